From an optimization exercise on the open Yosys and OpenROAD flow, aimed at small area; shortcuts taken in it are not production practice.
Where RTL was checked, it was by simulation tests only, not by an equivalence proof against the original.
Runs are listed by start time; runs that overlapped did not see each other's results, and the first one shown may already differ from the original design.
Not every run is shown, and edits may drop behaviour that the tests do not exercise.
Only the layout flow was run in runs 3 to 8; the RTL was not checked for function there.
The flow treats the clock pin as an ideal source, which a real chip does not have.
Power is estimated from default activity; no workload was simulated.

**design.v**
```verilog
module traffic_lights #(
  parameter CLK_FREQ          = 2,
  parameter TIME_RED_YELLOW   = 10,
  parameter BLINK_TIME_GREEN  = 15,
  parameter HALF_PERIOD_BLINK = 3  
) (
  input  logic        clk_i,
  input  logic        srst_i,
  input  logic [2:0]  cmd_type_i,
  input  logic        cmd_valid_i,
  input  logic [15:0] cmd_data_i,
  output logic        red_o,
  output logic        yellow_o,
  output logic        green_o
);
localparam CLK_FREQ_RED_YELLOW   = CLK_FREQ*TIME_RED_YELLOW;
localparam CLK_FREQ_BLINK_GREEN  = CLK_FREQ*BLINK_TIME_GREEN;
localparam PERIOD_BLINK          = 2*HALF_PERIOD_BLINK;
logic        turn_on;
logic        turn_off;
logic        notransition;
logic        set_yellow_time;
logic        set_red_time;
logic        set_green_time;
logic [15:0] time_red;
logic [15:0] time_yellow;
logic [15:0] time_green;
logic [15:0] clk_red;
logic [15:0] clk_yellow;
logic [15:0] clk_green;
logic [15:0] clk_red_yellow;
logic [15:0] clk_blink_green;
logic [9:0] cnt_blink_yellow;
logic [9:0] cnt_blink_green;
logic        timeout_yellow;
logic        timeout_green;
logic        timeout_red;
logic        green_time_valid;
logic        red_time_valid;
logic        yellow_time_valid;
logic        yellow_prev;
logic        green_prev;
enum logic [2:0] {
  IDLE_S,
  RED_S,
  RED_YELLOW_S,
  GREEN_S,
  BLINK_GREEN_S,
  YELLOW_S,
  NOTRANSITION_S
} state, next_state;
always_ff @( posedge clk_i )
  begin
    if( srst_i )
      state <= IDLE_S;
    else
      state <= next_state;
  end
always_comb
  begin
    next_state = state;
    case( state )
      IDLE_S:
        begin
          if( turn_on && cmd_valid_i )
            next_state = RED_S;
          if( notransition && cmd_valid_i )
            next_state = NOTRANSITION_S;
        end
      RED_S:
        begin
          if( timeout_red ) 
            next_state = RED_YELLOW_S;
          if( turn_off && cmd_valid_i )
            next_state = IDLE_S;
          if( notransition && cmd_valid_i )
            next_state = NOTRANSITION_S;
        end
      RED_YELLOW_S:
        begin
          if( clk_red_yellow == CLK_FREQ_RED_YELLOW - 16'd1 )
            next_state = GREEN_S;
          if( turn_off && cmd_valid_i )
            next_state = IDLE_S; 
          if( notransition && cmd_valid_i )
            next_state = NOTRANSITION_S;
        end
      GREEN_S:
        begin
          if( timeout_green ) 
            next_state = BLINK_GREEN_S;
          if( turn_off && cmd_valid_i )
            next_state = IDLE_S;
          if( notransition && cmd_valid_i )
            next_state = NOTRANSITION_S;
        end
      BLINK_GREEN_S:
        begin
          if( clk_blink_green == CLK_FREQ_BLINK_GREEN - 16'd1 )
            next_state = YELLOW_S;
          if( turn_off && cmd_valid_i )
            next_state = IDLE_S;
          if( notransition && cmd_valid_i )
            next_state = NOTRANSITION_S;
        end
      YELLOW_S:
        begin
          if( timeout_yellow ) 
            next_state = RED_S;
          if( turn_off && cmd_valid_i )
            next_state = IDLE_S;
          if( notransition && cmd_valid_i )
            next_state = NOTRANSITION_S;
        end
      NOTRANSITION_S:
        begin
          if( turn_off && cmd_valid_i )
            next_state = IDLE_S;
          if( turn_on && cmd_valid_i )
            next_state = RED_S;
        end
      default:
        next_state = IDLE_S;
    endcase
  end
always_comb
  begin
    red_o    = 1'b0;
    yellow_o = yellow_prev;
    green_o  = green_prev;
    case( state )
      IDLE_S:
        begin
          red_o    = 1'b0;
          yellow_o = 1'b0;
          green_o  = 1'b0;
        end
      RED_S:
        begin
          red_o    = 1'b1;
          yellow_o = 1'b0;
          green_o  = 1'b0;
        end
      RED_YELLOW_S:
        begin
          red_o    = 1'b1;
          yellow_o = 1'b1;
          green_o  = 1'b0;
        end
      GREEN_S:
        begin
          red_o    = 1'b0;
          yellow_o = 1'b0;
          green_o  = 1'b1;
        end
      BLINK_GREEN_S:
        begin
          red_o    = 1'b0;
          yellow_o = 1'b0;
          if( cnt_blink_green == PERIOD_BLINK*CLK_FREQ - 10'd1 || cnt_blink_green == 10'h3FF)
            green_o = !green_prev;
        end
      YELLOW_S:
        begin
          red_o    = 1'b0;
          yellow_o = 1'b1;
          green_o  = 1'b0;
        end
      NOTRANSITION_S:
        begin
          red_o    = 1'b0;
          green_o  = 1'b0;
          if( cnt_blink_yellow == PERIOD_BLINK*CLK_FREQ - 10'd1 || cnt_blink_yellow == 10'h3FF )
            yellow_o = !yellow_prev;
        end        
    endcase
  end
always_ff @( posedge clk_i )
  begin
    case( state )
      IDLE_S, NOTRANSITION_S:
        begin
        clk_red          <= 16'd0;
        clk_red_yellow   <= 16'd0; 
        clk_green        <= 16'd0;
        clk_blink_green  <= 16'd0;
        clk_yellow       <= 16'd0;   
        end 
      RED_S:
        begin
          if( clk_red == time_red*CLK_FREQ - 16'd2 )
            clk_red <= 16'd0;
          else if( !timeout_red )
            clk_red <= clk_red + 16'd1;          
        end
      RED_YELLOW_S:
        begin
          if( clk_red_yellow == CLK_FREQ_RED_YELLOW - 16'd1 )
            clk_red_yellow <= 16'd0;
          else
            clk_red_yellow <= clk_red_yellow + 16'd1;
        end
      GREEN_S:
        begin
        if( clk_green == CLK_FREQ*time_green  - 16'd2 )
          clk_green <= 16'd0;
        else if( !timeout_green )
          clk_green <= clk_green + 16'd1;
      end
      BLINK_GREEN_S:
        begin
          if( clk_blink_green == CLK_FREQ_BLINK_GREEN - 16'd1 )
            clk_blink_green <= 16'd0;
          else
            clk_blink_green <= clk_blink_green + 16'd1;
        end
      YELLOW_S:
        begin
          if( clk_yellow == time_yellow*CLK_FREQ - 16'd2 )
            clk_yellow <= 16'd0;
          else if( !timeout_yellow )
            clk_yellow <= clk_yellow + 16'd1;
        end
    endcase
  end
always_ff @( posedge clk_i )
  begin
    if( state == NOTRANSITION_S )
      begin
        if( cnt_blink_yellow == PERIOD_BLINK*CLK_FREQ - 10'd1 )
          cnt_blink_yellow <= 10'd0;
        else
          cnt_blink_yellow <= cnt_blink_yellow + 10'd1;
      end
    else
      cnt_blink_yellow <= 10'h3FF;
  end
always_ff @( posedge clk_i )
  begin
    if( state == RED_S )
      begin       
        if( clk_red == time_red*CLK_FREQ - 16'd2 )
          timeout_red <= 1'b1;
      end
    else
      timeout_red <= 1'b0;      
  end
always_ff @( posedge clk_i )
  begin
    if( state == GREEN_S )
      begin
        if( clk_green == CLK_FREQ*time_green  - 16'd2 )
          timeout_green <= 1'b1;
      end
    else
      timeout_green <= 1'b0;
  end
always_ff @( posedge clk_i )
  begin
    if( state == YELLOW_S )
      begin
        if( clk_yellow == time_yellow*CLK_FREQ - 16'd2 )
          timeout_yellow <= 1'b1;
      end
    else
      timeout_yellow <= 1'b0;
  end
always_ff @( posedge clk_i )
  begin
    if( state == BLINK_GREEN_S )
      begin
        if( cnt_blink_green == PERIOD_BLINK*CLK_FREQ - 10'd1 )
          cnt_blink_green <= 10'd0;
        else
          cnt_blink_green <= cnt_blink_green + 10'd1;
      end
    else
      cnt_blink_green  <= 10'h3FF;
  end
always_ff @( posedge clk_i )
  begin
    if( state == BLINK_GREEN_S )
      green_prev <= green_o;
    else
      green_prev <= 1'b0;
  end
always_ff @( posedge clk_i )
  begin
  if( state == NOTRANSITION_S )
    yellow_prev <= yellow_o;
  else
    yellow_prev <= 1'b0;
  end
assign green_time_valid  = ( cmd_valid_i ) && ( state == NOTRANSITION_S ) && ( set_green_time );
assign red_time_valid    = ( cmd_valid_i ) && ( state == NOTRANSITION_S ) && ( set_red_time );
assign yellow_time_valid = ( cmd_valid_i ) && ( state == NOTRANSITION_S ) && ( set_yellow_time );
always_ff @( posedge clk_i )
  begin
    if( green_time_valid )
      time_green  <= cmd_data_i;
  end
always_ff @( posedge clk_i )
  begin
    if( red_time_valid )
      time_red    <= cmd_data_i;
  end
always_ff @( posedge clk_i )
  begin
    if( yellow_time_valid )
      time_yellow <= cmd_data_i;
  end
assign turn_on         = ( cmd_type_i == 3'd0 );
assign turn_off        = ( cmd_type_i == 3'd1 );
assign notransition    = ( cmd_type_i == 3'd2 );
assign set_green_time  = ( cmd_type_i == 3'd3 );
assign set_red_time    = ( cmd_type_i == 3'd4 );
assign set_yellow_time = ( cmd_type_i == 3'd5 );
endmodule
```
**run.sh**
```bash
#!/bin/bash
# synth_recipe.tcl (not shown) runs the flow's synth.tcl, then flattens the netlist and writes it again
# the make line also repeats each setting of config.mk as NAME=value (left out here)
make -C /OpenROAD-flow-scripts/flow DESIGN_CONFIG=/design/flow/config.mk WORK_HOME=/design/flow/orfs CLKGATE_MAP_FILE= SYNTH_SCRIPT=/design/flow/synth_recipe.tcl finish
```
**config.mk**
```make
export PLATFORM = sky130hd
export DESIGN_NAME = traffic_lights
export DESIGN_NICKNAME = traffic_lights
export VERILOG_FILES = /design/flow/design.v
export SDC_FILE = /design/flow/constraint.sdc
export NUM_CORES = 4
export LEC_CHECK = 0
export CAP_MARGIN = 20
export CORE_MARGIN = 2
export CORE_UTILIZATION = 40
export SLEW_MARGIN = 20
```
**constraint.sdc**
```tcl
create_clock -name core_clock -period 5.0 [get_ports {clk_i}]
set_input_delay 1.0000 -clock core_clock [delete_from_list [all_inputs] [get_ports {clk_i}]]
set_output_delay 1.0000 -clock core_clock [all_outputs]
set_load 0.01 [all_outputs]
```
==> metrics.cfg, run 1 <==
[status]
outcome = no timing/DRC/antenna violations

[yosys]
synth-compound-area-share = 0.0797
synth_adder_area_share = 0.0170
synth_edf_count = 128
synth.top_cell.area_share = 0.443
synthTopCellsByCount = edfxtp_1, nor2_1, xnor2_1
syn_area_per_cell_um2 = 10.2
yosys.area_share.simple = 0.230
netlist_area_mm2 = 0.00867
ys_types = 67
synth_largest_area_cell = edfxtp_1
ys_ff_latch = 156
synth-xor-area-share = 0.140
async_flop_share = 0
synth.area.top_cells = edfxtp_1, xnor2_1, xor2_1, dfxtp_1, nor2_1
synth_cells = 850
synth_nets = 883
synth.most_common_cell = edfxtp_1
synth_top_family_by_area = simple AND/OR/NAND/NOR gates
yosys_warnings = 1
synth.mux.area_fraction = 0.00115
synth_ff_type = edfxtp_1
ys_seq_area_frac = 0.508

[clocking]
clock_sinks = 156
path_clk_slew_ns = 0.06
cts_tree = built
worstSkewPairLatency_ns = 0.42
clockRootBuffer = clkbuf_16
cts.repair.resized = 0
cts_inserted_buffers = 17
cts_max_level = 4
hold_buffers = 0
clockBufferDepth = 2
post-cts-setup-buffers = 0

[pwr]
power_density_mw_per_mm2 = 521
p_leak_uw = 0.00324
vdd_drop_max_v = 0.000270

[detailed_routing]
drtIter0Drc = 438
route.detailed.drc = 0
vias = 6101
drt-total-wl_mm = 17.5
wl_per_cell_um = 15.0
drtPass1Iterations = 5
vias_per_cell = 5.25
ant_nets = 0

[sta]
relSlewSlack = 0.384
rsz0062_at_grt = false
slew_violations = 0
fin_skew_ns = 0.0146
post-route-period-util = 0.823
fmax_mhz = 243
fin_crit_ns = 4.12
finalSetupTns_ns = 0
finalSetupViolCount = 0
tightest_slew_ns = 0.921
finalHoldViolCount = 0

[worst_setup_path]
slowest_delay_ns = 0.60
crit_type = flip-flop to output pin
end_kind = output pin
cp_cell_sequence = or4_1, nor4_1, a31oi_1, xnor2_1, o21ai_0, o21ai_0, clkdlybuf4s50_1
worstPathArrival_ns = 3.12
path_max_fanout = 5
startpoint_type = flip-flop
required_ns = 4.00
crit_slowest_cell = clkdlybuf4s50_1
crit_top_cell = o21ai_0

[placement]
io_buffer_count = 24
dp_hpwl_mm = 12.3
gp_congestion = 0.813

[hold_path]
hold_class = flip-flop to flip-flop

[die]
fp.dieW_um = 151
start_util = 0.410
die_area_mm2 = 0.0229
die_h_um = 151
core_area_mm2 = 0.0212
io_pins = 25
rows = 53

[grt]
grt_start_max_net_pins = 21
grt_util_all_layers = 0.161
grt_pass1_wl_mm = 28.8
antenna_found_initial = 0
grt_pass1_vias = 5727
grt-ovfl-total = 0

[cells_and_area]
area.growth.synth_to_final_pct = 13.8
multiInputGateArea_mm2 = 0.00408
ff_latch_area_mm2 = 0.00440
num_antenna_cells = 0
post-route-util = 0.466
fin_nets = 908
nFillCells = 1970
layout-drive-gt1-share = 0.0755

[flow_run]
maxCapViolations = 0

## critical path, delay by kind of cell (launching register included)
kind / cells / cell delay [ns]
and+or+nand+nor: 2 / 1.07
buffers and inverters: 1 / 0.60
AOI/OAI and AO/OA: 3 / 0.50
DFF: 1 / 0.33
xor gates and xnor gates: 1 / 0.19
## state kept, by name, summed over array words and instances (netlist names), 3 cells and up
name and cells:
time_green 16, time_red 16, clk_green 16, clk_red_yellow 16, cnt_blink_yellow 10, time_yellow 16
state 3, clk_red 16, clk_yellow 16, clk_blink_green 16, cnt_blink_green 10
## cells in the final DEF, fill, tap and decap left out, types with 9 or more instances in the layout
cell and count:
edfxtp_1 128, and3_1 23, nor3_1 18, clkbuf_16 17, nand4_1 19, or3_1 13
nand3_1 46, nor4_1 16, clkdlybuf4s50_1 24, xor2_1 66, or2_2 9, xnor2_1 70
nand2_1 55, inv_1 24, dfxtp_1 28, o21ai_0 25, nor2_2 10, buf_4 9
nor2_1 125, a21oi_1 16, ha_1 11
## power breakdown
part | internal [uW] | total (uW) | switching, uW | leakage (uW)
Sequential | 1880 | 2330 | 457 | 0.00153
Combinational | 652 | 1400 | 744 | 0.00141
Clock | 886 | 1410 | 528 | 0.000305
## worst paths after layout
check | end | cells after the start | slack [ns] | from
worst min register to register | timeout_red | 2 | 0.49 | timeout_red
worst max-delay path | yellow_o | 7 | 0.88 | cnt_blink_yellow[5]
worst min-delay path | timeout_red | 2 | 0.49 | timeout_red
worst max register to register | clk_red[5] | 9 | 1.15 | time_red[0]
## cells by family (layout without fill, tap and decap cells)
| logic type | count (synthesis) | after routing |
|---|---|---|
| muxes | 1 | 1 |
| DFF | 156 | 156 |
| AOI/OAI and AO/OA | 101 | 101 |
| xor gates and xnor gates | 137 | 137 |
| buffers and inverters | 51 | 89 |
| and+or+nand+nor | 392 | 392 |
| adders and majority gates | 12 | 12 |
## stage by stage
step / cells / instance area (um2) / hold WS (ns) / worst slack, ns / power, uW
after global routing: 1163 / 9870 / 0.530 / 0.531 / 5480
final: 1163 / 9870 / 0.495 / 0.885 / 5140
after detailed placement: 1131 / 9220 / 0.484 / 1.18 / 3760
after floorplan: 850 / 8670 / 0.456 / 0.616 / 3370
after CTS: 1163 / 9870 / 0.495 / 0.867 / 5200
after global placement: 1131 / 9220 / 0.487 / 1.35 / 3750
## layer usage
metal	vias to the layer above	global-route usage	wire length (um)
met1	2871	0.225	8650
met4	0	0.0491	205
met5	-	0	0
li1	3133	-	-
met3	10	0.0431	676
met2	87	0.245	7960
## layout make-up
cell class                 count  area share
timing repair buffer          33      0.0312
inverter                      24     0.00913
clock buffer                  17      0.0431
multi-input combinational    643       0.413
sequential                   156       0.446
clock inverter                15      0.0223
tap                          275      0.0349
==> run 2: changes to the inputs <==
==> design.v (replaced) <==
module traffic_lights (
  input  logic        clk_i,
  input  logic        srst_i,
  input  logic [2:0]  cmd_type_i,
  input  logic        cmd_valid_i,
  input  logic [15:0] cmd_data_i,
  output logic        red_o,
  output logic        yellow_o,
  output logic        green_o
);
localparam logic [2:0] S_OFF = 3'd0,
                       S_BLK = 3'd1,
                       S_R   = 3'd2,
                       S_RY  = 3'd3,
                       S_G   = 3'd4,
                       S_GB  = 3'd5,
                       S_Y   = 3'd6;
logic [2:0]  state, next_state;
logic [15:0] time_red, time_yellow, time_green;
logic [15:0] u;
logic        p;
logic        term;
logic cmd_on, cmd_off, cmd_blink;
assign cmd_on    = cmd_valid_i && ( cmd_type_i == 3'd0 );
assign cmd_off   = cmd_valid_i && ( cmd_type_i == 3'd1 );
assign cmd_blink = cmd_valid_i && ( cmd_type_i == 3'd2 );
assign term = ( &u ) && !p;
always_comb
  begin
    next_state = state;
    case( state )
      S_OFF:
        begin
          if( cmd_on )    next_state = S_R;
          if( cmd_blink ) next_state = S_BLK;
        end
      S_BLK:
        begin
          if( cmd_on )    next_state = S_R;
          if( cmd_off )   next_state = S_OFF;
        end
      default:
        begin
          if( term )
            case( state )
              S_R:     next_state = S_RY;
              S_RY:    next_state = S_G;
              S_G:     next_state = S_GB;
              S_GB:    next_state = S_Y;
              default: next_state = S_R;
            endcase
          if( cmd_off )   next_state = S_OFF;
          if( cmd_blink ) next_state = S_BLK;
        end
    endcase
  end
always_ff @( posedge clk_i )
  if( srst_i )
    state <= S_OFF;
  else
    state <= next_state;
logic        load;
logic [15:0] load_val;
assign load = term || ( next_state != state );
always_comb
  case( next_state )
    S_R:     load_val = ~time_red;
    S_RY:    load_val = ~16'd10;
    S_G:     load_val = ~time_green;
    S_GB:    load_val = ~16'd15;
    S_Y:     load_val = ~time_yellow;
    default: load_val = ~16'd12;
  endcase
always_ff @( posedge clk_i )
  if( load )
    begin
      u <= load_val;
      p <= 1'b1;
    end
  else
    begin
      p <= !p;
      if( p && ( u[15] || u[0] ) )
        u <= u + 16'd1;
    end
always_ff @( posedge clk_i )
  if( cmd_valid_i && state == S_BLK )
    case( cmd_type_i )
      3'd3: time_green  <= cmd_data_i;
      3'd4: time_red    <= cmd_data_i;
      3'd5: time_yellow <= cmd_data_i;
      default: ;
    endcase
logic [4:0] ph;
assign ph = { u[3:0], p };
assign red_o    = ( state == S_R ) || ( state == S_RY );
assign yellow_o = ( state == S_RY ) || ( state == S_Y ) ||
                  ( state == S_BLK && ph <= 5'd18 );
assign green_o  = ( state == S_G ) ||
                  ( state == S_GB && ( ph <= 5'd12 || ph >= 5'd25 ) );
endmodule
==> run 2 against run 1 <==
Against the previous run: fmax is 9.5% higher; critical path depth stayed put; sequential power is 67% lower; critical endpoint is now u[13].
==> metrics.cfg, run 2 <==
[worst_setup_path]
cp_num_buf_inv = 1
r2r_start = u[0]
end_kind = flip-flop
cp_cell_sequence = clkdlybuf4s50_1, nor3b_2, a2111oi_0, a31oi_1, nand3_2, xnor2_1, nand3_1
path_max_fanout = 16
r2r-end = u[6]
crit_type = primary input to flip-flop
crit_slowest_cell = nand3_1
startpoint_type = primary input
worstRegToRegCells = 7
slowest_delay_ns = 0.60
r2r_slack_ns = 1.73
worstPathArrival_ns = 3.62
worst-path-stages = 7
critPathLaunch = cmd_type_i[1]
required_ns = 4.86
crit_family = simple AND/OR/NAND/NOR gates

[pwr]
vdd_drop_max_v = 0.000187
p_leak_uw = 0.00130
total_power_uw = 1510
power_density_mw_per_mm2 = 399

[hold_path]
min_to = p
min-delay-start = p
min_path_cells = 1
hold_class = flip-flop to flip-flop

[sta]
slew_violations = 0
fin_skew_ns = 0.00686
post-route-period-util = 0.752
finalSetupViolCount = 0
setup_ws_ns = 1.24
rsz0062_at_grt = false
finalSetupTns_ns = 0
finalHoldViolCount = 0
tightest_slew_ns = 1.06
relSlewSlack = 0.295
fin_crit_ns = 3.76
fmax_mhz = 266

[clocking]
cts.repair.resized = 0
worstSkewPairLatency_ns = 0.33
clockBufferDepth = 2
cts_tree = built
post-cts-setup-buffers = 0
cts_max_level = 3
clock_sinks = 68
cts_inserted_buffers = 9
hold_buffers = 0
path_clk_slew_ns = 0.07
clockRootBuffer = clkbuf_8

[detailed_routing]
drtIter0Drc = 102
vias_per_cell = 5.30
ant_nets = 0
drt-total-wl_mm = 6.23
wl_per_cell_um = 16.1
vias = 2055
drtPass1Iterations = 4
route.detailed.drc = 0

[yosys]
synth.area.top_cells = edfxtp_1, mux2i_1, dfxtp_1, o22ai_1, a21oi_1
ys_seq_area_frac = 0.609
synthTopCellsByCount = edfxtp_1, nor2_1, a21oi_1, mux2i_1, nand2_1
synth_cells = 252
synth_ff_type = edfxtp_1
ys_types = 53
ys_ff_latch = 68
synth_edf_count = 64
synth_nets = 278
async_flop_share = 0
yosys_warnings = 1
syn_area_per_cell_um2 = 13.0
synth.top_cell.area_share = 0.585
netlist_area_mm2 = 0.00329
synth_largest_area_cell = edfxtp_1
synth.most_common_cell = edfxtp_1

[cells_and_area]
nFillCells = 761
layout-drive-gt1-share = 0.131
mostFrequentLayoutCells = edfxtp_1, clkdlybuf4s50_1, nor2_1
post-route-util = 0.467
layout.cells.non_filler = 388
fin_nets = 304
num_antenna_cells = 0
final_common_cell = edfxtp_1
area.growth.synth_to_final_pct = 14.9

[placement]
io_buffer_count = 24
dp_hpwl_mm = 4.36
dp.cells = 372
dp_worst_setup_slack_ns = 0.866
gp_congestion = 0.796

[flow_run]
maxCapViolations = 0

[die]
die_h_um = 94.7
core_area_mm2 = 0.00809
io_pins = 25
die_area_mm2 = 0.00896
start_util = 0.406
fp.dieW_um = 94.7
rows = 33

[status]
outcome = no timing/DRC/antenna violations

[grt]
grt-ovfl-total = 0
grt_util_all_layers = 0.152
grt_start_max_net_pins = 26
antenna_found_initial = 0
grt_pass1_vias = 1999
grt_pass1_wl_mm = 10.2

run 2: final cells by class:
| type | instances | area (um2) | share of cell area |
|---|---|---|---|
| clock buffer | 9 | 124 | 0.0328 |
| clock inverter | 7 | 42.5 | 0.0113 |
| inverter | 9 | 33.8 | 0.00895 |
| multi-input combinational | 162 | 1170 | 0.310 |
| sequential | 68 | 2000 | 0.530 |
| tap | 105 | 131 | 0.0348 |
| timing repair buffer | 28 | 270 | 0.0716 |
run 2: stage by stage:
| step | area [um2] | hold slack, ns |
|---|---|---|
| after floorplan | 3290 | 0.425 |
| after global placement | 3610 | 0.460 |
| after detailed placement | 3610 | 0.477 |
| after CTS | 3780 | 0.494 |
| after global routing | 3780 | 0.533 |
| final | 3780 | 0.494 |
run 2: cells by family (layout without fill, tap and decap cells):
kind of cell               count (synthesis)  count (layout)  synth area share
AOI/OAI and AO/OA                         58              58             0.127
and+or+nand+nor                           69              69             0.119
muxes                                     15              15            0.0472
buffers and inverters                     22              53            0.0396
DFF                                       68              68             0.609
xor gates and xnor gates                  16              16            0.0426
adders and majority gates                  4               4            0.0152
run 2: power breakdown:
part	switching (uW)	internal, uW	leakage [uW]
Clock	207	177	0.0000828
Combinational	205	142	0.000621
Sequential	72.2	704	0.000601
Total	484	1020	0.00130
run 2: worst max path at each step:
| stage | end | slack (ns) |
|---|---|---|
| finish | u[13] | 1.24 |
| global route | u[6] | 0.95 |
| CTS | u[13] | 1.23 |
| detailed placement | u[10] | 0.87 |
| global placement | u[9] | 0.96 |
| floorplan | time_yellow[0] | 1.69 |
run 2: per-layer routing:
layer,part of all wire,wire (um),vias to the layer above,global-route usage
met3,0.030,184,5,0.0311
met2,0.49,3070,31,0.243
li1,-,-,1021,-
met1,0.47,2920,998,0.205
met4,0.0096,60,0,0.0580
met5,0,0,-,0
==> run 3: changes to the inputs <==
--- a/design.v
+++ b/design.v
@@ -73,14 +73,9 @@
   endcase
+logic inc;
+assign inc = p && ( u[15] || u[0] );
 always_ff @( posedge clk_i )
-  if( load )
-    begin
-      u <= load_val;
-      p <= 1'b1;
-    end
-  else
-    begin
-      p <= !p;
-      if( p && ( u[15] || u[0] ) )
-        u <= u + 16'd1;
-    end
+  begin
+    p <= load || !p;
+    u <= load ? load_val : u + { 15'd0, inc };
+  end
 always_ff @( posedge clk_i )
==> flow/run.sh (new file) <==
#!/bin/bash
# Own layout flow: the standard synthesis, then an area-oriented re-mapping of
# its combinational logic (registers untouched), then the standard ORFS layout
# with small port buffers and a lighter clock tree.
set -euo pipefail
W=$(pwd)
F=$W/flow
PLAT=${FLOW_PLATFORM:-sky130hd}
R=$W/orfs/results/$PLAT/traffic_lights/base
LIB=$FLOW_HOME/platforms/$PLAT/lib/sky130_fd_sc_hd__tt_025C_1v80.lib

# 1. standard synthesis
bash standard.sh synth > $W/log_synth.txt 2>&1
cp $R/1_2_yosys.v $W/std_1_2_yosys.v

# 2. re-map combinational logic for area
python3 $F/genlib.py $W/comb_cells.v $LIB > $W/log_genlib.txt 2>&1
DU=$(make -s -f - <<MK
include $FLOW_HOME/platforms/$PLAT/config.mk
all:
	@echo \$(DONT_USE_CELLS)
MK
)
DUARGS=""
for c in $DU; do DUARGS="$DUARGS -dont_use $c"; done
yosys -p "read_verilog $W/comb_cells.v; read_liberty -lib -ignore_redef $LIB; read_verilog $W/std_1_2_yosys.v; hierarchy -top $FLOW_TOP; flatten; techmap; opt -purge; abc -liberty $LIB $DUARGS -script $F/remap.abc; opt_clean -purge; setundef -zero; hilomap -singleton -hicell sky130_fd_sc_hd__conb_1 HI -locell sky130_fd_sc_hd__conb_1 LO; hierarchy -top $FLOW_TOP; stat -liberty $LIB; write_verilog -noattr $W/remap.v" > $W/log_remap.txt 2>&1
cp $W/remap.v $R/1_2_yosys.v
touch $R/1_2_yosys.v

# 3. layout
bash standard.sh \
  "BUFFER_PORTS_ARGS=-buffer_cell sky130_fd_sc_hd__buf_1" \
  "CTS_ARGS=-sink_clustering_enable -repair_clock_nets -dont_use_dummy_load -buf_list sky130_fd_sc_hd__clkbuf_4 -root_buf sky130_fd_sc_hd__clkbuf_4" \
  finish > $W/log_layout.txt 2>&1
==> flow/genlib.py (new file) <==
import re,sys
t=open(sys.argv[2]).read()
cells=re.split(r'\n\s*cell\s*\(\s*"?',t)[1:]
out=[]
for c in cells:
    name=re.match(r'([\w]+)',c).group(1)
    if re.search(r'\b(ff|latch|statetable)\s*\(',c): continue
    ins=[];outs=[]
    for m in re.finditer(r'(?<![\w_])pin\s*\(\s*"?(\w+)"?\s*\)\s*\{',c):
        pn=m.group(1); body=c[m.end():]
        nxt=re.search(r'(?<![\w_])pin\s*\(',body)
        if nxt: body=body[:nxt.start()]
        d=re.search(r'direction\s*:\s*"?(\w+)',body)
        if not d: continue
        d=d.group(1)
        if d=='input': ins.append(pn)
        elif d=='output':
            f=re.search(r'\bfunction\s*:\s*"([^"]*)"',body)
            outs.append((pn,f.group(1) if f else None))
    if not outs or any(f is None for _,f in outs): continue
    ports=ins+[o for o,_ in outs]
    s=f"module {name}({', '.join(ports)});\n"
    for i in ins: s+=f"  input {i};\n"
    for o,f in outs:
        e=f.replace('!','~').replace('*','&').replace('+','|')
        e=re.sub(r'\)\s*\(',')&(',e)
        s+=f"  output {o};\n  assign {o} = {e};\n"
    s+="endmodule\n"
    out.append(s)
open(sys.argv[1],'w').write(''.join(out))
print(len(out))
==> flow/remap.abc (new file) <==
strash
&get -n
&st
&syn2
&dch -f
&nf -a -R 1000
&st
&syn2
&dch -f
&nf -a -R 1000
&put
==> standard.sh (new file) <==
#!/bin/bash
# synth_recipe.tcl (not shown) runs the flow's synth.tcl, then flattens the netlist and writes it again
# the make line also repeats each setting of config.mk as NAME=value (left out here)
make -C /OpenROAD-flow-scripts/flow DESIGN_CONFIG=/design/flow/config.mk WORK_HOME=/design/flow/orfs CLKGATE_MAP_FILE= SYNTH_SCRIPT=/design/flow/synth_recipe.tcl "${@:-finish}"
removed: run.sh
==> run 3 against run 2 <==
Against the previous run: still clean on timing, DRC and antenna; die area decreased by 12%; critical path depth is 2 higher; clock power decreased by 37%; largest cell class unchanged.
==> metrics.cfg, run 3 <==
[grt]
grt_start_max_net_pins = 21
grt_util_all_layers = 0.170
grt-ovfl-total = 0
antenna_found_initial = 0
grt_pass1_vias = 1971
grt_pass1_wl_mm = 9.69

[worst_setup_path]
required_ns = 5.27
slowest_delay_ns = 0.73
crit_type = flip-flop to flip-flop
path_max_fanout = 11
cp_cell_sequence = nand4_1, nor4_1, and4b_1, a21boi_0, o22a_1, nor4_2, a32oi_1, o21ai_0, a21oi_1
worstPathArrival_ns = 3.32
cp_num_buf_inv = 0
crit_family = simple AND/OR/NAND/NOR gates
crit_slowest_cell = nor4_2
end_kind = flip-flop
startpoint_type = flip-flop

[cells_and_area]
post-route-util = 0.468
fin_nets = 319
final_common_cell = edfxtp_1
mostFrequentLayoutCells = edfxtp_1, o21ai_0, nor2_1
area.growth.synth_to_final_pct = 12.0
num_antenna_cells = 0
layout-drive-gt1-share = 0.0576
layout.cells.non_filler = 391

[pwr]
switchingPower_uw = 283
vdd_drop_max_v = 0.000116
p_leak_uw = 0.00102
power_density_mw_per_mm2 = 333
combPwrFrac = 0.135
p_sw_frac = 0.263
p_seq_frac = 0.640
internal_power_uw = 790
clock_power_share = 0.225

[die]
start_util = 0.418
die_area_mm2 = 0.00787
die_h_um = 88.7
rows = 30
fp.dieW_um = 88.7
io_pins = 25
core_area_mm2 = 0.00687

[sta]
whs_ns = 0.444
post-route-period-util = 0.610
rsz0062_at_grt = false
setup_ws_ns = 1.95
relSlewSlack = 0.330
fmax_mhz = 328
finalSetupTns_ns = 0
fin_crit_ns = 3.05
fin_skew_ns = 0.0261
finalSetupViolCount = 0
finalHoldViolCount = 0
tightest_slew_ns = 1.00
slew_violations = 0

[clocking]
post-cts-setup-buffers = 0
path_clk_slew_ns = 0.08
clockRootBuffer = clkbuf_4
worstSkewPairLatency_ns = 0.40
cts_inserted_buffers = 9
cts_max_level = 3
cts_tree = built
clockBufferDepth = 2
clock_sinks = 68
cts.repair.resized = 0
hold_buffers = 0

[yosys]
yosys_warnings = 1
syn_area_per_cell_um2 = 11.1
netlist_area_mm2 = 0.00287
synth_cells = 259
synth_nets = 281

[status]
outcome = no timing/DRC/antenna violations

[detailed_routing]
wl_per_cell_um = 14.7
drt-total-wl_mm = 5.74
drtPass1Iterations = 4
drtIter0Drc = 173
ant_nets = 0
vias = 2073
route.detailed.drc = 0
vias_per_cell = 5.30

[placement]
gp_congestion = 0.884
dp_worst_setup_slack_ns = 1.67
dp_hpwl_mm = 3.98
io_buffer_count = 24
dp.cells = 382

[flow_run]
maxCapViolations = 0

[hold_path]
hold_class = flip-flop to flip-flop

==> run 3: final timing paths <==
path	start	endpoint	slack, ns	cells past startpoint
setup / recovery	u[5]	u[0]	1.95	9
hold / removal	p	p	0.44	1
setup reg to reg	u[5]	u[0]	1.95	9
hold reg to reg	p	p	0.44	1
==> run 3: layout make-up <==
cell class / count / area, um2
Clock buffer: 9 / 67.6
Fill cell: 671 / 3650
Inverter: 5 / 18.8
Multi-Input combinational cell: 186 / 1060
Sequential cell: 68 / 1840
Tap cell: 96 / 120
Timing Repair Buffer: 27 / 113
==> run 3: power by group through the flow <==
| stage | Combinational [uW] | Sequential, uW | Clock [uW] |
|---|---|---|---|
| 5_1_grt | 169 | 694 | 277 |
| 3_5_place_dp | 144 | 699 | 0 |
| 6_report | 145 | 686 | 241 |
| 3_3_place_gp | 142 | 698 | 0 |
| 2_1_floorplan | 108 | 689 | 0 |
| 4_1_cts | 146 | 686 | 254 |
==> run 3: layer usage <==
layer / track usage / routed length [um]
met3: 0.0289 / 178
met1: 0.219 / 2710
met2: 0.258 / 2700
met4: 0.121 / 147
met5: 0 / 0
==> run 3: through the flow <==
step                power [uW]  cell area [um2]
detailed placement         844             3150
finish                    1070             3220
global route              1140             3220
floorplan                  797             2870
global placement           841             3140
CTS                       1090             3220
==> run 4: changes to the inputs <==
==> design.v (replaced) <==
module traffic_lights (
  input  logic        clk_i,
  input  logic        srst_i,
  input  logic [2:0]  cmd_type_i,
  input  logic        cmd_valid_i,
  input  logic [15:0] cmd_data_i,
  output logic        red_o,
  output logic        yellow_o,
  output logic        green_o
);
localparam logic [2:0] S_OFF = 3'd0,
                       S_BLK = 3'd1,
                       S_R   = 3'd2,
                       S_RY  = 3'd3,
                       S_G   = 3'd4,
                       S_GB  = 3'd5,
                       S_Y   = 3'd6;
logic [2:0]  state, next_state;
logic [15:0] time_red, time_yellow, time_green;
logic [15:0] u;
logic        p;
logic        term;
logic is_off, is_blk, is_r, is_ry, is_g, is_gb, is_y;
assign is_off = ( state == S_OFF );
assign is_blk = ( state == S_BLK );
assign is_r   = ( state == S_R   );
assign is_ry  = ( state == S_RY  );
assign is_g   = ( state == S_G   );
assign is_gb  = ( state == S_GB  );
assign is_y   = ( state == S_Y   );
logic cmd_on, cmd_off, cmd_blink;
assign cmd_on    = cmd_valid_i && ( cmd_type_i == 3'd0 );
assign cmd_off   = cmd_valid_i && ( cmd_type_i == 3'd1 );
assign cmd_blink = cmd_valid_i && ( cmd_type_i == 3'd2 );
logic is_dur;
assign is_dur = is_r || is_g || is_y;
assign term = !p && ( is_dur ? ( &u ) :
                      is_ry  ? ( u[3] && u[0] ) :             
                      is_gb  ? ( u[3] && u[2] && u[1] ) :     
                               ( u[3] && u[1] && u[0] ) );    
logic go_on, go_blk;
assign go_on  = cmd_on && ( is_off || is_blk );
assign go_blk = cmd_blink && !is_blk;
always_comb
  begin
    next_state = state;
    if( term )
      case( state )
        S_R:     next_state = S_RY;
        S_RY:    next_state = S_G;
        S_G:     next_state = S_GB;
        S_GB:    next_state = S_Y;
        S_Y:     next_state = S_R;
        default: ;
      endcase
    if( go_on )                 next_state = S_R;
    if( go_blk )                next_state = S_BLK;
    if( cmd_off && !is_off )    next_state = S_OFF;
  end
always_ff @( posedge clk_i )
  if( srst_i )
    state <= S_OFF;
  else
    state <= next_state;
logic sel_r, sel_g, sel_y, load;
assign sel_r  = go_on || ( is_y && term && !cmd_blink );
assign sel_g  = is_ry && term && !cmd_blink;
assign sel_y  = is_gb && term && !cmd_blink;
assign load   = go_blk || go_on || term;
logic [15:0] nl;    
assign nl = ~( ( {16{sel_r}} & time_red   ) |
               ( {16{sel_g}} & time_green ) |
               ( {16{sel_y}} & time_yellow ) );
logic [16:0] c;     
logic [15:0] x;
assign c[0] = p && ( u[15] || u[0] || !is_dur );
always_comb
  for( int i = 0; i < 16; i++ )
    begin
      c[i+1] = c[i] && u[i];
      x[i]   = u[i] ^ c[i];
    end
always_ff @( posedge clk_i )
  begin
    p <= load || !p;
    u <= nl & ( {16{load}} | x );
  end
always_ff @( posedge clk_i )
  if( cmd_valid_i && is_blk )
    case( cmd_type_i )
      3'd3: time_green  <= cmd_data_i;
      3'd4: time_red    <= cmd_data_i;
      3'd5: time_yellow <= cmd_data_i;
      default: ;
    endcase
logic [3:0] m;
assign m = u[3:0];
assign red_o    = is_r || is_ry;
assign yellow_o = is_ry || is_y ||
                  ( is_blk && ( u[15] || m < 4'd5 || ( m == 4'd5 && !p ) ) );
assign green_o  = is_g ||
                  ( is_gb && ( u[15] || m < 4'd5 || ( m == 4'd5 && !p ) ||
                               m >= 4'd12 || ( m == 4'd11 && p ) ) );
endmodule
==> flow/run.sh (replaced) <==
#!/bin/bash
set -euo pipefail
W=$(pwd)
F=$W/flow
PLAT=${FLOW_PLATFORM:-sky130hd}
R=$W/orfs/results/$PLAT/traffic_lights/base

# 1. standard synthesis (reference for the registers)
bash standard.sh synth > $W/log_synth_std.txt 2>&1
cp $R/1_2_yosys.v $W/std_1_2_yosys.v

# 2. area-oriented synthesis with a few ABC scripts; keep the smallest
best=""; best_area=""
for s in $F/abc*.script; do
  n=$(basename $s .script)
  make -C $FLOW_HOME DESIGN_CONFIG=$W/config.mk WORK_HOME=$W/orfs_$n CLKGATE_MAP_FILE= \
    SYNTH_SCRIPT=$F/mysynth.tcl MY_ABC=$s synth > $W/log_synth_$n.txt 2>&1 || continue
  v=$W/orfs_$n/results/$PLAT/traffic_lights/base/1_2_yosys.v
  python3 $F/flopcheck.py $W/std_1_2_yosys.v $v >> $W/log_flopcheck.txt 2>&1 || continue
  a=$(grep 'Chip area' $W/orfs_$n/reports/$PLAT/traffic_lights/base/synth_stat.txt | awk '{print $NF}')
  echo "$n $a" >> $W/log_areas.txt
  if [[ -z "$best" ]] || python3 -c "import sys; sys.exit(0 if $a < $best_area else 1)"; then
    best=$v; best_area=$a
  fi
done
if [[ -n "$best" ]]; then
  cp $best $R/1_2_yosys.v
  touch $R/1_2_yosys.v
fi

# 3. layout
bash standard.sh \
  "BUFFER_PORTS_ARGS=-buffer_cell sky130_fd_sc_hd__buf_1" \
  "CTS_ARGS=${CTS_ARGS_OVERRIDE:--sink_clustering_enable -repair_clock_nets -dont_use_dummy_load -buf_list sky130_fd_sc_hd__clkbuf_4 -root_buf sky130_fd_sc_hd__clkbuf_4}" \
  finish > $W/log_layout.txt 2>&1
==> flow/abc1.script (new file) <==
strash
&get -n
&st
&syn2
&dch -f
&nf -a -R 1000
&st
&syn2
&dch -f
&nf -a -R 1000
&put
==> flow/abc2.script (new file) <==
strash
dc2
&get -n
&st
&dch -f
&nf -a -R 2000
&st
&syn3
&dch -f
&nf -a -R 2000
&st
&syn2
&dch -f
&nf -a -R 2000
&put
==> flow/abc3.script (new file) <==
strash
&get -n
&dch
&nf -a -R 1000
&put
==> flow/flopcheck.py (new file) <==
# flopcheck.py std.v my.v : same flip-flop instances (name and cell type)?
import re, sys
def flops(f):
    t = open(f).read()
    return sorted(re.findall(r'^\s*(sky130_fd_sc_hd__(?:e?df\w+|dl\w+|sdf\w+))\s+(\S+)\s*\(', t, re.M))
a, b = flops(sys.argv[1]), flops(sys.argv[2])
print(len(a), len(b))
sys.exit(0 if a == b and a else 1)
==> flow/mysynth.tcl (new file) <==
proc synth {args} { yosys synth -nofsm -noshare {*}$args }
set f [open $::env(SCRIPTS_DIR)/synth.tcl]
set t [read $f]
close $f
set n [regsub -all {log_cmd abc \{\*\}\$abc_args} $t {log_cmd abc {*}[lreplace $abc_args 1 1 $::env(MY_ABC)]} t]
if { $n != 1 } { error "abc call not found in synth.tcl" }
uplevel #0 $t
# left out here: clear keep_hierarchy, flatten, clean up, hide names made inside functions, write 1_2_yosys.v
removed: flow/remap.abc
==> run 4 against run 3 <==
Against the previous run: still clean; critical path depth increased by 11; clock skew increased by 0.0043 ns; design area decreased by 7.8%; combinational power increased by 42%; flip-flop and latch count unchanged; synthesized cell count decreased by 30%; worst setup slack got worse by 1.2 ns; core utilization decreased by 0.40 points.
==> metrics.cfg, run 4 <==
[sta]
finalHoldViolCount = 0
finalSetupTns_ns = 0
slew_violations = 0
finalSetupViolCount = 0
whs_ns = 0.443
fmax_mhz = 234
fin_crit_ns = 4.28
setup_ws_ns = 0.723
relSlewSlack = 0.441
fin_skew_ns = 0.0304
rsz0062_at_grt = false
post-route-period-util = 0.855
tightest_slew_ns = 0.837

[detailed_routing]
vias = 1656
vias_per_cell = 5.58
drtIter0Drc = 156
drtPass1Iterations = 5
route.detailed.drc = 0
ant_nets = 0
wl_per_cell_um = 16.5
drt-total-wl_mm = 4.91

[flow_run]
maxCapViolations = 0

[pwr]
vdd_drop_max_v = 0.000181
total_power_uw = 1160
power_density_mw_per_mm2 = 392
p_leak_uw = 0.000995

[clocking]
worstSkewPairLatency_ns = 0.41
path_clk_slew_ns = 0.10
clockBufferDepth = 2
clockRootBuffer = clkbuf_4
cts_inserted_buffers = 9
cts_tree = built
hold_buffers = 0
cts.repair.resized = 0
cts_max_level = 3
post-cts-setup-buffers = 0
clock_sinks = 68

[worst_setup_path]
required_ns = 5.31
r2r_slack_ns = 0.72
path_max_fanout = 9
cp_cell_sequence = nor2_1, or2_0, o31a_1, ha_1, ha_1, ha_1, ha_1, ha_1, ha_1, ha_1, ha_1, ha_1, ha_1, ha_1, ha_1, ha_1, ha_1, ha_1, xor2_1, o21a_1
crit_type = flip-flop to flip-flop
worstPathArrival_ns = 4.59
crit_slowest_cell = dfxtp_1
end_kind = flip-flop
slowest_delay_ns = 0.48
startpoint_type = flip-flop
crit_top_cell = ha_1

[die]
die_h_um = 85.7
io_pins = 25
fp.dieW_um = 85.7
rows = 29
start_util = 0.418
die_area_mm2 = 0.00734
core_area_mm2 = 0.00639

[cells_and_area]
fin_nets = 259
num_antenna_cells = 0
final_common_cell = edfxtp_1
layout-drive-gt1-share = 0.0682
area.growth.synth_to_final_pct = 11.1
stdcell_area_mm2 = 0.00297
mostFrequentLayoutCells = edfxtp_1, buf_1, dfxtp_1

[grt]
grt_start_max_net_pins = 19
grt_pass1_vias = 1657
grt-ovfl-total = 0
antenna_found_initial = 0
grt_pass1_wl_mm = 8.09
grt_util_all_layers = 0.148

[placement]
io_buffer_count = 24
gp_congestion = 0.794
placed_area_mm2 = 0.00290
dp_hpwl_mm = 3.25
dp_worst_setup_slack_ns = 0.768

[yosys]
synth_nets = 219
yosys_warnings = 1
syn_area_per_cell_um2 = 14.7
synth_cells = 182
netlist_area_mm2 = 0.00267

[status]
outcome = no timing/DRC/antenna violations

[hold_path]
hold_class = flip-flop to flip-flop

==> run 4: metal layers <==
metal	part of all wire	global-route usage	vias to the layer above	wire length (um)
li1	-	-	822	-
met1	0.48	0.195	781	2360
met2	0.45	0.220	44	2210
met3	0.052	0.0587	9	253
met4	0.018	0.0563	0	89
met5	0	0	-	0
==> run 4: cell type report <==
| cell class | instances | area (um2) |
|---|---|---|
| Sequential cell | 68 | 1840 |
| Timing Repair Buffer | 29 | 128 |
| Clock buffer | 9 | 67.6 |
| Fill cell | 615 | 3420 |
| Inverter | 3 | 11.3 |
| Multi-Input combinational cell | 111 | 821 |
| Tap cell | 77 | 96.3 |
==> run 4: critical path: cells and delay by family (launching register included) <==
| kind | cells | cell delay [ns] |
|---|---|---|
| and+or+nand+nor | 2 | 0.45 |
| DFF | 1 | 0.48 |
| AOI/OAI and AO/OA | 2 | 0.43 |
| xor gates and xnor gates | 1 | 0.14 |
| adders and majority gates | 15 | 2.71 |
==> run 4: worst paths after layout <==
path / to / cells past startpoint / startpoint
hold / removal: p / 1 / p
hold reg to reg: p / 1 / p
setup reg to reg: u[15] / 20 / state[2]
setup / recovery: u[15] / 20 / state[2]
==> run 4: report_power, final <==
part | total, uW | leakage [uW] | switching, uW | internal (uW)
clock network | 240 | 0.0000414 | 156 | 83.5
logic | 206 | 0.000357 | 99.3 | 107
registers | 716 | 0.000597 | 52.6 | 664
total | 1160 | 0.000995 | 308 | 854
==> run 4: stage by stage <==
| step | cells | utilization |
|---|---|---|
| after detailed placement | 288 | 0.454 |
| after CTS | 297 | 0.464 |
| after global placement | 288 | 0.454 |
| final | 297 | 0.464 |
| after global routing | 297 | 0.464 |
| after floorplan | 182 | - |
==> run 5: changes to the inputs <==
--- a/flow/run.sh
+++ b/flow/run.sh
@@ -33,3 +33,3 @@
   "BUFFER_PORTS_ARGS=-buffer_cell sky130_fd_sc_hd__buf_1" \
-  "CTS_ARGS=${CTS_ARGS_OVERRIDE:--sink_clustering_enable -repair_clock_nets -dont_use_dummy_load -buf_list sky130_fd_sc_hd__clkbuf_4 -root_buf sky130_fd_sc_hd__clkbuf_4}" \
+  "CTS_ARGS=-repair_clock_nets -dont_use_dummy_load -buf_list sky130_fd_sc_hd__clkbuf_8 -root_buf sky130_fd_sc_hd__clkbuf_8" \
   finish > $W/log_layout.txt 2>&1
--- a/config.mk
+++ b/config.mk
@@ -10,2 +10,3 @@
 export CORE_UTILIZATION = 40
+export GPL_TIMING_DRIVEN = 0
 export SLEW_MARGIN = 20
==> run 5 against run 4 <==
Against the previous run: core utilization up 0.94 points; worst setup slack lost 0.042 ns; combinational power shrank 2%; worst hold slack worse by 0.0023 ns; sequential power barely moved; largest cell class unchanged.
==> metrics.cfg, run 5 <==
[worst_setup_path]
worstPathArrival_ns = 4.54
r2r_start = state[1]
path_max_fanout = 9
r2r_slack_ns = 0.68
end_kind = flip-flop
crit_type = flip-flop to flip-flop
startpoint_type = flip-flop
worstRegToRegCells = 20
required_ns = 5.22
critPathLaunch = state[1]
r2r-end = u[15]

[detailed_routing]
drt-total-wl_mm = 4.95
drtIter0Drc = 141
route.detailed.drc = 0
drtPass1Iterations = 5
vias_per_cell = 5.64
wl_per_cell_um = 16.8
ant_nets = 0
vias = 1664

[pwr]
p_leak_uw = 0.00101
power_density_mw_per_mm2 = 409
total_power_uw = 1240
vdd_drop_max_v = 0.000181

[sta]
finalHoldViolCount = 0
fin_skew_ns = 0.0233
tightest_slew_ns = 0.829
fmax_mhz = 232
slew_violations = 0
fin_crit_ns = 4.32
post-route-period-util = 0.864
rsz0062_at_grt = false
finalSetupTns_ns = 0
finalSetupViolCount = 0
relSlewSlack = 0.447
whs_ns = 0.441

[yosys]
netlist_area_mm2 = 0.00267
yosys_warnings = 1
synth_nets = 219
syn_area_per_cell_um2 = 14.7
synth_cells = 182

[clocking]
cts_inserted_buffers = 9
worstSkewPairLatency_ns = 0.33
cts_max_level = 3
path_clk_slew_ns = 0.06
clockBufferDepth = 2
clockRootBuffer = clkbuf_8
clock_sinks = 68
cts_tree = built
post-cts-setup-buffers = 0
hold_buffers = 0
cts.repair.resized = 0

[cells_and_area]
num_antenna_cells = 0
final_common_cell = edfxtp_1
mostFrequentLayoutCells = edfxtp_1, buf_1, dfxtp_1
layout.cells.non_filler = 295
layout-drive-gt1-share = 0.0780
fin_nets = 257
nFillCells = 599
area.growth.synth_to_final_pct = 13.4

[placement]
dp.cells = 286
dp_hpwl_mm = 3.41
gp_congestion = 0.822
io_buffer_count = 24

[grt]
grt_start_max_net_pins = 19
grt_pass1_wl_mm = 8.16
grt_util_all_layers = 0.150
antenna_found_initial = 0
grt_pass1_vias = 1707
grt-ovfl-total = 0

[die]
io_pins = 25
core_area_mm2 = 0.00639
die_h_um = 85.7
die_area_mm2 = 0.00734
rows = 29
start_util = 0.418
fp.dieW_um = 85.7

[status]
outcome = no timing/DRC/antenna violations

[hold_path]
min_path_cells = 1
min_to = p
hold_class = flip-flop to flip-flop
min-delay-start = p

[flow_run]
maxCapViolations = 0

==> run 5: changes by cell type in the layout (fill, tap and decap cells not counted) <==
cell      previous run  this run
buf_4                5         1
buf_6                0         2
clkbuf_4             9         0
clkbuf_8             0         9
nor2_1               7         4
nor2_2               0         3
o21bai_1             1         0
o21bai_2             0         1
==> run 5: final cells by class <==
| type | instances | area, um2 | share of cell area |
|---|---|---|---|
| sequential | 68 | 1840 | 0.609 |
| multi-input combinational | 111 | 832 | 0.275 |
| clock buffer | 9 | 124 | 0.0409 |
| timing repair buffer | 27 | 120 | 0.0397 |
| tap | 77 | 96.3 | 0.0318 |
| inverter | 3 | 11.3 | 0.00372 |
==> run 5: worst max path at each step <==
stage / end / cells after the start
after floorplan: u[15] / 20
after global routing: u[15] / 20
after global placement: u[15] / 20
after CTS: u[15] / 20
after detailed placement: u[15] / 20
final: u[15] / 20
==> run 5: metrics by stage <==
step / util / worst slack [ns] / cell area [um2]
finish: 0.474 / 0.681 / 3030
global route: 0.474 / 0.463 / 3030
CTS: 0.474 / 0.678 / 3030
detailed placement: 0.454 / 0.680 / 2900
global placement: 0.447 / 0.682 / 2860
floorplan: - / 0.996 / 2670
==> run 5: power by group <==
group / switching, uW / internal, uW / leakage, uW / total [uW]
registers: 50.0 / 665 / 0.000597 / 715
clock network: 161 / 160 / 0.0000647 / 320
logic: 96.7 / 105 / 0.000351 / 202
total: 308 / 930 / 0.00101 / 1240
==> run 5: worst max-delay path, cell delays in order, from the launching register on <==
cell	delay, ns
dfxtp_1	0.49
nor2_1	0.16
or2_0	0.30
o31a_1	0.27
ha_1	0.18
ha_1	0.18
ha_1	0.18
ha_1	0.19
ha_1	0.18
ha_1	0.18
ha_1	0.18
ha_1	0.18
ha_1	0.18
ha_1	0.18
ha_1	0.18
ha_1	0.18
ha_1	0.18
ha_1	0.18
ha_1	0.18
xor2_1	0.14
o21a_1	0.16
==> run 5: routing by layer <==
| metal | track usage | vias up | routed length (um) |
|---|---|---|---|
| met5 | 0 | - | 0 |
| li1 | - | 818 | - |
| met3 | 0.0654 | 8 | 243 |
| met1 | 0.173 | 803 | 2180 |
| met4 | 0.0693 | 0 | 112 |
| met2 | 0.242 | 35 | 2420 |
==> run 6: changes to the inputs <==
--- a/flow/run.sh
+++ b/flow/run.sh
@@ -33,3 +33,3 @@
   "BUFFER_PORTS_ARGS=-buffer_cell sky130_fd_sc_hd__buf_1" \
-  "CTS_ARGS=-repair_clock_nets -dont_use_dummy_load -buf_list sky130_fd_sc_hd__clkbuf_8 -root_buf sky130_fd_sc_hd__clkbuf_8" \
+  "CTS_ARGS=-sink_clustering_enable -sink_clustering_size 35 -sink_clustering_max_diameter 400 -repair_clock_nets -dont_use_dummy_load -buf_list sky130_fd_sc_hd__clkbuf_4 -root_buf sky130_fd_sc_hd__clkbuf_4" \
   finish > $W/log_layout.txt 2>&1
==> run 6 against run 5 <==
Against the previous run: final cell count is the same; count of clock-buffer cells in the layout is the same; clock power shrank 26%; synthesized area is the same; clock skew grew 0.017 ns; total power shrank 6.9%; via count grew 0.48%; non-clock buffer count is the same; global-route usage shrank 0.16 points; worst hold slack gained 0.0052 ns; critical path type unchanged; largest power group unchanged.
==> metrics.cfg, run 6 <==
[status]
outcome = no timing/DRC/antenna violations

[sta]
slew_violations = 0
finalHoldViolCount = 0
relSlewSlack = 0.451
fin_skew_ns = 0.0404
fin_crit_ns = 4.30
rsz0062_at_grt = false
finalSetupTns_ns = 0
finalSetupViolCount = 0
post-route-period-util = 0.859
fmax_mhz = 233
tightest_slew_ns = 0.819

[detailed_routing]
drtPass1Iterations = 7
drt-total-wl_mm = 4.87
vias = 1672
wl_per_cell_um = 16.5
vias_per_cell = 5.67
drtIter0Drc = 152
ant_nets = 0
route.detailed.drc = 0

[worst_setup_path]
crit_slowest_cell = dfxtp_1
required_ns = 5.29
worstRegToRegCells = 20
worstPathArrival_ns = 4.58
path_max_fanout = 9
crit_type = flip-flop to flip-flop
cp_cell_sequence = nor2_1, or2_0, o31a_1, ha_1, ha_1, ha_1, ha_1, ha_1, ha_1, ha_1, ha_1, ha_1, ha_1, ha_1, ha_1, ha_1, ha_1, ha_1, xor2_1, o21a_1
crit_family = adder cells
r2r_start = state[1]
startpoint_type = flip-flop
r2r_slack_ns = 0.70
critical_path.endpoint = u[15]
crit_top_cell = ha_1
slowest_delay_ns = 0.48
r2r-end = u[15]
worst-path-stages = 20
end_kind = flip-flop
cp_num_buf_inv = 0
critPathLaunch = state[1]

[clocking]
cts.repair.resized = 0
cts_tree = built
worstSkewPairLatency_ns = 0.40
clock_sinks = 68
cts_inserted_buffers = 9
path_clk_slew_ns = 0.09
hold_buffers = 0
clockBufferDepth = 2
clockRootBuffer = clkbuf_4
cts_max_level = 3
post-cts-setup-buffers = 0

[grt]
grt_start_max_net_pins = 19
grt_pass1_wl_mm = 8.16
antenna_found_initial = 0
grt-ovfl-total = 0
grt_pass1_vias = 1700
grt_util_all_layers = 0.149

[die]
core_area_mm2 = 0.00639
fp.dieW_um = 85.7
rows = 29
io_pins = 25
die_h_um = 85.7
die_area_mm2 = 0.00734
start_util = 0.418

[yosys]
synth_nets = 219
synth_cells = 182
syn_area_per_cell_um2 = 14.7
netlist_area_mm2 = 0.00267
yosys_warnings = 1

[cells_and_area]
fin_nets = 257
stdcell_area_mm2 = 0.00297
post-route-util = 0.465
multiInputGateArea_um2 = 832
final_common_cell = edfxtp_1
ff_latch_area_mm2 = 0.00184
area.growth.synth_to_final_pct = 11.3
num_antenna_cells = 0
mostFrequentLayoutCells = edfxtp_1, buf_1, dfxtp_1
nFillCells = 606
layout-drive-gt1-share = 0.0780

[placement]
placed_area_mm2 = 0.00290
io_buffer_count = 24
dp_hpwl_mm = 3.41
gp_congestion = 0.822

[hold_path]
hold_class = flip-flop to flip-flop

[pwr]
vdd_drop_max_v = 0.000157
p_leak_uw = 0.000990
total_power_uw = 1150
power_density_mw_per_mm2 = 388

[flow_run]
maxCapViolations = 0

[run 6: worst min path at each step]
| stage | from | endpoint | slack (ns) | cells after the start |
|---|---|---|---|---|
| global route | p | p | 0.49 | 1 |
| finish | p | p | 0.45 | 1 |
| CTS | p | p | 0.44 | 1 |
| global placement | p | p | 0.42 | 1 |
| floorplan | p | p | 0.40 | 1 |
| detailed placement | p | p | 0.43 | 1 |
[run 6: report_power, final]
| part | internal (uW) | switching, uW | total (uW) | leakage, uW |
|---|---|---|---|---|
| combinational | 105 | 96.4 | 201 | 0.000351 |
| sequential | 664 | 50.2 | 714 | 0.000597 |
| clock | 83.6 | 153 | 237 | 0.0000414 |
[run 6: per-stage QoR]
stage | hold slack [ns] | instances | worst slack, ns
floorplan | 0.396 | 182 | 0.996
global placement | 0.419 | 283 | 0.682
detailed placement | 0.427 | 286 | 0.680
CTS | 0.443 | 295 | 0.685
global route | 0.485 | 295 | 0.476
finish | 0.446 | 295 | 0.705
[run 6: layout make-up]
type,instances,share of cell area
Sequential cell,68,0.620
Clock buffer,9,0.0228
Tap cell,77,0.0324
Timing Repair Buffer,27,0.0405
Inverter,3,0.00379
Multi-Input combinational cell,111,0.280
[run 6: metal layers]
| metal | track usage | part of all wire | up-vias |
|---|---|---|---|
| met1 | 0.174 | 0.44 | 810 |
| met2 | 0.241 | 0.49 | 38 |
| li1 | - | - | 820 |
| met4 | 0.0606 | 0.014 | 0 |
| met3 | 0.0626 | 0.052 | 4 |
| met5 | 0 | 0 | - |
[run 6: worst register-to-register path: stages, from the launching register on]
cell and delay (ns):
dfxtp_1 0.48, nor2_1 0.16, or2_0 0.30, o31a_1 0.27
ha_1 0.18, ha_1 0.18, ha_1 0.18, ha_1 0.19
ha_1 0.18, ha_1 0.18, ha_1 0.18, ha_1 0.18
ha_1 0.18, ha_1 0.18, ha_1 0.18, ha_1 0.18
ha_1 0.18, ha_1 0.18, ha_1 0.18, xor2_1 0.14
o21a_1 0.16
==> run 7: changes to the inputs <==
--- a/flow/run.sh
+++ b/flow/run.sh
@@ -33,3 +33,3 @@
   "BUFFER_PORTS_ARGS=-buffer_cell sky130_fd_sc_hd__buf_1" \
-  "CTS_ARGS=-sink_clustering_enable -sink_clustering_size 35 -sink_clustering_max_diameter 400 -repair_clock_nets -dont_use_dummy_load -buf_list sky130_fd_sc_hd__clkbuf_4 -root_buf sky130_fd_sc_hd__clkbuf_4" \
+  "CTS_ARGS=${CTS_ARGS_OVERRIDE:--sink_clustering_enable -repair_clock_nets -dont_use_dummy_load -buf_list sky130_fd_sc_hd__clkbuf_4 -root_buf sky130_fd_sc_hd__clkbuf_4}" \
   finish > $W/log_layout.txt 2>&1
--- a/config.mk
+++ b/config.mk
@@ -7,6 +7,6 @@
 export LEC_CHECK = 0
-export CAP_MARGIN = 20
+export CAP_MARGIN = 0
 export CORE_MARGIN = 2
-export CORE_UTILIZATION = 40
+export CORE_UTILIZATION = 60
 export GPL_TIMING_DRIVEN = 0
-export SLEW_MARGIN = 20
+export SLEW_MARGIN = 0
==> run 7 against run 6 <==
Against the previous run: critical path type unchanged; sequential power barely moved; worst setup slack got worse by 0.051 ns; via count increased by 0.24%; first-iteration DRC count down 14%; largest power group unchanged; worst hold slack worse by 0.014 ns; fmax decreased by 1.2%; die area decreased by 32%; count of clock-buffer cells in the layout did not move; final cell count down 8.1%; largest cell class unchanged; global-route usage grew 5.6 points.
==> metrics.cfg, run 7 <==
[yosys]
netlist_area_mm2 = 0.00267
yosys_warnings = 1
synth_nets = 219
synth_cells = 182
syn_area_per_cell_um2 = 14.7

[die]
die_h_um = 70.7
start_util = 0.617
die_area_mm2 = 0.00500
core_area_mm2 = 0.00432
fp.dieW_um = 70.7
rows = 24
io_pins = 25

[worst_setup_path]
end_kind = flip-flop
cp_num_buf_inv = 0
slowest_delay_ns = 0.48
required_ns = 5.25
crit_type = flip-flop to flip-flop
worstPathArrival_ns = 4.60
crit_top_cell = ha_1
crit_family = adder cells
startpoint_type = flip-flop
cp_cell_sequence = nor2_1, or2_0, o31a_1, ha_1, ha_1, ha_1, ha_1, ha_1, ha_1, ha_1, ha_1, ha_1, ha_1, ha_1, ha_1, ha_1, ha_1, ha_1, xor2_1, o21a_1
path_max_fanout = 9
crit_slowest_cell = dfxtp_1

[placement]
gp_congestion = 0.860
dp_worst_setup_slack_ns = 0.673
dp.cells = 261
io_buffer_count = 24
dp_hpwl_mm = 3.24

[grt]
grt_pass1_vias = 1594
grt-ovfl-total = 0
antenna_found_initial = 0
grt_start_max_net_pins = 19
grt_pass1_wl_mm = 7.50
grt_util_all_layers = 0.204

[detailed_routing]
drt-total-wl_mm = 4.68
drtIter0Drc = 131
wl_per_cell_um = 17.3
vias = 1676
ant_nets = 0
vias_per_cell = 6.18
route.detailed.drc = 0
drtPass1Iterations = 6

[clocking]
worstSkewPairLatency_ns = 0.38
clock_sinks = 68
cts_max_level = 3
cts_inserted_buffers = 9
path_clk_slew_ns = 0.08
clockBufferDepth = 2
post-cts-setup-buffers = 0
cts_tree = built
clockRootBuffer = clkbuf_4
hold_buffers = 0
cts.repair.resized = 0

[sta]
rsz0062_at_grt = false
finalSetupViolCount = 0
finalHoldViolCount = 0
fin_crit_ns = 4.35
fmax_mhz = 230
setup_ws_ns = 0.653
tightest_slew_ns = 1.22
relSlewSlack = 0.187
finalSetupTns_ns = 0
post-route-period-util = 0.869
fin_skew_ns = 0.0261
slew_violations = 0

[pwr]
p_leak_uw = 0.000991
power_density_mw_per_mm2 = 394
vdd_drop_max_v = 0.000276

[cells_and_area]
num_antenna_cells = 0
post-route-util = 0.679
layout.cells.non_filler = 271
fin_nets = 258
mostFrequentLayoutCells = edfxtp_1, buf_1, dfxtp_1
area.growth.synth_to_final_pct = 9.94
final_common_cell = edfxtp_1
nFillCells = 324
layout-drive-gt1-share = 0.0639

[flow_run]
maxCapViolations = 0

[status]
outcome = no timing/DRC/antenna violations

[hold_path]
hold_class = flip-flop to flip-flop

## run 7: metrics by stage
| step | power (uW) | area, um2 | hold slack [ns] |
|---|---|---|---|
| 2_1_floorplan | 873 | 2670 | 0.396 |
| 3_3_place_gp | 919 | 2820 | 0.417 |
| 3_5_place_dp | 936 | 2860 | 0.423 |
| 4_1_cts | 1160 | 2920 | 0.434 |
| 5_1_grt | 1240 | 2930 | 0.446 |
| 6_report | 1160 | 2930 | 0.432 |
## run 7: metal layers
metal	up-vias	routed length (um)	GRT usage
met1	802	1920	0.245
met5	-	0	0
li1	820	-	-
met4	0	78	0.124
met3	8	226	0.0541
met2	46	2460	0.332
## run 7: final cells by class
class,instances,area (um2),share of cell area
well taps,52,65.1,0.0222
clock buffers,9,67.6,0.0230
inverters,3,11.3,0.00384
flip-flops and latches,68,1840,0.628
multi-input cells,111,821,0.280
repair buffers,28,128,0.0435
## run 7: where the power goes
group	total, uW	internal [uW]	switching [uW]
Sequential	716	664	51.9
Clock	234	83.6	150
Combinational	206	106	99.5
Total	1160	854	302
## run 7: path summary, 6_finish.rpt
path | startpoint | end | slack (ns) | cells past startpoint
hold / removal | p | p | 0.43 | 1
hold reg to reg | p | p | 0.43 | 1
setup / recovery | state[2] | u[15] | 0.65 | 20
setup reg to reg | state[2] | u[15] | 0.65 | 20
==> run 8: changes to the inputs <==
--- a/config.mk
+++ b/config.mk
@@ -9,3 +9,3 @@
 export CORE_MARGIN = 2
-export CORE_UTILIZATION = 60
+export CORE_UTILIZATION = 40
 export GPL_TIMING_DRIVEN = 0
==> run 8 against run 7 <==
Against the previous run: routed wire length is 5.8% higher; synthesized cell count stayed put; register-to-register slack hardly changed; count of clock-buffer cells in the layout stayed put; worst setup slack worse by 0.0054 ns; final cell count is 8.9% higher; clock power is 2% higher; critical path type unchanged; still clean on timing, DRC and antenna.
==> metrics.cfg, run 8 <==
[status]
outcome = no timing/DRC/antenna violations

[worst_setup_path]
startpoint_type = flip-flop
r2r_start = state[2]
crit_slowest_cell = dfxtp_1
crit_type = flip-flop to flip-flop
crit_top_cell = ha_1
worstRegToRegCells = 20
cp_num_buf_inv = 0
end_kind = flip-flop
required_ns = 5.27
r2r-end = u[15]
cp_cell_sequence = nor2_1, or2_0, o31a_1, ha_1, ha_1, ha_1, ha_1, ha_1, ha_1, ha_1, ha_1, ha_1, ha_1, ha_1, ha_1, ha_1, ha_1, ha_1, xor2_1, o21a_1
slowest_delay_ns = 0.50
r2r_slack_ns = 0.65
crit_family = adder cells
worstPathArrival_ns = 4.62
path_max_fanout = 9

[pwr]
vdd_drop_max_v = 0.000171
p_leak_uw = 0.000991
power_density_mw_per_mm2 = 389

[sta]
slew_violations = 0
tightest_slew_ns = 1.18
post-route-period-util = 0.870
fin_crit_ns = 4.35
finalSetupTns_ns = 0
finalSetupViolCount = 0
relSlewSlack = 0.210
fin_skew_ns = 0.0227
fmax_mhz = 230
rsz0062_at_grt = false
finalHoldViolCount = 0

[hold_path]
min_to = p
hold_class = flip-flop to flip-flop
min_path_cells = 1
min-delay-start = p

[grt]
grt_util_all_layers = 0.153
grt_start_max_net_pins = 19
antenna_found_initial = 0
grtUsageMet2 = 0.246
grt_pass1_vias = 1714
grt-ovfl-total = 0
top_usage_layer = met2
grt_pass1_wl_mm = 8.40
grtUsageMet1 = 0.188
grt_use_met3 = 0.0577

[clocking]
cts_tree = built
hold_buffers = 0
clockBufferDepth = 2
clockRootBuffer = clkbuf_4
cts_inserted_buffers = 9
cts_max_level = 3
cts.repair.resized = 0
clock_sinks = 68
post-cts-setup-buffers = 0
worstSkewPairLatency_ns = 0.38
path_clk_slew_ns = 0.08

[yosys]
synth_nets = 219
synth_cells = 182
syn_area_per_cell_um2 = 14.7
netlist_area_mm2 = 0.00267
yosys_warnings = 1

[cells_and_area]
post-route-util = 0.465
stdcell_area_mm2 = 0.00297
multiInputGateArea_um2 = 830
layout-drive-gt1-share = 0.0734
area.growth.synth_to_final_pct = 11.3
ff_latch_area_mm2 = 0.00184
nFillCells = 606
mostFrequentLayoutCells = edfxtp_1, buf_1, dfxtp_1
num_antenna_cells = 0
final_common_cell = edfxtp_1
fin_nets = 257
layout.cells.non_filler = 295

[placement]
placed_area_mm2 = 0.00290
gp_congestion = 0.822
dp.cells = 286
dp_hpwl_mm = 3.39
io_buffer_count = 24

[detailed_routing]
drt-total-wl_mm = 4.95
vias = 1661
drtPass1Iterations = 4
route.detailed.drc = 0
ant_nets = 0
drtIter0Drc = 114
wl_per_cell_um = 16.8
vias_per_cell = 5.63

[die]
io_pins = 25
fp.dieW_um = 85.7
start_util = 0.418
rows = 29
core_area_mm2 = 0.00639
die_area_mm2 = 0.00734
die_h_um = 85.7

[flow_run]
maxCapViolations = 0

run 8: changes by cell type in the layout (fill, tap and decap cells not counted), sizes merged:
cell and change:
buf -1
run 8: stage by stage:
| step | power (uW) | hold slack (ns) | worst slack (ns) |
|---|---|---|---|
| 3_5_place_dp | 933 | 0.426 | 0.649 |
| 3_3_place_gp | 928 | 0.419 | 0.682 |
| 6_report | 1160 | 0.440 | 0.648 |
| 5_1_grt | 1240 | 0.480 | 0.432 |
| 2_1_floorplan | 873 | 0.396 | 0.996 |
| 4_1_cts | 1170 | 0.444 | 0.628 |
run 8: layer usage:
metal | vias up | part of all wire
met2 | 43 | 0.50
met5 | - | 0
met1 | 799 | 0.44
met3 | 4 | 0.054
li1 | 815 | -
met4 | 0 | 0.0099
run 8: cell type report:
| class | instances | area share |
|---|---|---|
| inverter | 3 | 0.00379 |
| tap | 77 | 0.0324 |
| multi-input combinational | 111 | 0.279 |
| clock buffer | 9 | 0.0227 |
| sequential | 68 | 0.620 |
| timing repair buffer | 27 | 0.0417 |
run 8: worst reg2reg max path: stages (launching register included):
cell     delay, ns
dfxtp_1       0.50
nor2_1        0.17
or2_0         0.30
o31a_1        0.27
ha_1          0.18
ha_1          0.18
ha_1          0.18
ha_1          0.19
ha_1          0.18
ha_1          0.18
ha_1          0.18
ha_1          0.18
ha_1          0.18
ha_1          0.18
ha_1          0.18
ha_1          0.18
ha_1          0.18
ha_1          0.18
ha_1          0.18
xor2_1        0.14
o21a_1        0.16
run 8: worst max-delay path by stage:
stage	end	from	slack [ns]	depth (start not counted)
2_1_floorplan	u[15]	state[2]	1.0	20
6_report	u[15]	state[2]	0.65	20
3_3_place_gp	u[15]	state[1]	0.68	20
3_5_place_dp	u[15]	state[2]	0.65	20
5_1_grt	u[15]	state[2]	0.43	20
4_1_cts	u[15]	state[2]	0.63	20
run 8: power by group:
part / switching (uW) / leakage (uW) / internal, uW
Sequential: 50.7 / 0.000597 / 664
Combinational: 97.1 / 0.000352 / 105
Clock: 155 / 0.0000414 / 83.7
Total: 302 / 0.000991 / 853
==> run 9: changes to the inputs <==
--- a/design.v
+++ b/design.v
@@ -10,9 +10,9 @@
 );
-localparam logic [2:0] S_OFF = 3'd0,
-                       S_BLK = 3'd1,
-                       S_R   = 3'd2,
-                       S_RY  = 3'd3,
-                       S_G   = 3'd4,
-                       S_GB  = 3'd5,
-                       S_Y   = 3'd6;
+localparam logic [2:0] S_OFF = 3'd4,
+                       S_BLK = 3'd0,
+                       S_R   = 3'd6,
+                       S_RY  = 3'd2,
+                       S_G   = 3'd3,
+                       S_GB  = 3'd1,
+                       S_Y   = 3'd7;
 logic [2:0]  state, next_state;
==> flow/abc4.script (new file) <==
strash
&get -n
&st
&syn3
&dch -f
&nf -a -R 1000
&put
==> flow/abc5.script (new file) <==
strash
&get -n
&st
&dch -x -f
&nf -a -R 1000
&put
--- a/config.mk
+++ b/config.mk
@@ -7,6 +7,6 @@
 export LEC_CHECK = 0
-export CAP_MARGIN = 0
+export CAP_MARGIN = 20
 export CORE_MARGIN = 2
-export CORE_UTILIZATION = 40
+export CORE_UTILIZATION = 60
 export GPL_TIMING_DRIVEN = 0
-export SLEW_MARGIN = 0
+export SLEW_MARGIN = 20
==> run 9 against run 8 <==
Against the previous run: global-route usage is 5.4 points higher; worst setup slack better by 0.049 ns; die area is 33% lower; worst hold slack worse by 0.00065 ns; first-iteration DRC count increased by 54%.
==> metrics.cfg, run 9 <==
[status]
outcome = no timing/DRC/antenna violations

[worst_setup_path]
startpoint_type = flip-flop
crit_type = flip-flop to flip-flop
end_kind = flip-flop
path_max_fanout = 14
cp_cell_sequence = o21ai_0, o31a_1, ha_1, ha_1, ha_1, ha_1, ha_1, ha_1, ha_1, ha_1, ha_1, ha_1, ha_1, ha_1, ha_1, ha_1, ha_1, xor2_1, o21a_1
crit_top_cell = ha_1
crit_slowest_cell = dfxtp_1
worstPathArrival_ns = 4.58
slowest_delay_ns = 0.60
required_ns = 5.28

[cells_and_area]
layout-drive-gt1-share = 0.0718
layout.cells.non_filler = 261
area.growth.synth_to_final_pct = 9.06
mostFrequentLayoutCells = edfxtp_1, buf_1, dfxtp_1
nFillCells = 312
num_antenna_cells = 0
final_common_cell = edfxtp_1
fin_nets = 248
ff_latch_area_mm2 = 0.00184
multiInputGateArea_um2 = 801

[placement]
gp_congestion = 0.920
dp_hpwl_mm = 3.00
io_buffer_count = 24
dp.cells = 252

[clocking]
clock_sinks = 68
cts.repair.resized = 0
worstSkewPairLatency_ns = 0.41
post-cts-setup-buffers = 0
cts_max_level = 3
path_clk_slew_ns = 0.08
hold_buffers = 0
cts_inserted_buffers = 9
cts_tree = built
clockBufferDepth = 2
clockRootBuffer = clkbuf_4

[detailed_routing]
ant_nets = 0
vias = 1649
drt-total-wl_mm = 4.65
drtPass1Iterations = 5
wl_per_cell_um = 17.8
route.detailed.drc = 0
vias_per_cell = 6.32
drtIter0Drc = 175

[die]
io_pins = 25
rows = 24
start_util = 0.614
core_area_mm2 = 0.00429
fp.dieW_um = 70.3
die_area_mm2 = 0.00494
die_h_um = 70.3

[pwr]
switchingPower_uw = 295
internal_power_uw = 852
p_seq_frac = 0.619
p_sw_frac = 0.257
clock_power_share = 0.203
p_leak_uw = 0.000943
power_density_mw_per_mm2 = 399
combPwrFrac = 0.178
vdd_drop_max_v = 0.000181

[grt]
grt-ovfl-total = 0
grt_pass1_vias = 1651
grt_start_max_net_pins = 18
antenna_found_initial = 0
grt_pass1_wl_mm = 7.62
grt_util_all_layers = 0.207

[yosys]
synth_nets = 213
yosys_warnings = 1
synth_cells = 176
netlist_area_mm2 = 0.00264
syn_area_per_cell_um2 = 15.0

[sta]
finalSetupTns_ns = 0
relSlewSlack = 0.349
tightest_slew_ns = 0.976
finalSetupViolCount = 0
fmax_mhz = 232
fin_crit_ns = 4.30
post-route-period-util = 0.861
fin_skew_ns = 0.0506
finalHoldViolCount = 0
slew_violations = 0
rsz0062_at_grt = false

[flow_run]
maxCapViolations = 0

[hold_path]
hold_class = flip-flop to flip-flop

-- run 9: per-layer routing --
metal,vias up,part of all wire,GRT usage
li1,796,-,-
met1,797,0.43,0.247
met2,48,0.51,0.336
met3,8,0.045,0.0577
met4,0,0.015,0.118
met5,-,0,0
-- run 9: final cells by class --
| type | count | share of cell area |
|---|---|---|
| flip-flops and latches | 68 | 0.640 |
| multi-input cells | 105 | 0.278 |
| repair buffers | 24 | 0.0313 |
| clock buffers | 9 | 0.0235 |
| well taps | 52 | 0.0226 |
| inverters | 3 | 0.00391 |
-- run 9: stage by stage --
stage                util  worst slack [ns]  cell area, um2  total power [uW]  hold slack [ns]
floorplan               -              1.07            2640               867            0.392
global placement    0.650             0.622            2790               913            0.421
detailed placement  0.654             0.718            2810               928            0.420
CTS                 0.669             0.706            2870              1160            0.436
global route        0.670             0.511            2880              1220            0.459
finish              0.670             0.697            2880              1150            0.439
-- run 9: worst paths after layout --
kind	start	depth (start not counted)	slack (ns)	endpoint
setup reg to reg	state[1]	19	0.70	u[15]
hold reg to reg	p	1	0.44	p
setup / recovery	state[1]	19	0.70	u[15]
hold / removal	p	1	0.44	p
-- run 9: worst max-delay path, delay by kind of cell (launching register included) --
family | cells | cell delay, ns
flip-flops | 1 | 0.60
AO/OA/AOI/OAI | 3 | 0.72
XOR/XNOR | 1 | 0.14
adder cells (fa/ha/maj) | 15 | 2.77
-- run 9: power by group through the flow --
stage	logic, uW	clock network [uW]	registers (uW)
after global placement	195	0	718
final	204	232	710
after detailed placement	206	0	722
after global routing	236	267	719
after floorplan	157	0	710
after CTS	208	240	710
==> run 10: changes to the inputs <==
--- a/flow/run.sh
+++ b/flow/run.sh
@@ -30,6 +30,9 @@
 
-# 3. layout
+# 3. layout; the clock tree is built by flow/cts_pre.tcl (four clock buffers
+# fed by the clock port), CTS is told to skip the clock net
+export MCT_NBUF=${MCT_NBUF:-4}
+export MCT_CELL=${MCT_CELL:-sky130_fd_sc_hd__clkbuf_8}
 bash standard.sh \
   "BUFFER_PORTS_ARGS=-buffer_cell sky130_fd_sc_hd__buf_1" \
-  "CTS_ARGS=${CTS_ARGS_OVERRIDE:--sink_clustering_enable -repair_clock_nets -dont_use_dummy_load -buf_list sky130_fd_sc_hd__clkbuf_4 -root_buf sky130_fd_sc_hd__clkbuf_4}" \
+  "PRE_CTS_TCL=$F/cts_pre.tcl" \
   finish > $W/log_layout.txt 2>&1
==> flow/cts_pre.tcl (new file) <==
# PRE_CTS hook: build a small manual clock tree; CTS then skips the clock.
source [file join [file dirname [info script]] mantree.tcl]
build_manual_clock_tree clk_i $::env(MCT_NBUF) $::env(MCT_CELL)
==> flow/mantree.tcl (new file) <==
# Manual clock tree: the clock port drives NBUF clock buffers, each driving
# a compact group of flip-flops (recursive bisection of their positions).
proc mct_split { sinks n } {
  if { $n <= 1 || [llength $sinks] <= 1 } { return [list $sinks] }
  set xs [lmap s $sinks { lindex $s 0 }]
  set ys [lmap s $sinks { lindex $s 1 }]
  set dx [expr { [tcl::mathfunc::max {*}$xs] - [tcl::mathfunc::min {*}$xs] }]
  set dy [expr { [tcl::mathfunc::max {*}$ys] - [tcl::mathfunc::min {*}$ys] }]
  set idx [expr { $dx >= $dy ? 0 : 1 }]
  set sinks [lsort -integer -index $idx $sinks]
  set n1 [expr { $n / 2 }]
  set k [expr { int(round(double([llength $sinks]) * $n1 / $n)) }]
  return [concat [mct_split [lrange $sinks 0 [expr { $k - 1 }]] $n1] \
                 [mct_split [lrange $sinks $k end] [expr { $n - $n1 }]]]
}

proc build_manual_clock_tree { clk_port nbuf cell } {
  set block [ord::get_db_block]
  set db [ord::get_db]
  set clk_net [[$block findBTerm $clk_port] getNet]
  set master [$db findMaster $cell]
  set sinks {}
  foreach it [$clk_net getITerms] {
    set inst [$it getInst]
    set box [$inst getBBox]
    lappend sinks [list [expr { ([$box xMin] + [$box xMax]) / 2 }] \
                        [expr { ([$box yMin] + [$box yMax]) / 2 }] $it]
  }
  set g 0
  foreach grp [mct_split $sinks $nbuf] {
    if { [llength $grp] == 0 } { continue }
    set inst [odb::dbInst_create $block $master "clkbuf_man_$g"]
    set net [odb::dbNet_create $block "clknet_man_$g"]
    $net setSigType CLOCK
    [$inst findITerm A] connect $clk_net
    [$inst findITerm X] connect $net
    set sx 0; set sy 0
    foreach s $grp {
      set it [lindex $s 2]
      $it disconnect
      $it connect $net
      incr sx [lindex $s 0]; incr sy [lindex $s 1]
    }
    set cnt [llength $grp]
    $inst setLocation [expr { $sx / $cnt }] [expr { $sy / $cnt }]
    $inst setPlacementStatus PLACED
    puts "manual clock tree: buffer $g ($cell) drives $cnt flip-flops"
    incr g
  }
  set_cts_config -skip_nets [list [$clk_net getName]]
}
removed: flow/genlib.py
==> run 10 against run 9 <==
Against the previous run: sequential share of layout area increased by 0.28 points; flip-flop and latch count unchanged; combinational power barely moved; worst setup slack worse by 0.024 ns; via count down 2.6%; die area stayed put.
==> metrics.cfg, run 10 <==
[sta]
slew_violations = 0
fin_crit_ns = 4.33
finalHoldViolCount = 0
whs_ns = 0.451
finalSetupTns_ns = 0
finalSetupViolCount = 0
fmax_mhz = 231
rsz0062_at_grt = false
tightest_slew_ns = 0.957
relSlewSlack = 0.362
post-route-period-util = 0.865
setup_ws_ns = 0.673
fin_skew_ns = 0.0117

[die]
die_h_um = 70.3
die_area_mm2 = 0.00494
rows = 24
io_pins = 25
core_area_mm2 = 0.00429
start_util = 0.614
fp.dieW_um = 70.3

[detailed_routing]
drtPass1Iterations = 5
drtIter0Drc = 173
vias_per_cell = 6.27
wl_per_cell_um = 17.7
drt-total-wl_mm = 4.53
ant_nets = 0
vias = 1606
route.detailed.drc = 0

[placement]
dp_worst_setup_slack_ns = 0.718
placed_area_mm2 = 0.00281
io_buffer_count = 24
gp_congestion = 0.920
dp_hpwl_mm = 3.00

[cells_and_area]
stdcell_area_mm2 = 0.00286
area.growth.synth_to_final_pct = 8.59
fin_nets = 243
mostFrequentLayoutCells = edfxtp_1, buf_1, dfxtp_1
num_antenna_cells = 0
layout-drive-gt1-share = 0.0490
final_common_cell = edfxtp_1

[clocking]
path_clk_slew_ns = 0.10
hold_buffers = 0
worstSkewPairLatency_ns = 0.16
cts.repair.resized = 0
post-cts-setup-buffers = 0

[pwr]
total_power_uw = 1110
p_seq_frac = 0.639
vdd_drop_max_v = 0.000239
p_leak_uw = 0.000930
combPwrFrac = 0.184
internal_power_uw = 842
p_sw_frac = 0.242
clock_power_share = 0.177
switchingPower_uw = 268
power_density_mw_per_mm2 = 388

[grt]
antenna_found_initial = 0
grt_util_all_layers = 0.185
grt_pass1_vias = 1624
grt-ovfl-total = 0
grt_start_max_net_pins = 18
grt_pass1_wl_mm = 7.43

[yosys]
syn_area_per_cell_um2 = 15.0
synth_nets = 213
yosys_warnings = 1
netlist_area_mm2 = 0.00264
synth_cells = 176

[flow_run]
maxCapViolations = 0

[worst_setup_path]
path_max_fanout = 14
startpoint_type = flip-flop
crit_type = flip-flop to flip-flop
required_ns = 5.06
end_kind = flip-flop
worstPathArrival_ns = 4.39

[status]
outcome = no timing/DRC/antenna violations

[hold_path]
hold_class = flip-flop to flip-flop

==> run 10: changes by cell type in the layout (fill, tap and decap cells not counted) <==
cell,before,now
clkbuf_8,0,4
clkbuf_4,9,0
==> run 10: worst paths after layout <==
check | start | to | slack [ns] | cells after the start
setup reg to reg | state[1] | u[15] | 0.67 | 19
setup / recovery | state[1] | u[15] | 0.67 | 19
hold / removal | p | p | 0.45 | 1
hold reg to reg | p | p | 0.45 | 1
==> run 10: metrics by stage <==
stage           util  cells
6_report       0.667    256
5_1_grt        0.667    256
4_1_cts        0.666    256
3_5_place_dp   0.654    252
3_3_place_gp   0.650    252
2_1_floorplan      -    176
==> run 10: power by group through the flow <==
stage | logic [uW] | clock network [uW] | registers (uW)
finish | 204 | 196 | 710
global route | 236 | 224 | 719
CTS | 208 | 154 | 723
detailed placement | 206 | 0 | 722
global placement | 195 | 0 | 718
floorplan | 157 | 0 | 710
==> run 10: critical path, stage by stage, from the launching register on <==
cell	delay [ns]
dfxtp_1	0.61
o21ai_0	0.26
o31a_1	0.29
ha_1	0.18
ha_1	0.18
ha_1	0.19
ha_1	0.18
ha_1	0.19
ha_1	0.18
ha_1	0.18
ha_1	0.19
ha_1	0.19
ha_1	0.18
ha_1	0.19
ha_1	0.20
ha_1	0.18
ha_1	0.18
ha_1	0.19
xor2_1	0.14
o21a_1	0.16
==> run 10: layout make-up <==
type / count / area (um2)
Sequential cell: 68 / 1840
Timing Repair Buffer: 24 / 90.1
Fill cell: 312 / 1430
Tap cell: 52 / 65.1
Inverter: 3 / 11.3
Multi-Input combinational cell: 105 / 801
Buffer: 4 / 55.1
==> run 10: metal layers <==
| metal | routed length (um) | GRT usage |
|---|---|---|
| met1 | 1840 | 0.243 |
| met2 | 2370 | 0.336 |
| met3 | 263 | 0.0159 |
| met4 | 54 | 0.0363 |
| met5 | 0 | 0 |
==> run 11: changes to the inputs <==
==> flow/abc1.script (replaced) <==
strash
&get -n
&st
&syn3
&dch -f
&nf -a -R 1000
&put
==> flow/abc2.script (replaced) <==
strash
&get -n
&deepsyn -T 60
&put
strash
&get -n
&st
&dch -f
&nf -a -R 1000
&put
==> flow/abc3.script (replaced) <==
strash
&get -n
&deepsyn -T 120 -S 7
&put
strash
&get -n
&st
&dch -f
&nf -a -R 1000
&put
removed: flow/abc4.script
removed: flow/abc5.script
==> run 11 against run 10 <==
Against the previous run: global-route usage down 0.45 points; critical path type unchanged; synthesized cell count is 2.8% lower; highest routed layer unchanged; critical path depth decreased by 1; fmax decreased by 0.22%; register-to-register slack barely moved; design area increased by 0.39%; worst setup slack got worse by 0.0098 ns; worst hold slack better by 0.0035 ns; largest power group unchanged; flip-flop and latch count unchanged; clock skew rose by 0.0016 ns.
==> metrics.cfg, run 11 <==
[status]
outcome = no timing/DRC/antenna violations

[worst_setup_path]
slowest_delay_ns = 0.53
worst-path-stages = 18
critical_path.endpoint = u[14]
required_ns = 5.06
crit_top_cell = ha_1
path_max_fanout = 9
crit_slowest_cell = dfxtp_1
startpoint_type = flip-flop
r2r_slack_ns = 0.66
cp_num_buf_inv = 1
critPathLaunch = state[1]
worstRegToRegCells = 18
crit_family = adder cells
cp_cell_sequence = clkinv_1, o41a_1, ha_1, ha_1, ha_1, ha_1, ha_1, ha_1, ha_1, ha_1, ha_1, ha_1, ha_1, ha_1, ha_1, ha_1, ha_1, o21a_1
r2r_start = state[1]
crit_type = flip-flop to flip-flop
worstPathArrival_ns = 4.39
r2r-end = u[14]
end_kind = flip-flop

[detailed_routing]
ant_nets = 0
drt-total-wl_mm = 4.42
drtPass1Iterations = 4
vias_per_cell = 6.13
wl_per_cell_um = 17.4
drtIter0Drc = 160
vias = 1556
route.detailed.drc = 0

[sta]
slew_violations = 0
finalSetupViolCount = 0
finalSetupTns_ns = 0
fin_crit_ns = 4.34
relSlewSlack = 0.392
post-route-period-util = 0.867
setup_ws_ns = 0.664
finalHoldViolCount = 0
tightest_slew_ns = 0.911
rsz0062_at_grt = false
fin_skew_ns = 0.0132
fmax_mhz = 231

[placement]
gp_congestion = 0.881
dp_hpwl_mm = 3.13
dp_worst_setup_slack_ns = 0.693
io_buffer_count = 24

[pwr]
p_leak_uw = 0.000971
vdd_drop_max_v = 0.000263
power_density_mw_per_mm2 = 399

[die]
io_pins = 25
die_h_um = 70
fp.dieW_um = 70
start_util = 0.613
die_area_mm2 = 0.00490
rows = 24
core_area_mm2 = 0.00426

[grt]
antenna_found_initial = 0
grt_util_all_layers = 0.180
grt-ovfl-total = 0
grt_pass1_wl_mm = 7.15
grt_pass1_vias = 1586
grt_start_max_net_pins = 19

[flow_run]
maxCapViolations = 0

[cells_and_area]
fin_nets = 241
final_common_cell = edfxtp_1
area.growth.synth_to_final_pct = 10.0
multiInputGateArea_um2 = 774
layout-drive-gt1-share = 0.0644
nFillCells = 326
num_antenna_cells = 0
ff_latch_area_mm2 = 0.00184
mostFrequentLayoutCells = edfxtp_1, buf_1, dfxtp_1

[clocking]
cts.repair.resized = 0
worstSkewPairLatency_ns = 0.16
hold_buffers = 0
post-cts-setup-buffers = 0
path_clk_slew_ns = 0.10

[yosys]
synth_cells = 171
yosys_warnings = 1
netlist_area_mm2 = 0.00261
synth_nets = 208
syn_area_per_cell_um2 = 15.3

[hold_path]
hold_class = flip-flop to flip-flop

## run 11: how the worst min path moves through the flow
stage,from,endpoint,depth (start not counted)
CTS,p,p,1
detailed placement,p,p,1
finish,p,p,1
floorplan,p,p,1
global route,p,p,1
global placement,p,p,1
## run 11: layout make-up
type                       count  share of cell area
buffer                         4              0.0191
inverter                       5             0.00653
multi-input combinational     98               0.269
sequential                    68               0.641
tap                           52              0.0226
timing repair buffer          27              0.0418
## run 11: routing by layer
metal,wire length (um),GRT usage,up-vias,share of wire
met4,41,0.0363,0,0.0093
met2,2190,0.316,46,0.50
li1,-,-,767,-
met5,0,0,-,0
met1,1930,0.247,739,0.44
met3,259,0.0188,4,0.059
## run 11: through the flow
stage	hold WS [ns]	total power (uW)	cell area, um2	instances	util
after floorplan	0.393	890	2610	171	-
after global placement	0.409	940	2770	247	0.649
after detailed placement	0.420	964	2820	250	0.661
after CTS	0.419	1120	2870	254	0.674
after global routing	0.472	1220	2880	254	0.674
final	0.455	1150	2880	254	0.674
## run 11: worst reg2reg max path, delay by kind of cell, from the launching register on
kind | cells | cell delay (ns)
buf+inv | 1 | 0.23
compound gates | 2 | 0.65
flops | 1 | 0.53
fa+ha+maj | 15 | 2.83
## run 11: power breakdown
part           internal [uW]  switching [uW]  total, uW  leakage [uW]
Sequential               667            51.3        718      0.000599
Combinational            121             110        232      0.000343
Clock                   74.1             123        197     0.0000288
Total                    862             285       1150      0.000971
==> run 12: changes to the inputs <==
--- a/config.mk
+++ b/config.mk
@@ -7,3 +7,3 @@
 export LEC_CHECK = 0
-export CAP_MARGIN = 20
+export CAP_MARGIN = 0
 export CORE_MARGIN = 2
@@ -11,2 +11,2 @@
 export GPL_TIMING_DRIVEN = 0
-export SLEW_MARGIN = 20
+export SLEW_MARGIN = 0
==> run 12 against run 11 <==
Against the previous run: fmax up 0.14%; combinational power barely moved; worst hold slack improved by 0.012 ns; routed wire length up 0.75%; critical endpoint is now u[15]; clock skew increased by 0.0019 ns; critical path type unchanged; register-to-register slack hardly changed.
==> metrics.cfg, run 12 <==
[die]
die_h_um = 70
io_pins = 25
rows = 24
die_area_mm2 = 0.00490
core_area_mm2 = 0.00426
start_util = 0.613
fp.dieW_um = 70

[clocking]
hold_buffers = 0
path_clk_slew_ns = 0.10
worstSkewPairLatency_ns = 0.16
post-cts-setup-buffers = 0
cts.repair.resized = 0

[worst_setup_path]
r2r-end = u[15]
end_kind = flip-flop
r2r_slack_ns = 0.67
worstRegToRegCells = 19
crit_top_cell = ha_1
worstPathArrival_ns = 4.42
cp_cell_sequence = clkinv_1, o41a_1, ha_1, ha_1, ha_1, ha_1, ha_1, ha_1, ha_1, ha_1, ha_1, ha_1, ha_1, ha_1, ha_1, ha_1, ha_1, xnor2_1, a21boi_0
slowest_delay_ns = 0.52
crit_type = flip-flop to flip-flop
path_max_fanout = 9
required_ns = 5.09
crit_slowest_cell = dfxtp_1
r2r_start = state[1]
startpoint_type = flip-flop

[sta]
slew_violations = 0
fin_skew_ns = 0.0152
finalSetupTns_ns = 0
fmax_mhz = 231
tightest_slew_ns = 1.17
post-route-period-util = 0.866
fin_crit_ns = 4.33
finalSetupViolCount = 0
rsz0062_at_grt = false
relSlewSlack = 0.219
setup_ws_ns = 0.669
finalHoldViolCount = 0

[grt]
grt_pass1_wl_mm = 7.11
grt_start_max_net_pins = 19
antenna_found_initial = 0
grt_pass1_vias = 1505
grt-ovfl-total = 0
grt_util_all_layers = 0.179

[placement]
gp_congestion = 0.881
dp_worst_setup_slack_ns = 0.704
io_buffer_count = 24
dp_hpwl_mm = 3.22

[pwr]
vdd_drop_max_v = 0.000296
power_density_mw_per_mm2 = 396
p_leak_uw = 0.000984

[detailed_routing]
wl_met3_um = 220
vias_per_cell = 6.11
ant_nets = 0
vias = 1564
drtIter0Drc = 173
wl_per_cell_um = 17.4
met2_length_mm = 2.20
route.detailed.drc = 0
highest_layer = met4
met1_length_mm = 1.99
drtPass1Iterations = 6
drt-total-wl_mm = 4.45

[cells_and_area]
fin_nets = 243
layout-drive-gt1-share = 0.0588
nFillCells = 304
final_common_cell = edfxtp_1
num_antenna_cells = 0
area.growth.synth_to_final_pct = 10.6
mostFrequentLayoutCells = edfxtp_1, buf_1, dfxtp_1

[yosys]
syn_area_per_cell_um2 = 15.3
netlist_area_mm2 = 0.00261
synth_cells = 171
synth_nets = 208
yosys_warnings = 1

[hold_path]
min-delay-start = p
hold_class = flip-flop to flip-flop
min_to = p
min_path_cells = 1

[flow_run]
maxCapViolations = 0

[status]
outcome = no timing/DRC/antenna violations

-- run 12: cell count changes in the layout (fill, tap and decap cells not counted), sizes merged --
| cell | previous run | this run |
|---|---|---|
| buf | 27 | 29 |
-- run 12: how the worst max path moves through the flow --
stage,start,to,slack [ns],cells after the start
3_3_place_gp,state[1],u[14],0.80,18
2_1_floorplan,state[1],u[14],1.04,18
6_report,state[1],u[15],0.67,19
3_5_place_dp,state[1],u[15],0.70,19
4_1_cts,state[1],u[15],0.69,19
5_1_grt,state[1],u[15],0.36,19
-- run 12: cell type report --
class / instances / area, um2 / share of cell area
well taps: 52 / 65.1 / 0.0225
plain buffers: 4 / 55.1 / 0.0190
inverters: 5 / 18.8 / 0.00649
flip-flops and latches: 68 / 1840 / 0.637
multi-input cells: 98 / 767 / 0.265
repair buffers: 29 / 143 / 0.0494
-- run 12: where the power goes --
| part | leakage, uW | internal (uW) | switching (uW) |
|---|---|---|---|
| clock | 0.0000288 | 74.0 | 121 |
| combinational | 0.000356 | 121 | 110 |
| sequential | 0.000599 | 667 | 51.2 |
-- run 12: per-layer routing --
| layer | GRT usage | vias to the layer above |
|---|---|---|
| met3 | 0.0188 | 4 |
| li1 | - | 776 |
| met1 | 0.242 | 742 |
| met5 | 0 | - |
| met4 | 0.0214 | 0 |
| met2 | 0.326 | 42 |
-- run 12: through the flow --
stage	util	hold WS [ns]	instances	total power (uW)	instance area (um2)
after floorplan	-	0.393	171	890	2610
after global placement	0.649	0.409	247	940	2770
after detailed placement	0.664	0.423	252	962	2830
after CTS	0.677	0.426	256	1120	2890
after global routing	0.678	0.473	256	1220	2890
final	0.678	0.467	256	1140	2890
-- run 12: critical path: cells and delay by family (launching register included) --
kind / cells / cell delay [ns]
xor+xnor: 1 / 0.12
fa+ha+maj: 15 / 2.77
flops: 1 / 0.52
buf+inv: 1 / 0.23
compound gates: 2 / 0.63
==> run 13: changes to the inputs <==
--- a/config.mk
+++ b/config.mk
@@ -9,3 +9,3 @@
 export CORE_MARGIN = 2
-export CORE_UTILIZATION = 60
+export CORE_UTILIZATION = 70
 export GPL_TIMING_DRIVEN = 0
==> run 13 against run 12 <==
Against the previous run: combinational power rose by 3%; highest routed layer unchanged; design area fell by 0.78%; synthesized area did not move; flip-flop and latch count did not move; sequential share of layout area rose by 0.50 points; first-iteration DRC count rose by 0.58%; routed wire length fell by 0.22%.
==> metrics.cfg, run 13 <==
[cells_and_area]
mostFrequentLayoutCells = edfxtp_1, buf_1, dfxtp_1
fin_nets = 241
area.growth.synth_to_final_pct = 9.72
num_antenna_cells = 0
final_common_cell = edfxtp_1
layout-drive-gt1-share = 0.0594

[grt]
grt_pass1_vias = 1547
grt_util_all_layers = 0.218
grt_start_max_net_pins = 19
antenna_found_initial = 0
grt_pass1_wl_mm = 7.05
grt-ovfl-total = 0

[pwr]
vdd_drop_max_v = 0.000311
power_density_mw_per_mm2 = 401
p_leak_uw = 0.000971

[clocking]
path_clk_slew_ns = 0.10
hold_buffers = 0
worstSkewPairLatency_ns = 0.16
cts.repair.resized = 0
post-cts-setup-buffers = 0

[yosys]
yosys_warnings = 1
syn_area_per_cell_um2 = 15.3
netlist_area_mm2 = 0.00261
synth_cells = 171
synth_nets = 208

[detailed_routing]
ant_nets = 0
wl_per_cell_um = 17.8
drtIter0Drc = 174
vias_per_cell = 6.32
vias = 1580
route.detailed.drc = 0
drt-total-wl_mm = 4.44
drtPass1Iterations = 5

[placement]
io_buffer_count = 24
dp_worst_setup_slack_ns = 0.660
gp_congestion = 0.871
dp_hpwl_mm = 3.08

[worst_setup_path]
worstPathArrival_ns = 4.44
end_kind = flip-flop
startpoint_type = flip-flop
r2r_start = state[1]
critPathLaunch = state[1]
crit_type = flip-flop to flip-flop
path_max_fanout = 9
required_ns = 5.06

[flow_run]
maxCapViolations = 0

[sta]
relSlewSlack = 0.207
setup_ws_ns = 0.617
finalHoldViolCount = 0
whs_ns = 0.439
post-route-period-util = 0.877
tightest_slew_ns = 1.19
fin_crit_ns = 4.38
finalSetupTns_ns = 0
fin_skew_ns = 0.0104
rsz0062_at_grt = false
slew_violations = 0
finalSetupViolCount = 0
fmax_mhz = 228

[die]
fp.dieW_um = 65.1
io_pins = 25
start_util = 0.719
rows = 22
die_h_um = 65.1
core_area_mm2 = 0.00363
die_area_mm2 = 0.00424

[hold_path]
min-delay-start = p
hold_class = flip-flop to flip-flop

[status]
outcome = no timing/DRC/antenna violations

-- run 13: area by class of cell --
cell class	count	area, um2
plain buffers	4	55.1
fillers	235	766
inverters	5	18.8
multi-input cells	98	772
flip-flops and latches	68	1840
well taps	48	60.1
repair buffers	27	120
-- run 13: final timing paths --
| check | endpoint | slack, ns | cells after the start |
|---|---|---|---|
| hold / removal | p | 0.44 | 1 |
| setup / recovery | u[14] | 0.62 | 18 |
| hold reg to reg | p | 0.44 | 1 |
| setup reg to reg | u[14] | 0.62 | 18 |
-- run 13: per-stage QoR --
step / util / power [uW] / instances / area [um2]
6_report: 0.789 / 1150 / 250 / 2870
2_1_floorplan: - / 890 / 171 / 2610
3_5_place_dp: 0.772 / 965 / 246 / 2800
3_3_place_gp: 0.761 / 936 / 243 / 2760
5_1_grt: 0.789 / 1220 / 250 / 2870
4_1_cts: 0.787 / 1130 / 250 / 2860
-- run 13: critical path, cell delays in order, from the launching register on --
cell and delay (ns):
dfxtp_1 0.52, clkinv_1 0.24, o41a_1 0.48, ha_1 0.20
ha_1 0.19, ha_1 0.18, ha_1 0.18, ha_1 0.18
ha_1 0.18, ha_1 0.18, ha_1 0.20, ha_1 0.19
ha_1 0.18, ha_1 0.18, ha_1 0.19, ha_1 0.19
ha_1 0.20, ha_1 0.27, o21a_1 0.18
-- run 13: report_power, final --
group	switching [uW]	total, uW	leakage, uW	internal [uW]
registers	49.2	716	0.000599	667
logic	117	240	0.000343	123
clock network	120	193	0.0000288	74.0
total	286	1150	0.000971	864
-- run 13: routing by layer --
metal  global-route usage  routed length [um]  vias to the layer above
met5                    0                   0                        -
met4               0.0521                 101                        0
met3               0.0257                 295                       11
met2                0.392                2190                       66
met1                0.288                1860                      740
li1                     -                   -                      763
==> run 14: changes to the inputs <==
--- a/flow/run.sh
+++ b/flow/run.sh
@@ -34,3 +34,14 @@
 export MCT_CELL=${MCT_CELL:-sky130_fd_sc_hd__clkbuf_8}
+# the layout's repair may use only small buffers (the platform's don't-use list
+# plus the larger buffers)
+DU=$(make -s -f - <<MK
+include $FLOW_HOME/platforms/$PLAT/config.mk
+all:
+	@echo \$(DONT_USE_CELLS)
+MK
+)
+DU="$DU sky130_fd_sc_hd__buf_4 sky130_fd_sc_hd__buf_6 sky130_fd_sc_hd__buf_8 sky130_fd_sc_hd__buf_12 sky130_fd_sc_hd__buf_16"
+echo "$DU" > $W/log_dont_use.txt
 bash standard.sh \
+  "DONT_USE_CELLS=$DU" \
   "BUFFER_PORTS_ARGS=-buffer_cell sky130_fd_sc_hd__buf_1" \
--- a/config.mk
+++ b/config.mk
@@ -7,6 +7,6 @@
 export LEC_CHECK = 0
-export CAP_MARGIN = 0
+export CAP_MARGIN = 20
 export CORE_MARGIN = 2
-export CORE_UTILIZATION = 70
+export CORE_UTILIZATION = 60
 export GPL_TIMING_DRIVEN = 0
-export SLEW_MARGIN = 0
+export SLEW_MARGIN = 20
==> run 14 against run 13 <==
Against the previous run: still clean on timing, DRC and antenna; die area is 16% higher; worst hold slack better by 0.012 ns; combinational power is 5% lower; largest cell class unchanged; largest power group unchanged.
==> metrics.cfg, run 14 <==
[status]
outcome = no timing/DRC/antenna violations

[worst_setup_path]
cp_num_buf_inv = 1
end_kind = flip-flop
worstRegToRegCells = 18
startpoint_type = flip-flop
crit_slowest_cell = dfxtp_1
r2r-end = u[14]
crit_type = flip-flop to flip-flop
crit_family = adder cells
path_max_fanout = 9
worstPathArrival_ns = 4.38
cp_cell_sequence = clkinv_1, o41a_1, ha_1, ha_1, ha_1, ha_1, ha_1, ha_1, ha_1, ha_1, ha_1, ha_1, ha_1, ha_1, ha_1, ha_1, ha_1, o21a_1
slowest_delay_ns = 0.52
crit_top_cell = ha_1
r2r_start = state[1]
required_ns = 5.06
r2r_slack_ns = 0.69

[hold_path]
hold_class = flip-flop to flip-flop
min_path_cells = 1
min_to = p
min-delay-start = p

[flow_run]
maxCapViolations = 0

[detailed_routing]
drtPass1Iterations = 9
drt-total-wl_mm = 4.38
route.detailed.drc = 0
wl_per_cell_um = 17.3
vias_per_cell = 6.19
drtIter0Drc = 172
ant_nets = 0
vias = 1572

[cells_and_area]
mostFrequentLayoutCells = edfxtp_1, buf_1, dfxtp_1
post-route-util = 0.671
num_antenna_cells = 0
layout-drive-gt1-share = 0.0644
area.growth.synth_to_final_pct = 9.43
final_common_cell = edfxtp_1
fin_nets = 241

[grt]
grt_util_all_layers = 0.175
grt_pass1_wl_mm = 6.98
grt-ovfl-total = 0
antenna_found_initial = 0
grt_start_max_net_pins = 19
grt_pass1_vias = 1521

[placement]
io_buffer_count = 24
gp_congestion = 0.881
dp_hpwl_mm = 3.09

[die]
rows = 24
die_area_mm2 = 0.00490
core_area_mm2 = 0.00426
io_pins = 25
fp.dieW_um = 70
start_util = 0.613
die_h_um = 70

[yosys]
netlist_area_mm2 = 0.00261
yosys_warnings = 1
syn_area_per_cell_um2 = 15.3
synth_cells = 171
synth_nets = 208

[sta]
finalSetupTns_ns = 0
fin_skew_ns = 0.0129
finalSetupViolCount = 0
finalHoldViolCount = 0
post-route-period-util = 0.863
slew_violations = 0
whs_ns = 0.451
fmax_mhz = 232
rsz0062_at_grt = false
fin_crit_ns = 4.31
tightest_slew_ns = 0.896
relSlewSlack = 0.402

[clocking]
path_clk_slew_ns = 0.10
hold_buffers = 0
post-cts-setup-buffers = 0
cts.repair.resized = 0
worstSkewPairLatency_ns = 0.16

[pwr]
p_leak_uw = 0.000969
power_density_mw_per_mm2 = 399
vdd_drop_max_v = 0.000279

-- run 14: metrics by stage --
stage | cell area [um2] | setup slack [ns] | total power [uW] | std cells
after CTS | 2860 | 0.689 | 1120 | 254
after floorplan | 2610 | 1.04 | 890 | 171
final | 2860 | 0.686 | 1140 | 254
after global routing | 2860 | 0.408 | 1220 | 254
after detailed placement | 2800 | 0.710 | 961 | 250
after global placement | 2770 | 0.801 | 940 | 247
-- run 14: worst register-to-register path, cell delays in order, from the launching register on --
cell,delay (ns)
dfxtp_1,0.52
clkinv_1,0.23
o41a_1,0.47
ha_1,0.20
ha_1,0.19
ha_1,0.19
ha_1,0.19
ha_1,0.18
ha_1,0.18
ha_1,0.18
ha_1,0.18
ha_1,0.18
ha_1,0.18
ha_1,0.17
ha_1,0.18
ha_1,0.18
ha_1,0.18
ha_1,0.26
o21a_1,0.18
-- run 14: how the worst max path moves through the flow --
stage | cells after the start | end | start | slack, ns
finish | 18 | u[14] | state[1] | 0.69
global route | 19 | u[15] | state[1] | 0.41
CTS | 18 | u[14] | state[1] | 0.69
detailed placement | 18 | u[14] | state[1] | 0.71
global placement | 18 | u[14] | state[1] | 0.80
floorplan | 18 | u[14] | state[1] | 1.04
-- run 14: final cells by class --
class / instances / area, um2
Sequential cell: 68 / 1840
Fill cell: 320 / 1400
Multi-Input combinational cell: 98 / 774
Timing Repair Buffer: 27 / 105
Tap cell: 52 / 65.1
Buffer: 4 / 55.1
Inverter: 5 / 18.8
-- run 14: metal layers --
metal  global-route usage  up-vias  wire [um]
met4               0.0299        0         63
li1                     -      767          -
met2                0.304       59       2130
met5                    0        -          0
met3               0.0245        8        307
met1                0.242      738       1890
-- run 14: power breakdown --
group,internal [uW],switching [uW],total [uW]
registers,667,49.9,717
clock network,74.1,123,198
logic,119,109,228
==> run 15: changes to the inputs <==
--- a/flow/run.sh
+++ b/flow/run.sh
@@ -30,6 +30,6 @@
 
-# 3. layout; the clock tree is built by flow/cts_pre.tcl (four clock buffers
+# 3. layout; the clock tree is built by flow/cts_pre.tcl (two clock buffers
 # fed by the clock port), CTS is told to skip the clock net
-export MCT_NBUF=${MCT_NBUF:-4}
-export MCT_CELL=${MCT_CELL:-sky130_fd_sc_hd__clkbuf_8}
+export MCT_NBUF=${MCT_NBUF:-2}
+export MCT_CELL=${MCT_CELL:-sky130_fd_sc_hd__clkbuf_16}
 # the layout's repair may use only small buffers (the platform's don't-use list
==> run 15 against run 14 <==
Against the previous run: still clean; die area unchanged; synthesized cell count unchanged; core utilization down 0.12 points; total power down 0.23%; register-to-register slack about the same; fmax about the same; design area down 0.17%; synthesized area unchanged; clock power down 2%; first-iteration DRC count down 0.58%; combinational power about the same; global-route usage down 0.22 points; critical path type unchanged; critical endpoint unchanged; largest cell class unchanged; largest power group unchanged.
==> metrics.cfg, run 15 <==
[worst_setup_path]
cp_num_buf_inv = 1
end_kind = flip-flop
critPathLaunch = state[1]
r2r_start = state[1]
critical_path.endpoint = u[14]
worstRegToRegCells = 18
path_max_fanout = 9
startpoint_type = flip-flop
cp_cell_sequence = clkinv_1, o41a_1, ha_1, ha_1, ha_1, ha_1, ha_1, ha_1, ha_1, ha_1, ha_1, ha_1, ha_1, ha_1, ha_1, ha_1, ha_1, o21a_1
crit_top_cell = ha_1
worstPathArrival_ns = 4.38
r2r-end = u[14]
slowest_delay_ns = 0.51
crit_slowest_cell = dfxtp_1
crit_type = flip-flop to flip-flop
required_ns = 5.07
r2r_slack_ns = 0.69
crit_family = adder cells
worst-path-stages = 18

[sta]
fin_skew_ns = 0.00636
post-route-period-util = 0.862
tightest_slew_ns = 0.902
finalSetupTns_ns = 0
rsz0062_at_grt = false
setup_ws_ns = 0.688
relSlewSlack = 0.398
fin_crit_ns = 4.31
slew_violations = 0
fmax_mhz = 232
finalHoldViolCount = 0
finalSetupViolCount = 0

[die]
die_area_mm2 = 0.00490
start_util = 0.613
die_h_um = 70
fp.dieW_um = 70
core_area_mm2 = 0.00426
io_pins = 25
rows = 24

[status]
outcome = no timing/DRC/antenna violations

[detailed_routing]
ant_nets = 0
vias_per_cell = 6.18
drtIter0Drc = 171
vias = 1557
wl_per_cell_um = 17.0
drtPass1Iterations = 7
route.detailed.drc = 0
drt-total-wl_mm = 4.29

[grt]
grt_start_max_net_pins = 35
grt_pass1_wl_mm = 6.92
grt_util_all_layers = 0.173
grt-ovfl-total = 0
antenna_found_initial = 0
grt_pass1_vias = 1487

[cells_and_area]
mostFrequentLayoutCells = edfxtp_1, buf_1, dfxtp_1
fin_nets = 239
area.growth.synth_to_final_pct = 9.24
final_common_cell = edfxtp_1
num_antenna_cells = 0
layout-drive-gt1-share = 0.0550

[yosys]
netlist_area_mm2 = 0.00261
synth_nets = 208
syn_area_per_cell_um2 = 15.3
synth_cells = 171
yosys_warnings = 1

[clocking]
path_clk_slew_ns = 0.11
hold_buffers = 0
worstSkewPairLatency_ns = 0.17
cts.repair.resized = 0
post-cts-setup-buffers = 0

[pwr]
internal_power_uw = 860
p_seq_frac = 0.629
p_leak_uw = 0.000965
switchingPower_uw = 279
clock_power_share = 0.171
combPwrFrac = 0.200
power_density_mw_per_mm2 = 399
vdd_drop_max_v = 0.000205
p_sw_frac = 0.245

[hold_path]
min-delay-start = p
min_path_cells = 1
hold_class = flip-flop to flip-flop

[placement]
dp_worst_setup_slack_ns = 0.710
dp_hpwl_mm = 3.09
io_buffer_count = 24
gp_congestion = 0.881

[flow_run]
maxCapViolations = 0

-- run 15: changes by cell type in the layout (fill, tap and decap cells not counted), sizes merged --
cell    change
clkbuf      -2
-- run 15: final cells by class --
type                            instances  area, um2
Fill cell                             318       1410
Buffer                                  2       50.0
Multi-Input combinational cell         98        774
Inverter                                5       18.8
Sequential cell                        68       1840
Timing Repair Buffer                   27        105
Tap cell                               52       65.1
-- run 15: power by group through the flow --
| stage | Sequential, uW | Combinational (uW) | Clock, uW |
|---|---|---|---|
| after floorplan | 715 | 175 | 0 |
| after global placement | 724 | 215 | 0 |
| after detailed placement | 729 | 232 | 0 |
| after CTS | 730 | 231 | 154 |
| after global routing | 724 | 267 | 226 |
| final | 717 | 228 | 194 |
-- run 15: worst register-to-register path, stage by stage (launching register included) --
cell and delay [ns]:
dfxtp_1 0.51, clkinv_1 0.23, o41a_1 0.47, ha_1 0.19, ha_1 0.19, ha_1 0.19, ha_1 0.20, ha_1 0.18
ha_1 0.17, ha_1 0.18, ha_1 0.18, ha_1 0.18, ha_1 0.18, ha_1 0.17, ha_1 0.18, ha_1 0.18
ha_1 0.18, ha_1 0.26, o21a_1 0.18
-- run 15: worst min-delay path by stage --
stage | endpoint | slack [ns]
3_3_place_gp | p | 0.41
6_report | p | 0.46
2_1_floorplan | p | 0.39
3_5_place_dp | p | 0.42
4_1_cts | p | 0.42
5_1_grt | p | 0.47
-- run 15: layer usage --
layer | global-route usage | vias up | part of all wire
li1 | - | 760 | -
met2 | 0.302 | 50 | 0.49
met4 | 0.0256 | 0 | 0.011
met5 | 0 | - | 0
met3 | 0.0159 | 8 | 0.051
met1 | 0.245 | 739 | 0.45
-- run 15: stage by stage --
| stage | util | hold slack (ns) | instances | area, um2 | total power, uW |
|---|---|---|---|---|---|
| after detailed placement | 0.657 | 0.423 | 250 | 2800 | 961 |
| after CTS | 0.669 | 0.424 | 252 | 2850 | 1120 |
| after floorplan | - | 0.393 | 171 | 2610 | 890 |
| final | 0.670 | 0.456 | 252 | 2860 | 1140 |
| after global routing | 0.670 | 0.472 | 252 | 2860 | 1220 |
| after global placement | 0.649 | 0.409 | 247 | 2770 | 940 |

## what the ideal ports hide
The flow's constraints put no driver on any port. The routed layouts listed below were extracted and timed again, unchanged, in two steps.
Step 1 (the two cells are an assumption about what drives the block):
set clk [get_ports {clk_i}]
set_driving_cell -lib_cell sky130_fd_sc_hd__clkbuf_16 $clk
set_driving_cell -lib_cell sky130_fd_sc_hd__buf_2 [delete_from_list [all_inputs] $clk]
Step 2 also shifts input and output timing later by t, the mid clock arrival at the registers, as if the neighbouring blocks saw the same clock.
a / b / c = ideal ports / drivers / drivers and shift; a / b = the first two.
run | t (ns) | setup WS [ns] | worst register clock-pin slew, ns | cell pins on the clock port's net
run 1 | 0.463 | 0.885 / 0.838 / 1.149 | 0.07 / 0.07 | 1
run 2 | 0.359 | 1.241 / 1.248 / 0.888 | 0.07 / 0.07 | 1
run 3 | 0.414 | 1.952 / 1.952 / 1.700 | 0.11 / 0.11 | 1
run 4 | 0.421 | 0.723 / 0.723 / 0.723 | 0.11 / 0.11 | 1
run 5 | 0.347 | 0.681 / 0.681 / 0.681 | 0.07 / 0.07 | 1
run 6 | 0.406 | 0.705 / 0.705 / 0.705 | 0.11 / 0.11 | 1
run 7 | 0.396 | 0.653 / 0.653 / 0.653 | 0.10 / 0.10 | 1
run 8 | 0.398 | 0.648 / 0.648 / 0.648 | 0.10 / 0.10 | 1
run 9 | 0.406 | 0.697 / 0.697 / 0.697 | 0.12 / 0.12 | 1
run 10 | 0.207 | 0.673 / 0.673 / 0.673 | 0.10 / 0.10 | 4
run 11 | 0.206 | 0.664 / 0.664 / 0.664 | 0.10 / 0.10 | 4
run 12 | 0.208 | 0.669 / 0.669 / 0.669 | 0.10 / 0.10 | 4
run 13 | 0.208 | 0.617 / 0.617 / 0.617 | 0.10 / 0.10 | 4
run 14 | 0.206 | 0.686 / 0.686 / 0.686 | 0.10 / 0.10 | 4
run 15 | 0.209 | 0.688 / 0.688 / 0.688 | 0.11 / 0.11 | 2
After both steps every run listed still meets setup and hold. The setup slack of run 2, which loses most, moves by +0.007 ns with the drivers and by -0.353 ns with both steps.
